Source: an optimization exercise on an open RTL-to-GDS flow (aim: a short achievable clock period and few clock cycles). Production flows keep margins and buffers that such runs may drop. Function was checked by simulation only, so behaviour that the tests miss may differ from the original. The runs stand in the order in which they began. Some may have run side by side, so a run need not build on the results above it, and the first need not be the original design. Some runs may be left out. An edit can pass the tests and still lose a function that they never use. No activity file was given, so power comes from the tool's default toggle rates.

==> flow/design.v <==
module mux2to1 #(
		parameter DW = 32
)
(
		input select,
		input [DW-1:0] input_a, input_b,
		output [DW-1:0] out
);
assign out = (select) ? input_b : input_a;
endmodule
module mux4to1 #(
		parameter N = 32
)
(
		input[N-1:0] I0,I1,I2,I3,
		input[1:0] s,
		output reg[N-1:0] out
);
always @(*) begin
		case(s)
			2'b00: out = I0;
			2'b01: out = I1;
			2'b10: out = I2;
			2'b11: out = I3;
		endcase
	end	
endmodule 
module Sign_extend(
	input[15:0] in,
	input [1:0] mode,	 
	output reg [31:0] out
);
always @(*) begin
	case (mode)
		2'b00: out = { {16{in[15]}}, in};
		2'b01: out = { 16'h0000, in};
		default: out = { in, 16'h0000};
	endcase
end
endmodule
module ALU #(
	parameter WIDTH = 32
)
(
	output reg [WIDTH -1: 0] y,
	output zero, 
	input [WIDTH -1: 0] a, b,
	input [2:0] select,
	input c_in
);
reg cero;
always @(*) begin
		case ({select, c_in})
			4'b000_0: y = a + b;
			4'b001_0: y = a & b;
			4'b010_0: y = a | b;
			4'b011_0: y = a - b;
			4'b100_0: y = $signed(a) < $signed(b) ? 1 : 0;    
			4'b101_0: y = a << 1;
			4'b110_0: y = a >> 1;
			4'b111_0: y = b;
			default:		y = 32'h0;
		endcase
		cero = (y == 32'h0) ? 1 : 0; 
	end	
		assign zero = cero;
endmodule	
module Register #(
	parameter N=32
)
(	
	input [N-1:0] D,
	input clk, rst, en,  
	output reg [N-1:0] Q	
);
always@(negedge rst or posedge clk) begin	
	if(rst==0)
		Q <= 1'b0;
	else if (en==1)
		Q <= D;
	end
endmodule 
module PC #(
      parameter N = 32
)
(
		input enable , clk, reset,
		input [N-1:0] PCin,
		output reg [N-1:0] PCout
);
always @(posedge clk or negedge reset) begin
		if(!reset)begin	
			PCout <= 32'h400000;
		end
		else if(enable) begin
			PCout <= PCin; 
		end
end 
endmodule 
module Pri_deco(
input [4:0] Wregister,
output reg [31:0] out
);
always @(*) begin
	case(Wregister)
		0: out = 32'b0000_0000_0000_0000_0000_0000_0000_0000;
		1: out = 32'b0000_0000_0000_0000_0000_0000_0000_0010;
		2: out = 32'b0000_0000_0000_0000_0000_0000_0000_0100;
		3: out = 32'b0000_0000_0000_0000_0000_0000_0000_1000;
		4: out = 32'b0000_0000_0000_0000_0000_0000_0001_0000;
		5: out = 32'b0000_0000_0000_0000_0000_0000_0010_0000;
		6: out = 32'b0000_0000_0000_0000_0000_0000_0100_0000; 
		7: out = 32'b0000_0000_0000_0000_0000_0000_1000_0000;
		8: out = 32'b0000_0000_0000_0000_0000_0001_0000_0000;
		9: out = 32'b0000_0000_0000_0000_0000_0010_0000_0000;
		10: out = 32'b0000_0000_0000_0000_0000_0100_0000_0000;
		11: out = 32'b0000_0000_0000_0000_0000_1000_0000_0000;
		12: out = 32'b0000_0000_0000_0000_0001_0000_0000_0000;
		13: out = 32'b0000_0000_0000_0000_0010_0000_0000_0000;
		14: out = 32'b0000_0000_0000_0000_0100_0000_0000_0000;
		15: out = 32'b0000_0000_0000_0000_1000_0000_0000_0000;
		16: out = 32'b0000_0000_0000_0001_0000_0000_0000_0000;
		17: out = 32'b0000_0000_0000_0010_0000_0000_0000_0000;
		18: out = 32'b0000_0000_0000_0100_0000_0000_0000_0000;
		19: out = 32'b0000_0000_0000_1000_0000_0000_0000_0000;
		20: out = 32'b0000_0000_0001_0000_0000_0000_0000_0000;
		21: out = 32'b0000_0000_0010_0000_0000_0000_0000_0000;
		22: out = 32'b0000_0000_0100_0000_0000_0000_0000_0000;
		23: out = 32'b0000_0000_1000_0000_0000_0000_0000_0000;
		24: out = 32'b0000_0001_0000_0000_0000_0000_0000_0000;
		25: out = 32'b0000_0010_0000_0000_0000_0000_0000_0000;
		26: out = 32'b0000_0100_0000_0000_0000_0000_0000_0000;
		27: out = 32'b0000_1000_0000_0000_0000_0000_0000_0000;
		28: out = 32'b0001_0000_0000_0000_0000_0000_0000_0000;
		29: out = 32'b0010_0000_0000_0000_0000_0000_0000_0000;
		30: out = 32'b0100_0000_0000_0000_0000_0000_0000_0000;
		31: out = 32'b1000_0000_0000_0000_0000_0000_0000_0000;
	endcase
end
endmodule 
module Mux32to1 #(
	parameter WIDTH=32
)
(
	input [4:0] Sel,
	input [WIDTH-1:0] I0,I1,I2,I3,I4,I5,I6,I7,I8,I9,I10,I11,I12,I13,I14,I15,I16,I17,I18,I19,I20,
							I21,I22,I23,I24,I25,I26,I27,I28,I29,I30,I31,
   output reg [WIDTH-1:0] Data_out
); 
always@(*) begin
      case(Sel)
         0: Data_out = I0;
         1: Data_out = I1;
         2: Data_out = I2;
			3: Data_out = I3;
         4: Data_out = I4;
         5: Data_out = I5;
			6: Data_out = I6;
         7: Data_out = I7;
         8: Data_out = I8;
			9: Data_out = I9;
         10: Data_out = I10;
			11: Data_out = I11;
         12: Data_out = I12;
			13: Data_out = I13;
         14: Data_out = I14;
         15: Data_out = I15;
			16: Data_out = I16;
         17: Data_out = I17;
         18: Data_out = I18;
			19: Data_out = I19;
         20: Data_out = I20;
			21: Data_out = I21;
         22: Data_out = I22;
			23: Data_out = I23;
         24: Data_out = I24;
         25: Data_out = I25;
			26: Data_out = I26;
         27: Data_out = I27;
         28: Data_out = I28;
			29: Data_out = I29;
         30: Data_out = I30;
			31: Data_out = I31;
			endcase
		end
endmodule
module Register_File
#(
	parameter N = 32
)
(
	input clk, reset, Reg_write_in,
	input [4:0] Write_Register_1, Read_Register_1, Read_Register_2,
	input [N-1:0] Write_Data,
	output wire [N-1:0] Read_Data_1, Read_Data_2
);
wire [32 * N - 1: 0] q;
wire [32:0] t;  
Pri_deco decoprioridad(.Wregister(Write_Register_1), .out(t));
Register zero (.D(Write_Data), .clk(clk), .rst(reset), .en(Reg_write_in & t[0]), .Q(q[N-1:0]));
Register at (.D(Write_Data), .clk(clk), .rst(reset), .en(Reg_write_in & t[1]), .Q(q[2*N-1:1*N]));
Register v0 (.D(Write_Data), .clk(clk), .rst(reset), .en(Reg_write_in & t[2]), .Q(q[3*N-1:2*N]));
Register v1 (.D(Write_Data), .clk(clk), .rst(reset), .en(Reg_write_in & t[3]), .Q(q[4*N-1:3*N]));
Register a0 (.D(Write_Data), .clk(clk), .rst(reset), .en(Reg_write_in & t[4]), .Q(q[5*N-1:4*N]));
Register a1 (.D(Write_Data), .clk(clk), .rst(reset), .en(Reg_write_in & t[5]), .Q(q[6*N-1:5*N]));
Register a2 (.D(Write_Data), .clk(clk), .rst(reset), .en(Reg_write_in & t[6]), .Q(q[7*N-1:6*N]));
Register a3 (.D(Write_Data), .clk(clk), .rst(reset), .en(Reg_write_in & t[7]), .Q(q[8*N-1:7*N]));
Register t0 (.D(Write_Data), .clk(clk), .rst(reset), .en(Reg_write_in & t[8]), .Q(q[9*N-1:8*N]));
Register t1 (.D(Write_Data), .clk(clk), .rst(reset), .en(Reg_write_in & t[9]), .Q(q[10*N-1:9*N]));
Register t2 (.D(Write_Data), .clk(clk), .rst(reset), .en(Reg_write_in & t[10]), .Q(q[11*N-1:10*N]));
Register t3 (.D(Write_Data), .clk(clk), .rst(reset), .en(Reg_write_in & t[11]), .Q(q[12*N-1:11*N]));
Register t4 (.D(Write_Data), .clk(clk), .rst(reset), .en(Reg_write_in & t[12]), .Q(q[13*N-1:12*N]));
Register t5 (.D(Write_Data), .clk(clk), .rst(reset), .en(Reg_write_in & t[13]), .Q(q[14*N-1:13*N]));
Register t6 (.D(Write_Data), .clk(clk), .rst(reset), .en(Reg_write_in & t[14]), .Q(q[15*N-1:14*N]));
Register t7 (.D(Write_Data), .clk(clk), .rst(reset), .en(Reg_write_in & t[15]), .Q(q[16*N-1:15*N]));
Register s0 (.D(Write_Data), .clk(clk), .rst(reset), .en(Reg_write_in & t[16]), .Q(q[17*N-1:16*N]));
Register s1 (.D(Write_Data), .clk(clk), .rst(reset), .en(Reg_write_in & t[17]), .Q(q[18*N-1:17*N]));
Register s2 (.D(Write_Data), .clk(clk), .rst(reset), .en(Reg_write_in & t[18]), .Q(q[19*N-1:18*N]));
Register s3 (.D(Write_Data), .clk(clk), .rst(reset), .en(Reg_write_in & t[19]), .Q(q[20*N-1:19*N]));
Register s4 (.D(Write_Data), .clk(clk), .rst(reset), .en(Reg_write_in & t[20]), .Q(q[21*N-1:20*N]));
Register s5 (.D(Write_Data), .clk(clk), .rst(reset), .en(Reg_write_in & t[21]), .Q(q[22*N-1:21*N]));
Register s6 (.D(Write_Data), .clk(clk), .rst(reset), .en(Reg_write_in & t[22]), .Q(q[23*N-1:22*N]));
Register s7 (.D(Write_Data), .clk(clk), .rst(reset), .en(Reg_write_in & t[23]), .Q(q[24*N-1:23*N]));
Register t8 (.D(Write_Data), .clk(clk), .rst(reset), .en(Reg_write_in & t[24]), .Q(q[25*N-1:24*N]));
Register t9 (.D(Write_Data), .clk(clk), .rst(reset), .en(Reg_write_in & t[25]), .Q(q[26*N-1:25*N]));
Register k0 (.D(Write_Data), .clk(clk), .rst(reset), .en(Reg_write_in & t[26]), .Q(q[27*N-1:26*N]));
Register k1 (.D(Write_Data), .clk(clk), .rst(reset), .en(Reg_write_in & t[27]), .Q(q[28*N-1:27*N]));
Register gp (.D(Write_Data), .clk(clk), .rst(reset), .en(Reg_write_in & t[28]), .Q(q[29*N-1:28*N]));
Register sp (.D(Write_Data), .clk(clk), .rst(reset), .en(Reg_write_in & t[29]), .Q(q[30*N-1:29*N]));
Register fp (.D(Write_Data), .clk(clk), .rst(reset), .en(Reg_write_in & t[30]), .Q(q[31*N-1:30*N]));
Register ra (.D(Write_Data), .clk(clk), .rst(reset), .en(Reg_write_in & t[31]), .Q(q[32*N-1:31*N]));
Mux32to1 MUX1 (.I0(q[N-1:0]),
					.I1(q[2*N-1:1*N]),
					.I2(q[3*N-1:2*N]),
					.I3(q[4*N-1:3*N]),
					.I4(q[5*N-1:4*N]),
					.I5(q[6*N-1:5*N]),
					.I6(q[7*N-1:6*N]),
					.I7(q[8*N-1:7*N]),
					.I8(q[9*N-1:8*N]),
					.I9(q[10*N-1:9*N]),
					.I10(q[11*N-1:10*N]),
					.I11(q[12*N-1:11*N]),
					.I12(q[13*N-1:12*N]),
					.I13(q[14*N-1:13*N]),
					.I14(q[15*N-1:14*N]),
					.I15(q[16*N-1:15*N]),
					.I16(q[17*N-1:16*N]),
					.I17(q[18*N-1:17*N]),
					.I18(q[19*N-1:18*N]),
					.I19(q[20*N-1:19*N]),
					.I20(q[21*N-1:20*N]),
					.I21(q[22*N-1:21*N]),
					.I22(q[23*N-1:22*N]),
					.I23(q[24*N-1:23*N]),
					.I24(q[25*N-1:24*N]),
					.I25(q[26*N-1:25*N]),
					.I26(q[27*N-1:26*N]),
					.I27(q[28*N-1:27*N]),
					.I28(q[29*N-1:28*N]),
					.I29(q[30*N-1:29*N]),
					.I30(q[31*N-1:30*N]),
					.I31(q[32*N-1:31*N]),
					.Sel(Read_Register_1), 
					.Data_out(Read_Data_1));
Mux32to1 MUX2 (.I0(q[N-1:0]),
					.I1(q[2*N-1:1*N]),
					.I2(q[3*N-1:2*N]),
					.I3(q[4*N-1:3*N]),
					.I4(q[5*N-1:4*N]),
					.I5(q[6*N-1:5*N]),
					.I6(q[7*N-1:6*N]),
					.I7(q[8*N-1:7*N]),
					.I8(q[9*N-1:8*N]),
					.I9(q[10*N-1:9*N]),
					.I10(q[11*N-1:10*N]),
					.I11(q[12*N-1:11*N]),
					.I12(q[13*N-1:12*N]),
					.I13(q[14*N-1:13*N]),
					.I14(q[15*N-1:14*N]),
					.I15(q[16*N-1:15*N]),
					.I16(q[17*N-1:16*N]),
					.I17(q[18*N-1:17*N]),
					.I18(q[19*N-1:18*N]),
					.I19(q[20*N-1:19*N]),
					.I20(q[21*N-1:20*N]),
					.I21(q[22*N-1:21*N]),
					.I22(q[23*N-1:22*N]),
					.I23(q[24*N-1:23*N]),
					.I24(q[25*N-1:24*N]),
					.I25(q[26*N-1:25*N]),
					.I26(q[27*N-1:26*N]),
					.I27(q[28*N-1:27*N]),
					.I28(q[29*N-1:28*N]),
					.I29(q[30*N-1:29*N]),
					.I30(q[31*N-1:30*N]),
					.I31(q[32*N-1:31*N]),
					.Sel(Read_Register_2), 
					.Data_out(Read_Data_2));					
endmodule 
module Reg_wrap#(
	parameter N = 32
)
(
	input clk, reset, Reg_write_in,
	input [4:0] Write_Register_1, Read_Register_1, Read_Register_2,
	input [N-1:0] Write_Data,
	output [N-1:0] Read_Data_1, Read_Data_2	
);
Register_File register(
		.clk(clk), 
		.reset(reset), 
		.Reg_write_in(Reg_write_in),
		.Write_Register_1(Write_Register_1), 
		.Read_Register_1(Read_Register_1), 
		.Read_Register_2(Read_Register_2),
		.Write_Data(Write_Data),
		.Read_Data_1(Read_Data_1), 
		.Read_Data_2(Read_Data_2)
);
endmodule 
module data_path #(
	parameter WIDTH = 32
)
(
input clk_dp, rst, IorD, IRWrite, 
input RegWrite, ALUSrcA, MemtoReg, RegDst, PCene,
input [1:0] PCSrc,
input [1:0] ALUSrcB, 
input [1:0] ExtOp,
input [2:0] ALUSControl,
input  [WIDTH-1:0] Mem_Rdata,
output [WIDTH-1:0] Mem_Addr,
output [WIDTH-1:0] Mem_Wdata,
output [5:0] op, funct,
output Zero
);
wire[WIDTH-1:0] Sysmemout, rd1, rd2, adr, SrcA, ALUres; 
wire[WIDTH-1:0] SrcB, ALUout, outPCin, PCout, InstrOut, DataOut;
wire[WIDTH-1:0] wd3, regOUT, outreg1, outreg2, outmux;
wire[WIDTH-1:0] sigextOut, recOut, PCplus4, JumpAddr;
wire[4:0] A1, A2, A3_out;
wire zero_o, zero_i;
assign Zero = zero_i;
assign Mem_Addr = adr;
assign Mem_Wdata = outreg2;
assign Sysmemout = Mem_Rdata;
assign JumpAddr = {PCout[31:28], InstrOut[25:0], 2'b00};
assign op = InstrOut[31:26];
assign funct = InstrOut[5:0];
mux2to1 Adr( 
		.select(IorD),
		.input_a(PCout),
		.input_b(regOUT), 
		.out(adr)  
);
mux2to1 WD3( 
		.select(MemtoReg),
		.input_a(regOUT), 
		.input_b(DataOut),
		.out(wd3)  
);
mux2to1 AnALU( 
		.select(ALUSrcA),
		.input_a(PCout),
		.input_b(outreg1),
		.out(outmux)  
);
mux4to1 deALU( 
		.s(PCSrc),
		.I0(ALUres),  
		.I1(regOUT),
		.I2(JumpAddr),
		.I3(JumpAddr),
		.out(outPCin)  
);
mux2to1 #( .DW(5)) rtorrd
(		
		.select(RegDst),
		.input_a(InstrOut[20:16]),  
		.input_b(InstrOut[15:11]),
		.out(A3_out)  
);
mux4to1 mux4t01(
		.I0(outreg2),
		.I1(32'h4),
		.I2(sigextOut),
		.I3({sigextOut[29:0], 2'b00}),
		.s(ALUSrcB),
		.out(SrcB)
);
Register Instr (	
	.D(Sysmemout),
	.clk(clk_dp), 
	.rst(rst), 
	.en(IRWrite),  
	.Q(InstrOut)	
);
Register Data(	
	.D(Sysmemout),
	.clk(clk_dp), 
	.rst(rst), 
	.en(1'b1),  
	.Q(DataOut)	
);
Register Aluout(	
	.D(ALUres),
	.clk(clk_dp), 
	.rst(rst), 
	.en(1'b1),  
	.Q(regOUT)	
);
Register RD1(	
	.D(rd1),
	.clk(clk_dp), 
	.rst(rst), 
	.en(1'b1),  
	.Q(outreg1)	
);
Register RD2(	
	.D(rd2),
	.clk(clk_dp), 
	.rst(rst), 
	.en(1'b1),  
	.Q(outreg2)	 
);
PC PC(	
	.PCin(outPCin),
	.clk(clk_dp), 
	.reset(rst), 
	.enable(PCene),  
	.PCout(PCout)	
);
Reg_wrap RegiterFile(
	.clk(clk_dp), 
	.reset(rst),
	.Reg_write_in(RegWrite),
	.Write_Register_1(A3_out), 
	.Read_Register_1(InstrOut[25:21]), 
	.Read_Register_2(InstrOut[20:16]),
	.Write_Data(wd3), 
	.Read_Data_1(rd1),  
	.Read_Data_2(rd2)	  
);
ALU ALUv  
(  .y(ALUres), 
	.a(outmux), 
	.b(SrcB),
   .c_in(1'b0),
	.zero(zero_i),
	.select(ALUSControl)
);
Sign_extend sigext(
	.in(InstrOut[15:0]),
	.mode(ExtOp),
	.out(sigextOut)
);
endmodule 
module Data_Path_wrapper #(
	parameter DataWidth = 32
)
(
	input clk,
	input reset,
	input  [31:0] Mem_Rdata,
	output [31:0] Mem_Addr,
	output [31:0] Mem_Wdata,
	input  PCWrite,
	input  [1:0]PCSrc,
	input  RegWrite,
	input  IorD,
	input  IRWrite,
	input  RegDst,
	input  MemtoReg, 
	input  ALUSrcA,
	input  [1:0] ALUSrcB,
	input  [1:0] ExtOp,
	input  [2:0] ALUControl,
	output [5:0] Op,
	output [5:0] Funct,
	output		 Zero
);
data_path DP(
.clk_dp(clk),
.rst(reset),
.IorD(IorD),
.IRWrite(IRWrite), 
.RegWrite(RegWrite), 
.PCSrc(PCSrc), 
.ALUSrcA(ALUSrcA), 
.MemtoReg(MemtoReg), 
.RegDst(RegDst), 
.PCene(PCWrite),
.ALUSrcB(ALUSrcB), 
.ExtOp(ExtOp),
.ALUSControl(ALUControl),
.Mem_Rdata(Mem_Rdata),
.Mem_Addr(Mem_Addr),
.Mem_Wdata(Mem_Wdata),
.op(Op),
.funct(Funct),
.Zero(Zero)
);
endmodule  
module Control_Unit
(
	input clk,reset,Zero,
	input [5:0] Op, Funct, 
	output PCWrite,
	output reg I_or_D, Mem_Write, IR_Write,
	output reg Reg_Write, Mem_to_Reg, Reg_Dst, ALUSrcA,
	output reg [1:0] PC_Src,
	output reg [1:0]ALUSrcB,
	output reg [1:0] Ext_Op,
	output reg [2:0] ALU_Control 
);
	parameter
				FETCH = 4'b0000,
				DECODE = 4'b0001,
				EXECUTION_I = 4'b0010,
				EXECUTION_R = 4'b0011,
				EXECUTION_B = 4'b0100,
				EXECUTION_J = 4'b0101,
				EXECUTION_Iori = 4'b0110, 
				WRITEBACK_I = 4'b0111,
				WRITEBACK_R = 4'b1000,
				MEMADR = 4'b1001,
				MEMREAD = 4'b1010,
				MEMWB = 4'b1011,
				MEMWRITE = 4'b1100;
	reg [3:0] state, next_state;
	reg PC_Write, Branch;
	assign PCWrite = PC_Write | (Branch & (Zero ^ Op[0])); 
  always @ (posedge clk or negedge reset) begin
    if (!reset)
      	state <= FETCH;
    else 
         state <= next_state;
  end
always @(*) begin
	PC_Write = 0;
	Branch = 0;
	I_or_D = 0;
	Mem_Write = 0;
	IR_Write = 0;
	Reg_Write = 0;
	ALUSrcA = 0;
	ALUSrcB = 2'b00;
	ALU_Control = 3'b000;
	PC_Src = 2'b00;
	Reg_Dst = 1'b0;
	Mem_to_Reg = 1'b0;
	Ext_Op = 2'b00;
	next_state = FETCH;
	case (state) 
	FETCH:begin
				PC_Write= 1;
				IR_Write = 1;
				ALUSrcA = 0;
				ALUSrcB = 2'b01;
				ALU_Control  = 3'b000;
				PC_Src = 2'b00;
		next_state = DECODE;
			end
	DECODE:begin
				ALUSrcA = 1'b0;
				ALUSrcB = 2'b11;
				ALU_Control  = 3'b000;
				if(Op == 6'b000000)
					next_state = EXECUTION_R;		
				else if (Op == 6'b000100 || Op == 6'b000101)
					next_state = EXECUTION_B;		
				else if (Op == 6'b000010)
					next_state = EXECUTION_J;		
				else if (Op == 6'b001100 || Op == 6'b001101 || Op == 6'b001111)
					next_state = EXECUTION_Iori; 
				else if (Op == 6'b100011 || Op == 6'b101011)
					next_state = MEMADR;
				else
					next_state = EXECUTION_I;		
          end
	EXECUTION_I:begin
				ALUSrcA = 1;				
				ALUSrcB = 2'b10;		
				Ext_Op = 2'b00;
				if (Op == 6'b001010)
					ALU_Control= 3'b100;	 
				else
					ALU_Control= 3'b000;	 
			next_state = WRITEBACK_I;
		  end
		EXECUTION_R:  begin
			ALUSrcA = 1;
			ALUSrcB = 2'b00;
			case (Funct)
				6'b100010, 6'b100011: ALU_Control = 3'b011;	 
				6'b100100: ALU_Control = 3'b001;				 
				6'b100101: ALU_Control = 3'b010;				 
				6'b101010: ALU_Control = 3'b100;				 
				default:   ALU_Control = 3'b000;				 
			endcase
		next_state = WRITEBACK_R;
		end
		EXECUTION_B:  begin
			ALUSrcA = 1;
			ALUSrcB = 2'b00;
			ALU_Control= 3'b011;  
			PC_Src = 2'b01;				
			Branch = 1;
		next_state = FETCH;
		end
		EXECUTION_J:begin
			PC_Src = 2'b10;	
			PC_Write = 1;
		next_state = FETCH;
		end
		EXECUTION_Iori:begin
				ALUSrcA = 1;
				ALUSrcB = 2'b10;
				if (Op == 6'b001111) begin
					Ext_Op = 2'b10;
					ALU_Control= 3'b111;	 
				end else begin
					Ext_Op = 2'b01;
					ALU_Control= (Op == 6'b001100) ? 3'b001 : 3'b010;	 
				end
			next_state = WRITEBACK_I;
		  end
	MEMADR:begin
				ALUSrcA = 1;
				ALUSrcB = 2'b10;
				Ext_Op = 2'b00;
				ALU_Control = 3'b000;
			if (Op == 6'b100011)
				next_state = MEMREAD;
			else
				next_state = MEMWRITE;
			end
	MEMREAD:begin
				I_or_D = 1'b1;
			next_state = MEMWB;
			end
	MEMWB:begin
				Reg_Dst = 1'b0;
				Mem_to_Reg = 1'b1;
				Reg_Write = 1;
			next_state = FETCH;
			end
	MEMWRITE:begin
				I_or_D = 1'b1;
				Mem_Write = 1;
			next_state = FETCH;
			end
	WRITEBACK_I:begin
	         Reg_Dst = 0; 
            Mem_to_Reg = 0;
            Reg_Write = 1;
			next_state = FETCH;
			end
	WRITEBACK_R: begin
				Reg_Dst = 1;			 
            Mem_to_Reg = 0;
            Reg_Write = 1;
			next_state = FETCH;
			end
	default: next_state = FETCH;
		endcase 
	end
endmodule 
module MIPS
(
input clk_m,
input reset_m,
input  [31:0] mem_rdata,
output [31:0] mem_addr,
output [31:0] mem_wdata,
output        mem_we
);
wire [5:0] OP;
wire [5:0] FUNCT;
wire PCWRITE;
wire IORD;
wire MEMWRITE;
wire IRWRITE;
wire REGDST;
wire MEMREG;
wire REGWRITE;
wire ALUSRCA;
wire [1:0]ALUSRCB;
wire [2:0]ALUCONTROL;
wire [1:0] PCSRC;
wire [1:0] EXTOP;
wire 			ZERO;
Control_Unit cu(
	.clk(clk_m),
	.reset(reset_m),
	.Zero(ZERO),
	.Op(OP), 
	.Funct(FUNCT), 
	.PCWrite(PCWRITE),
	.I_or_D(IORD), 
	.Mem_Write(MEMWRITE), 
	.IR_Write(IRWRITE),
	.PC_Src(PCSRC), 
	.Reg_Write(REGWRITE), 
	.Mem_to_Reg(MEMREG), 
	.Reg_Dst(REGDST), 
	.ALUSrcA(ALUSRCA),
	.ALUSrcB(ALUSRCB),
	.Ext_Op(EXTOP),
	.ALU_Control(ALUCONTROL) 
);
Data_Path_wrapper dpw(
	.clk(clk_m),
	.reset(reset_m),
	.Mem_Rdata(mem_rdata),
	.Mem_Addr(mem_addr),
	.Mem_Wdata(mem_wdata),
	.PCWrite(PCWRITE),
	.PCSrc(PCSRC),
	.RegWrite(REGWRITE),
	.IorD(IORD),
	.IRWrite(IRWRITE),
	.RegDst(REGDST),
	.MemtoReg(MEMREG),
	.ALUSrcA(ALUSRCA),
	.ALUSrcB(ALUSRCB),
	.ExtOp(EXTOP),
	.ALUControl(ALUCONTROL),
	.Op(OP),
	.Funct(FUNCT),
	.Zero(ZERO)
);
assign mem_we = MEMWRITE;
endmodule
==> flow/run.sh <==
#!/bin/bash
# synth_recipe.tcl (not shown) runs the flow's synth.tcl, then flattens the netlist and writes it again
# the make line also repeats each setting of config.mk as NAME=value (left out here)
make -C /OpenROAD-flow-scripts/flow DESIGN_CONFIG=/design/flow/config.mk WORK_HOME=/design/flow/orfs CLKGATE_MAP_FILE= SYNTH_SCRIPT=/design/flow/synth_recipe.tcl finish
==> flow/config.mk <==
export PLATFORM = sky130hd
export DESIGN_NAME = MIPS
export DESIGN_NICKNAME = MIPS
export VERILOG_FILES = /design/flow/design.v
export SDC_FILE = /design/flow/constraint.sdc
export NUM_CORES = 4
export LEC_CHECK = 0
export CAP_MARGIN = 20
export CORE_MARGIN = 2
export CORE_UTILIZATION = 40
export SLEW_MARGIN = 20
==> flow/constraint.sdc <==
create_clock -name core_clock -period 10.0 [get_ports {clk_m}]
set_input_delay 2.0000 -clock core_clock [delete_from_list [all_inputs] [get_ports {clk_m}]]
set_output_delay 2.0000 -clock core_clock [all_outputs]
set_load 0.01 [all_outputs]
==> metrics.cfg, run 1 <==
[run_status]
outcome=complete, no violations

[clock_tree]
clk_path_buf_depth=3
cts_tree=built
cts_resized=0
insertion_delay_ns=0.81
ctsHoldBuffers=0
root_buffer=clkbuf_16
htree_levels=4
clkSinkCount=1188
clkTransAtPathRegs_ns=0.06
post-cts-setup-buffer-count=0
cts_buffers=132

[setup_path]
crit_start=cu.state[3]$_DFF_PN0_
worstPathCellList=nor2b_1 -> inv_1 -> nor2_1 -> nor2_1 -> buf_4 -> nor2_1 -> nand2_1 -> nand3_1 -> o21a_1 -> inv_1 -> ha_1 -> o311ai_0 -> a21oi_1 -> a311oi_1 -> a21oi_1 -> a221oi_1 -> nor4_1 -> nor3b_1 -> o32ai_1 -> or4b_2 -> a311oi_1 -> nand3_2 -> buf_4 -> mux2i_1
cp-start-kind=flip-flop
worst_path_dominant_cell_family=compound AO/OA/AOI/OAI gates
crit_buf_inv=4
required_ns=10.65
critical_path_arrival_ns=9.60
path_class=reg2reg
r2r_cells=24
crit_path_max_incr_delay_ns=0.94
reg2reg_slack_ns=1.05
crit_path_frequent_cell=nor2_1
critPathCaptureType=flip-flop
cp_slowest_cell=a221oi_1
timing.rr.start=cu.state[3]$_DFF_PN0_
crit_fanout=18
rr_endpoint=dpw.DP.PC.PCout[6]$_DFFE_PN0P_

[timing]
slew_headroom_pct=15.0
clock_skew_ns=0.0354
setup_tns_ns=0
fin_crit_sh_pct=89.5
period_needed_ns=8.95
setup_viol=0
drv_slew=0
worst_pin_slew_ns=1.27
max_freq_ghz=0.112
hold_viol_final=0
rsz0062_at_grt=false

[logic_synthesis]
yosys-top-cells-count=dfrtp_1 (1187), nor2_1 (678), a22oi_1 (620)
synth_area_leaders=dfrtp_1 (50%), a22oi_1 (7.9%), a21oi_1 (5.2%)
synth_top_area_share_pct=50.3
yosys_warnings=9
synth-edff-count=0
async_reset_ff_share_pct=100
synth_top_flop_cell=dfrtp_1
synthCells=6324
ys_seq_area_share_pct=50.3
syn-num-nets=6456
synth.most_common_cell=dfrtp_1
avgSynthCellArea_um2=9.34
ys_types=92
syn_area_um2=59100
synth_area_leader_cell=dfrtp_1
ys_ff_latch=1188

[die]
io_pins=99
start_util_pct=40.1
core_area_um2=147000
die-area_um2=151000
die_y_um=388
die_w_um=388
core.rowCount=141

[power_and_ir_drop]
p_per_area_nw_per_um2=351
peakVddDrop_mv=0.146
leakage_nw=29.0

[placed_design]
gp_congestion=0.959
io_buffers=98
hpwl_mm=171
placed_cells=7934

[min_path]
whs_path_depth=2
min_path_type=reg2reg
holdCritStartpoint=dpw.DP.RegiterFile.register.at.Q[0]$_DFFE_PN0P_
min_to=dpw.DP.RegiterFile.register.at.Q[0]$_DFFE_PN0P_

[drt]
first_iter_violations=10200
route.vias.total=57400
wl_mm=302
avgRoutedWirePerCell_um=36.9
route.detailed.drc=0
ant_nets=0
vias_per_cell=7.02
first_pass_iters=10

[final_layout]
drive_gt1_share_pct=10.4
fin_cells=8186
syn_to_final_growth_pct=13.4
nets=6273

[grt]
grt_pass1_wl_mm=422
antenna_found_initial=15
first_global_vias=54400
grt_usage_pct=39.3
grt_max_degree=180
overflow=0

[job]
drv_cap=0

[cell families after synthesis]
| kind of cell | Yosys count | share of synthesized area, % |
|---|---|---|
| compound gates | 2398 | 26.9 |
| simple gates | 1783 | 13.3 |
| flops | 1188 | 50.3 |
| buf+inv | 709 | 4.69 |
| mux | 145 | 2.68 |
| fa+ha+maj | 98 | 2.10 |
| xor+xnor | 3 | 0.0445 |
[stage by stage]
| step | power [mW] | util (%) | instance area (um^2) | hold slack [ns] | setup WS [ns] |
|---|---|---|---|---|---|
| after CTS | 23.0 | 45.5 | 66900 | 0.507 | 1.18 |
| after detailed placement | 17.8 | 42.4 | 62400 | 0.494 | 1.26 |
| after global routing | 24.4 | 45.5 | 67000 | 0.523 | 0.648 |
| after floorplan | 13.3 | - | 59100 | 0.458 | 3.48 |
| final | 23.5 | 45.5 | 67000 | 0.511 | 1.05 |
| after global placement | 17.7 | 42.4 | 62400 | 0.485 | 1.20 |
[cells in the final DEF (no fill, tap or decap), types with 15 or more instances in the layout]
| cell type | n |
|---|---|
| a221oi_1 | 162 |
| nor2_4 | 77 |
| nand3_1 | 174 |
| or4_1 | 58 |
| clkbuf_8 | 27 |
| or3_1 | 23 |
| a22o_1 | 156 |
| mux2i_2 | 29 |
| nor2_1 | 600 |
| nand4_1 | 104 |
| clkinv_2 | 28 |
| a21oi_1 | 611 |
| o21ai_0 | 552 |
| o22a_1 | 16 |
| o221ai_1 | 15 |
| dfrtp_1 | 1187 |
| a222oi_1 | 89 |
| inv_1 | 127 |
| nor3_1 | 21 |
| clkdlybuf4s50_1 | 97 |
| buf_4 | 160 |
| ha_1 | 96 |
| mux2i_1 | 27 |
| nand2_1 | 591 |
| clkbuf_1 | 17 |
| mux2_2 | 80 |
| clkbuf_16 | 138 |
| nor2b_1 | 18 |
| nand2b_1 | 17 |
| a211oi_1 | 16 |
| a22oi_1 | 620 |
[layout make-up]
cell class / instances / area (um^2)
tap: 1930 / 2410
fill: 14000 / 80100
clock buffer: 182 / 3890
multi-input combinational: 4427 / 27500
timing repair buffer: 264 / 2310
antenna: 10 / 25.0
inverter: 128 / 480
clock inverter: 57 / 662
sequential: 1188 / 29700
[power by group]
part / total, mW / switching [mW] / internal (mW)
combinational: 10.6 / 7.34 / 3.21
sequential: 7.79 / 1.55 / 6.24
clock: 5.19 / 2.16 / 3.02
total: 23.5 / 11.1 / 12.5
[per-layer routing]
| layer | global-route usage [%] | routed length [um] |
|---|---|---|
| met1 | 49.1 | 107000 |
| met2 | 55.0 | 122000 |
| met3 | 17.2 | 47800 |
| met4 | 25.3 | 25100 |
| met5 | 1.24 | 316 |
[worst max-delay path by stage]
stage,end,depth (start not counted)
global placement,dpw.DP.PC.PCout[20]$_DFFE_PN0P_,24
floorplan,dpw.DP.PC.PCout[25]$_DFFE_PN0P_,26
global route,dpw.DP.PC.PCout[10]$_DFFE_PN0P_,24
finish,dpw.DP.PC.PCout[6]$_DFFE_PN0P_,24
detailed placement,dpw.DP.PC.PCout[22]$_DFFE_PN1P_,24
CTS,dpw.DP.PC.PCout[22]$_DFFE_PN1P_,24
[worst reg2reg max path, stage by stage, from the launching register on]
cell and delay [ns]:
dfrtp_1 0.70, nor2b_1 0.42, inv_1 0.14, nor2_1 0.23, nor2_1 0.08, buf_4 0.19
nor2_1 0.53, nand2_1 0.11, nand3_1 0.10, o21a_1 0.27, inv_1 0.11, ha_1 0.25
o311ai_0 0.74, a21oi_1 0.26, a311oi_1 0.61, a21oi_1 0.37, a221oi_1 0.94, nor4_1 0.14
nor3b_1 0.25, o32ai_1 0.17, or4b_2 0.71, a311oi_1 0.33, nand3_2 0.57, buf_4 0.45
mux2i_1 0.13
Testbench counts, summed over its fixed seeds: cycles 64,030.
==> inputs of run 2 (changes only) <==
==> flow/design.v (replaced) <==
module MIPS
(
input clk_m,
input reset_m,
input  [31:0] mem_rdata,
output [31:0] mem_addr,
output [31:0] mem_wdata,
output        mem_we
);
localparam [31:0] RESET_PC = 32'h0040_0000;
reg  [31:0] addr_q, wd_q;
reg         we_q;
reg         m_act, m_ld;         
reg  [4:0]  m_rd;
reg         m_wen;
reg  [31:0] fpc;                 
reg  [31:0] ir, dpc;
reg         dv;
reg         xv;
reg  [31:0] xa, xb, xs, x_alt;
reg         fwdA, fwdB, fwdS;
reg  [4:0]  x_rd;
reg         x_wen;
reg         x_sub, x_and, x_or, x_slt;
reg         x_ld, x_st, x_br, x_bne, x_pred;
reg  [31:0] R;
reg  [4:0]  rdR;
reg         wenR;
assign mem_addr  = addr_q;
assign mem_wdata = wd_q;
assign mem_we    = we_q;
wire [31:0] rf [0:31];
assign rf[0] = 32'h0;
genvar gi;
generate
  for (gi = 1; gi < 32; gi = gi + 1) begin : g_rf
    reg [31:0] q;
    always @(posedge clk_m or negedge reset_m) begin
      if (!reset_m)
        q <= 32'h0;
      else if (wenR && rdR == gi)
        q <= R;
    end
    assign rf[gi] = q;
  end
endgenerate
wire [5:0]  op  = ir[31:26];
wire [4:0]  rs  = ir[25:21];
wire [4:0]  rt  = ir[20:16];
wire [4:0]  rd  = ir[15:11];
wire [5:0]  fn  = ir[5:0];
wire [31:0] simm = {{16{ir[15]}}, ir[15:0]};
wire [31:0] zimm = {16'h0, ir[15:0]};
wire d_r    = (op == 6'h00);
wire d_j    = (op == 6'h02);
wire d_beq  = (op == 6'h04);
wire d_bne  = (op == 6'h05);
wire d_br   = d_beq | d_bne;
wire d_slti = (op == 6'h0a);
wire d_andi = (op == 6'h0c);
wire d_ori  = (op == 6'h0d);
wire d_lui  = (op == 6'h0f);
wire d_ld   = (op == 6'h23);
wire d_st   = (op == 6'h2b);
wire d_rsub = d_r & (fn == 6'h22 || fn == 6'h23);
wire d_rand = d_r & (fn == 6'h24);
wire d_ror  = d_r & (fn == 6'h25);
wire d_rslt = d_r & (fn == 6'h2a);
wire [4:0] d_dst = d_r ? rd : rt;
wire       d_wen = !(d_j | d_br | d_st) && d_dst != 5'd0;
wire [31:0] rs_v = (wenR && rdR == rs) ? R : rf[rs];
wire [31:0] rt_v = (wenR && rdR == rt) ? R : rf[rt];
wire        d_bimm = !(d_r | d_br);
wire [31:0] d_b    = d_lui ? {ir[15:0], 16'h0} :
                     (d_andi | d_ori) ? zimm :
                     d_bimm ? simm : rt_v;
wire [31:0] d_a    = d_lui ? 32'h0 : rs_v;
wire x_fw  = xv & x_wen;
wire d_fwA = x_fw & (x_rd == rs) & !d_lui;
wire d_fwB = x_fw & (x_rd == rt) & !d_bimm;
wire d_fwS = x_fw & (x_rd == rt);
wire [31:0] dpc4     = dpc + 32'd4;
wire [31:0] d_btgt   = dpc4 + {simm[29:0], 2'b00};
wire [31:0] d_jtgt   = {dpc4[31:28], ir[25:0], 2'b00};
wire        d_pred   = d_br & ir[15];           
wire [31:0] a = fwdA ? R : xa;
wire [31:0] b = fwdB ? R : xb;
wire [31:0] s = fwdS ? R : xs;
wire [31:0] b2  = x_sub ? ~b : b;
wire [31:0] sum = a + b2 + {31'b0, x_sub};
wire        lt  = (a[31] ^ b[31]) ? a[31] : sum[31];
wire [31:0] res = x_and ? (a & b) :
                  x_or  ? (a | b) :
                  x_slt ? {31'b0, lt} : sum;
wire        eq  = (a == b);
wire        mispred = xv & x_br & ((eq ^ x_bne) ^ x_pred);
wire d_redir = dv & (d_j | d_pred);
wire [31:0] d_raddr = d_j ? d_jtgt : d_btgt;
wire [31:0] nfpc = mispred ? x_alt : d_redir ? d_raddr : (fpc + 32'd4);
always @(posedge clk_m or negedge reset_m) begin
  if (!reset_m) begin
    addr_q <= RESET_PC;
    fpc    <= RESET_PC;
    wd_q   <= 32'h0;
    we_q   <= 1'b0;
    m_act  <= 1'b0;
    m_ld   <= 1'b0;
    m_rd   <= 5'd0;
    m_wen  <= 1'b0;
    ir     <= 32'h0;
    dpc    <= 32'h0;
    dv     <= 1'b0;
    xv     <= 1'b0;
    xa     <= 32'h0;
    xb     <= 32'h0;
    xs     <= 32'h0;
    x_alt  <= 32'h0;
    fwdA   <= 1'b0;
    fwdB   <= 1'b0;
    fwdS   <= 1'b0;
    x_rd   <= 5'd0;
    x_wen  <= 1'b0;
    x_sub  <= 1'b0;
    x_and  <= 1'b0;
    x_or   <= 1'b0;
    x_slt  <= 1'b0;
    x_ld   <= 1'b0;
    x_st   <= 1'b0;
    x_br   <= 1'b0;
    x_bne  <= 1'b0;
    x_pred <= 1'b0;
    R      <= 32'h0;
    rdR    <= 5'd0;
    wenR   <= 1'b0;
  end else if (m_act) begin
    m_act  <= 1'b0;
    we_q   <= 1'b0;
    addr_q <= fpc;
    if (m_ld) begin
      R    <= mem_rdata;
      rdR  <= m_rd;
      wenR <= m_wen;
    end
  end else begin
    if (xv & x_wen & !x_ld) begin
      R    <= res;
      rdR  <= x_rd;
      wenR <= 1'b1;
    end
    if (xv & (x_ld | x_st) & !mispred) begin
      m_act  <= 1'b1;
      m_ld   <= x_ld;
      m_rd   <= x_rd;
      m_wen  <= x_wen;
      we_q   <= x_st;
      wd_q   <= s;
      addr_q <= sum;
    end else begin
      addr_q <= nfpc;
    end
    fpc <= nfpc;
    xv     <= dv & !mispred;
    xa     <= d_a;
    xb     <= d_b;
    xs     <= rt_v;
    fwdA   <= d_fwA;
    fwdB   <= d_fwB;
    fwdS   <= d_fwS;
    x_rd   <= d_dst;
    x_wen  <= d_wen;
    x_sub  <= d_rsub | d_rslt | d_slti;
    x_and  <= d_rand | d_andi;
    x_or   <= d_ror | d_ori;
    x_slt  <= d_rslt | d_slti;
    x_ld   <= d_ld;
    x_st   <= d_st;
    x_br   <= d_br;
    x_bne  <= d_bne;
    x_pred <= d_pred;
    x_alt  <= d_pred ? dpc4 : d_btgt;
    ir  <= mem_rdata;
    dpc <= fpc;
    dv  <= !mispred & !d_redir;
  end
end
endmodule
==> run 2 against run 1 <==
Effect of this change:
- global-route usage fell by 1.3 points
- hold slack worse by 0.030 ns
- first-iteration DRC count rose by 18%
- register-to-register slack improved by 3.1 ns
- synthesized cell count increased by 4.5%
- cell count rose by 9.2%
- clock power increased by 8.9%
- sequential power is 31% higher
- largest cell class is now multi-input combinational cells
- critical endpoint is now addr_q[27]$_DFF_PN0_
- still clean on timing, DRC and antenna
- non-clock buffer count is 39 higher
- worst setup slack improved by 3.1 ns
==> metrics.cfg, run 2 <==
[die]
die-area_um2=182000  ; was 151000 um^2
core_area_um2=178000  ; was 147000 um^2
start_util_pct=40.2  ; was 40.1%
die_y_um=427  ; was 388 um
core.rowCount=155  ; was 141
io_pins=99  ; unchanged
die_w_um=427  ; was 388 um

[logic_synthesis]
yosys-top-cells-count=dfrtp_1 (1345), mux2_2 (994), clkbuf_1 (574)  ; was dfrtp_1 (1187), nor2_1 (678), a22oi_1 (620)
async_reset_ff_share_pct=100  ; unchanged
synthCells=6608  ; was 6324
synth-compound-area-share_pct=18.2  ; was 26.9%
synth-edff-count=0  ; unchanged
syn-num-nets=6776  ; was 6456
synth_xor_area_share_pct=1.96  ; was 0.0445%
synth_simple_gate_area_share_pct=8.32  ; was 13.3%
ys_seq_area_share_pct=47.1  ; was 50.3%
synth_area_leaders=dfrtp_1 (47%), mux2_2 (16%), a22oi_1 (5.5%)  ; was dfrtp_1 (50%), a22oi_1 (7.9%), a21oi_1 (5.2%)
synth_top_family_by_area=multiplexers  ; was compound AO/OA/AOI/OAI gates
avgSynthCellArea_um2=10.8  ; was 9.34 um^2
ys_ff_latch=1347  ; was 1188
yosys_warnings=1  ; was 9
synth_top_area_share_pct=47.1  ; was 50.3%
synth_top_flop_cell=dfrtp_1  ; unchanged
ys_types=90  ; was 92
synthAdderAreaFrac_pct=2.37  ; was 2.10%
synth_mux_area_share_pct=18.3  ; was 2.68%
syn_area_um2=71500  ; was 59100 um^2
synth.most_common_cell=dfrtp_1  ; unchanged
synth_area_leader_cell=dfrtp_1  ; unchanged

[placed_design]
hpwl_mm=204  ; was 171 mm
placed_cells=8651  ; was 7934
dpl-instance-area_um2=75400  ; was 62400 um^2
gp_congestion=1.05  ; was 0.959
io_buffers=98  ; unchanged

[final_layout]
drive_gt1_share_pct=23.9  ; was 10.4%
final_cell_mix=dfrtp_1 (1338), mux2_2 (994), a22oi_1 (524), nand2_1 (474), nor2_1 (229)  ; was dfrtp_1 (1187), a22oi_1 (620), a21oi_1 (611), nor2_1 (600), nand2_1 (591)
largest_reg_flops=992
regMostFlops=g_rf.q
layout.cells.most_common=dfrtp_1  ; unchanged
fill_cells=16400  ; was 14000
syn_to_final_growth_pct=12.3  ; was 13.4%
fin_area_um2=80300  ; was 67000 um^2
fin_cells=8943  ; was 8186
nets=6613  ; was 6273
post-route-util_pct=45.1  ; was 45.5%

[grt]
met1_usage_pct=46.3  ; was 49.1%
grt_usage_pct=38.0  ; was 39.3%
grt_max_degree=199  ; was 180
grt_busiest_layer=met2  ; unchanged
antenna_found_initial=24  ; was 15
grtUsageMet3_pct=17.1  ; was 17.2%
use_met2_pct=51.6  ; was 55.0%
overflow=0  ; unchanged
grt_pass1_wl_mm=485  ; was 422 mm
first_global_vias=60900  ; was 54400

[power_and_ir_drop]
p_per_area_nw_per_um2=295  ; was 351 nW/um^2
sequentialPowerShare_pct=42.9  ; was 33.1%
p_sw_mw=9.28  ; was 11.1 mW
leakage_nw=33.7  ; was 29.0 nW
power.internal_mw=14.5  ; was 12.5 mW
p_comb_share_pct=33.3  ; was 44.9%
power.share.clock_pct=23.8  ; was 22.0%
peakVddDrop_mv=0.217  ; was 0.146 mV
sw_frac_of_total_pct=39.1  ; was 47.0%

[timing]
hold_viol_final=0  ; unchanged
setup_tns_ns=0  ; unchanged
setup_viol=0  ; unchanged
fin_crit_sh_pct=58.0  ; was 89.5%
slew_headroom_pct=15.3  ; was 15.0%
rsz0062_at_grt=false  ; unchanged
max_freq_ghz=0.172  ; was 0.112 GHz
clock_skew_ns=0.0376  ; was 0.0354 ns
hold_ws_ns=0.481  ; was 0.511 ns
worst_pin_slew_ns=1.27  ; about the same
period_needed_ns=5.80  ; was 8.95 ns
drv_slew=0  ; unchanged

[setup_path]
reg2reg_slack_ns=4.20  ; was 1.05 ns
crit_start=fwdB$_DFFE_PN0N_  ; was cu.state[3]$_DFF_PN0_
critPathCaptureType=flip-flop  ; unchanged
required_ns=10.75  ; was 10.65 ns
crit_end=addr_q[27]$_DFF_PN0_  ; was dpw.DP.PC.PCout[6]$_DFFE_PN0P_
cp-start-kind=flip-flop  ; unchanged
crit_fanout=79  ; was 18
r2r_cells=13  ; was 24
timing.rr.start=fwdB$_DFFE_PN0N_  ; was cu.state[3]$_DFF_PN0_
rr_endpoint=addr_q[27]$_DFF_PN0_  ; was dpw.DP.PC.PCout[6]$_DFFE_PN0P_
critical_path_arrival_ns=6.55  ; was 9.60 ns
path_class=reg2reg  ; unchanged

[drt]
route.detailed.drc=0  ; unchanged
vias_per_cell=7.28  ; was 7.02
route.vias.total=65100  ; was 57400
first_iter_violations=12000  ; was 10200
wl_mm=353  ; was 302 mm
avgRoutedWirePerCell_um=39.5  ; was 36.9 um
first_pass_iters=13  ; was 10
ant_nets=0  ; unchanged

[clock_tree]
htree_levels=4  ; unchanged
root_buffer=clkbuf_16  ; unchanged
cts_buffers=147  ; was 132
insertion_delay_ns=0.85  ; was 0.81 ns
cts_resized=0  ; unchanged
clk_path_buf_depth=3  ; unchanged
cts_tree=built  ; unchanged
post-cts-setup-buffer-count=0  ; unchanged
clkTransAtPathRegs_ns=0.07  ; was 0.06 ns
ctsHoldBuffers=0  ; unchanged
clkSinkCount=1347  ; was 1188

[job]
drv_cap=0  ; unchanged

[min_path]
min_path_type=reg2reg  ; unchanged
holdCritStartpoint=wd_q[26]$_DFFE_PN0P_  ; was dpw.DP.RegiterFile.register.at.Q[0]$_DFFE_PN0P_

[run_status]
outcome=complete, no violations  ; unchanged

[run 2: changes by cell type after synthesis, moves of 51 or more]
cell / change
nand2_1: -121
a21oi_1: -428
mux2i_1: +77
mux2_2: +914
nor2_1: -399
o21ai_0: -401
xnor2_1: +112
a22oi_1: -96
or4_1: -51
dfrtp_1: +158
o21ai_1: +122
[run 2: per-layer routing]
metal | routed length, um | part of all wire, %
met5 | 437 | 0.12
met3 | 54500 | 15
met2 | 139000 | 39
met4 | 35600 | 10
met1 | 124000 | 35
[run 2: worst max-delay path: stages, from the launching register on]
cell and delay, ns:
dfrtp_2 0.34, buf_4 0.64, mux2i_1 0.41, ha_1 0.29, nor4_1 0.61, nand4_1 0.52
o21ai_1 0.32, and3_2 0.21, buf_4 0.52, nor2_1 0.20, nand2_4 0.72, inv_2 0.37
and3_1 0.28, nor4_1 0.21
[run 2: final cells by class]
| type | instances | area, um^2 | area share [%] |
|---|---|---|---|
| Multi-Input combinational cell | 4541 | 35700 | 44.4 |
| Antenna cell | 31 | 77.6 | 0.0966 |
| Clock inverter | 54 | 669 | 0.833 |
| Timing Repair Buffer | 303 | 2630 | 3.27 |
| Inverter | 105 | 399 | 0.497 |
| Clock buffer | 207 | 4230 | 5.26 |
| Sequential cell | 1347 | 33700 | 42.0 |
| Tap cell | 2355 | 2950 | 3.67 |
[run 2: worst min path at each step]
stage	endpoint	slack, ns	cells past startpoint
2_1_floorplan	wenR$_DFFE_PN0P_	0.44	2
3_3_place_gp	xs[0]$_DFFE_PN0N_	0.46	2
3_5_place_dp	x_alt[14]$_DFFE_PN0N_	0.46	2
4_1_cts	x_alt[14]$_DFFE_PN0N_	0.48	2
5_1_grt	xb[30]$_DFFE_PN0N_	0.50	1
6_report	wd_q[26]$_DFFE_PN0P_	0.48	2
[run 2: power groups by stage]
stage	registers (mW)	logic, mW	clock network [mW]
final	10.2	7.90	5.65
after global routing	10.4	8.36	5.87
after CTS	10.1	7.63	5.65
after detailed placement	10.1	7.60	0
after global placement	10.1	7.44	0
after floorplan	9.29	5.25	0
[run 2: logic make-up (layout without fill, tap and decap cells)]
logic type	Yosys count	in the layout
other	0	31
muxes	1174	1174
and+or+nand+nor	1292	1292
adders and majority gates	134	134
AOI/OAI and AO/OA	1781	1781
buffers and inverters	720	669
DFF	1347	1347
xor gates and xnor gates	160	160
[run 2: stage by stage]
step	setup WS (ns)	total power, mW
after floorplan	6.31	14.5
after global placement	4.42	17.5
after detailed placement	4.39	17.7
after CTS	4.36	23.3
after global routing	4.01	24.6
final	4.20	23.7
Testbench counts for the RTL of run 2, summed over its fixed seeds: cycles 22,933.
==> inputs of run 3 (changes only) <==
==> flow/design.v (replaced) <==
module MIPS
(
input clk_m,
input reset_m,
input  [31:0] mem_rdata,
output [31:0] mem_addr,
output [31:0] mem_wdata,
output        mem_we
);
localparam [31:0] RESET_PC = 32'h0040_0000;
reg  [31:0] addr_q;              
reg         we_q;
reg  [31:0] fpc;                 
reg         m_act;               
reg         dv, xv;              
reg         wenR;                
reg  [31:1] rv;                  
reg  [31:0] wd_q;
reg         m_ld, m_wen;
reg  [4:0]  m_rd;
reg  [31:0] ir, dpc4;            
reg         dpred;               
reg  [31:0] xa, xb, xs, x_alt;   
reg         ldfA, ldfB, ldfS;    
reg         ldnB;                
reg  [4:0]  x_rd;
reg         x_wen;
reg         x_sub, x_and, x_or, x_slt, x_ar;
reg         x_ld, x_st, x_br, x_bne, x_pred;
reg  [31:0] R;
reg  [4:0]  rdR;
assign mem_addr  = addr_q;
assign mem_wdata = wd_q;
assign mem_we    = we_q;
reg  [31:1] rs_oh, rt_oh;
wire [31:0] rf [1:31];
genvar gi;
generate
  for (gi = 1; gi < 32; gi = gi + 1) begin : g_rf
    reg [31:0] q;
    always @(posedge clk_m) begin
      if (wenR && rdR == gi)
        q <= R;
    end
    always @(posedge clk_m or negedge reset_m) begin
      if (!reset_m)
        rv[gi] <= 1'b0;
      else if (wenR && rdR == gi)
        rv[gi] <= 1'b1;
    end
    assign rf[gi] = q;
  end
endgenerate
reg [31:0] rf_rs, rf_rt;
integer ri;
always @(*) begin
  rf_rs = 32'h0;
  rf_rt = 32'h0;
  for (ri = 1; ri < 32; ri = ri + 1) begin
    rf_rs = rf_rs | ({32{rs_oh[ri] & rv[ri]}} & rf[ri]);
    rf_rt = rf_rt | ({32{rt_oh[ri] & rv[ri]}} & rf[ri]);
  end
end
wire [5:0]  op  = ir[31:26];
wire [4:0]  rs  = ir[25:21];
wire [4:0]  rt  = ir[20:16];
wire [4:0]  rd  = ir[15:11];
wire [5:0]  fn  = ir[5:0];
wire [31:0] simm = {{16{ir[15]}}, ir[15:0]};
wire [31:0] zimm = {16'h0, ir[15:0]};
wire d_r    = (op == 6'h00);
wire d_j    = (op == 6'h02);
wire d_beq  = (op == 6'h04);
wire d_bne  = (op == 6'h05);
wire d_br   = d_beq | d_bne;
wire d_slti = (op == 6'h0a);
wire d_andi = (op == 6'h0c);
wire d_ori  = (op == 6'h0d);
wire d_lui  = (op == 6'h0f);
wire d_ld   = (op == 6'h23);
wire d_st   = (op == 6'h2b);
wire d_rsub = d_r & (fn == 6'h22 || fn == 6'h23);
wire d_rand = d_r & (fn == 6'h24);
wire d_ror  = d_r & (fn == 6'h25);
wire d_rslt = d_r & (fn == 6'h2a);
wire d_sub  = d_rsub | d_rslt | d_slti;
wire [4:0] d_dst = d_r ? rd : rt;
wire       d_wen = !(d_j | d_br | d_st) && d_dst != 5'd0;
wire [31:0] rs_v = (wenR && rdR == rs) ? R : rf_rs;
wire [31:0] rt_v = (wenR && rdR == rt) ? R : rf_rt;
wire        d_bimm = !(d_r | d_br);
wire [31:0] d_b    = d_lui ? {ir[15:0], 16'h0} :
                     (d_andi | d_ori) ? zimm :
                     d_bimm ? simm : rt_v;
wire [31:0] d_a    = d_lui ? 32'h0 : rs_v;
wire x_fw   = xv & x_wen;
wire d_mA   = x_fw & (x_rd == rs) & !d_lui;
wire d_mB   = x_fw & (x_rd == rt) & !d_bimm;
wire d_mS   = x_fw & (x_rd == rt);
wire [31:0] d_btgt = dpc4 + {simm[29:0], 2'b00};
wire        d_pred = dpred;
wire [31:0] sum = xa + xb + {31'b0, x_sub};
wire        lt  = (xa[31] == xb[31]) ? xa[31] : sum[31];    
wire [31:0] lg  = ({32{x_and}} & (xa & xb)) | ({32{x_or}} & (xa | xb)) |
                  {31'b0, x_slt & lt};
wire [31:0] res = x_ar ? sum : lg;
wire        eq  = (xa == xb);
wire        mispred = xv & x_br & ((eq ^ x_bne) ^ x_pred);
wire        x_go    = xv & (x_ld | x_st);       
wire        x_alu   = xv & x_wen & !x_ld;       
wire [31:0] fpc4    = fpc + 32'd4;
wire [5:0]  f_op    = mem_rdata[31:26];
wire        f_j     = (f_op == 6'h02);
wire        f_bp    = (f_op == 6'h04 || f_op == 6'h05) && f_short && f_blo[6];
wire [31:0] f_jt    = {fpc4[31:28], mem_rdata[25:0], 2'b00};
wire        f_short = &mem_rdata[15:6];
wire [6:0]  f_blo   = {1'b0, fpc4[7:2]} + {1'b0, mem_rdata[5:0]};
wire [31:0] f_bt    = {fpc4[31:8], f_blo[5:0], 2'b00};
wire [31:0] f_next  = f_j ? f_jt : f_bp ? f_bt : fpc4;
wire [31:0] nfpc    = mispred ? x_alt : f_next;
wire        fA = x_alu & d_mA;
wire        fB = x_alu & d_mB;
wire        fS = x_alu & d_mS;
wire [31:0] sum_b = sum ^ {32{d_sub}};
wire [31:0] lg_b  = lg ^ {32{d_sub}};
wire [31:0] db_b  = d_b ^ {32{d_sub}};
wire [31:0] xa_n = (fA & x_ar) ? sum   : fA ? lg   : d_a;
wire [31:0] xb_n = (fB & x_ar) ? sum_b : fB ? lg_b : db_b;
wire [31:0] xs_n = (fS & x_ar) ? sum   : fS ? lg   : rt_v;
always @(posedge clk_m or negedge reset_m) begin
  if (!reset_m) begin
    fpc    <= RESET_PC;
    m_act  <= 1'b0;
    dv     <= 1'b0;
    xv     <= 1'b0;
    wenR   <= 1'b0;
  end else begin
    if (m_act) begin
      m_act  <= 1'b0;
      if (m_ld)
        wenR <= m_wen;
    end else begin
      if (x_alu)
        wenR <= 1'b1;
      m_act  <= x_go;
      fpc    <= {nfpc[31:2], 2'b00};   
      xv     <= dv & !mispred;
      dv     <= !mispred;
    end
  end
end
always @(posedge clk_m) begin
  if (!reset_m) begin
    addr_q <= RESET_PC;
    we_q   <= 1'b0;
  end else if (m_act) begin
    addr_q <= fpc;
    we_q   <= 1'b0;
  end else begin
    addr_q <= x_go ? sum : nfpc;
    we_q   <= x_go & x_st;
  end
end
always @(posedge clk_m) begin
  wd_q <= xs;                    
  if (m_act) begin
    if (m_ld) begin
      R   <= mem_rdata;
      rdR <= m_rd;
      if (ldfA) xa <= mem_rdata;
      if (ldfB) xb <= ldnB ? ~mem_rdata : mem_rdata;
      if (ldfS) xs <= mem_rdata;
    end
    ldfA <= 1'b0;
    ldfB <= 1'b0;
    ldfS <= 1'b0;
  end else begin
    if (x_alu) begin
      R   <= res;
      rdR <= x_rd;
    end
    m_ld  <= x_ld;
    m_rd  <= x_rd;
    m_wen <= x_wen;
    xa     <= xa_n;
    xb     <= xb_n;
    xs     <= xs_n;
    ldfA   <= x_go & x_ld & x_wen & d_mA;
    ldfB   <= x_go & x_ld & x_wen & d_mB;
    ldfS   <= x_go & x_ld & x_wen & d_mS;
    ldnB   <= x_go & x_ld & x_wen & d_mB & d_sub;
    x_rd   <= d_dst;
    x_wen  <= d_wen;
    x_sub  <= d_sub;
    x_and  <= d_rand | d_andi;
    x_or   <= d_ror | d_ori;
    x_slt  <= d_rslt | d_slti;
    x_ar   <= !(d_rand | d_andi | d_ror | d_ori | d_rslt | d_slti);
    x_ld   <= d_ld;
    x_st   <= d_st;
    x_br   <= d_br;
    x_bne  <= d_bne;
    x_pred <= d_pred;
    x_alt  <= d_pred ? dpc4 : d_btgt;
    ir   <= mem_rdata;
    for (ri = 1; ri < 32; ri = ri + 1) begin
      rs_oh[ri] <= (mem_rdata[25:21] == ri);
      rt_oh[ri] <= (mem_rdata[20:16] == ri);
    end
    dpred <= f_bp;
    dpc4 <= fpc4;
  end
end
endmodule
==> flow/flow/run.sh (new file) <==
#!/bin/bash
# Layout flow: the standard flow (standard synthesis, floorplan, placement,
# CTS, routing), with the timing repair steps aiming for extra setup slack so
# that the layout closes at a shorter period than the design's clock.
set -euo pipefail
MARGIN=$(cat flow/setup_margin.txt)
bash standard.sh SETUP_SLACK_MARGIN=$MARGIN finish > standard_flow.log 2>&1
==> flow/flow/setup_margin.txt (new file) <==
7.0
==> flow/standard.sh (new file) <==
#!/bin/bash
# synth_recipe.tcl (not shown) runs the flow's synth.tcl, then flattens the netlist and writes it again
# the make line also repeats each setting of config.mk as NAME=value (left out here)
make -C /OpenROAD-flow-scripts/flow DESIGN_CONFIG=/design/flow/config.mk WORK_HOME=/design/flow/orfs CLKGATE_MAP_FILE= SYNTH_SCRIPT=/design/flow/synth_recipe.tcl "${@:-finish}"
--- a/flow/config.mk
+++ b/flow/config.mk
@@ -8,4 +8,4 @@
 export CAP_MARGIN = 20
 export CORE_MARGIN = 2
-export CORE_UTILIZATION = 40
+export CORE_UTILIZATION = 45
 export SLEW_MARGIN = 20
removed: flow/run.sh
==> run 3 against run 2 <==
Effect of this change:
- register-to-register slack better by 2.3 ns
- still clean
- routed wire length fell by 11%
- sequential share of layout area grew 10 points
- critical path depth stayed put
- hold slack worse by 0.17 ns
- global-route usage is 2.4 points higher
- maximum frequency grew 65%
- largest power group is now combinational cells
==> metrics.cfg, run 3 <==
[run_status]
outcome=complete, no violations  ; unchanged

[logic_synthesis]
synth_simple_gate_area_share_pct=8.98  ; was 8.32%
avgSynthCellArea_um2=12.9  ; was 10.8 um^2
async_reset_ff_share_pct=4.52  ; was 100%
yosys-top-cells-count=edfxtp_1 (1304), a22oi_1 (508), clkbuf_1 (317)  ; was dfrtp_1 (1345), mux2_2 (994), clkbuf_1 (574)
synth.most_common_cell=edfxtp_1  ; was dfrtp_1
synth-compound-area-share_pct=18.3  ; was 18.2%
syn-num-nets=5244  ; was 6776
synth-edff-count=1304  ; was 0
synth_xor_area_share_pct=1.96  ; about the same
synth_top_area_share_pct=59.6  ; was 47.1%
synthCells=5106  ; was 6608
yosys_warnings=1  ; unchanged
synthAdderAreaFrac_pct=2.03  ; was 2.37%
ys_ff_latch=1437  ; was 1347
synth_mux_area_share_pct=1.72  ; was 18.3%
ys_seq_area_share_pct=64.1  ; was 47.1%
syn_area_um2=65700  ; was 71500 um^2
synth_area_leader_cell=edfxtp_1  ; was dfrtp_1
synth_top_flop_cell=edfxtp_1  ; was dfrtp_1
ys_types=88  ; was 90
synth_area_leaders=edfxtp_1 (60%), a22oi_1 (5.8%), a22o_1 (2.7%)  ; was dfrtp_1 (47%), mux2_2 (16%), a22oi_1 (5.5%)
synth_top_family_by_area=compound AO/OA/AOI/OAI gates  ; was multiplexers

[setup_path]
crit_fanout=5  ; was 79
worst_path_dominant_cell_family=compound AO/OA/AOI/OAI gates  ; was simple AND/OR/NAND/NOR gates
crit_buf_inv=1  ; was 3
critPathCaptureType=flip-flop  ; unchanged
cp_slowest_cell=or3b_4  ; was nand2_4
worstPathCellList=fa_2 -> inv_2 -> fa_2 -> nand2b_4 -> a21oi_4 -> o221a_4 -> a21oi_4 -> o211a_1 -> or3b_4 -> a41oi_4 -> o22ai_2 -> a21oi_2 -> o22ai_2  ; was buf_4 -> mux2i_1 -> ha_1 -> nor4_1 -> nand4_1 -> o21ai_1 -> and3_2 -> buf_4 -> nor2_1 -> nand2_4 -> inv_2 -> and3_1 -> nor4_1
crit_path_max_incr_delay_ns=0.42  ; was 0.72 ns
required_ns=10.58  ; was 10.75 ns
path_class=reg2reg  ; unchanged
cp-start-kind=flip-flop  ; unchanged
critical_path_arrival_ns=4.11  ; was 6.55 ns

[drt]
avgRoutedWirePerCell_um=42.0  ; was 39.5 um
wl_mm=313  ; was 353 mm
vias_per_cell=7.51  ; was 7.28
route.detailed.drc=0  ; unchanged
first_pass_iters=11  ; was 13
ant_nets=0  ; unchanged
first_iter_violations=10900  ; was 12000
route.vias.total=55900  ; was 65100

[clock_tree]
cts_buffers=153  ; was 147
htree_levels=4  ; unchanged
clk_path_buf_depth=3  ; unchanged
cts_tree=built  ; unchanged
insertion_delay_ns=0.85  ; about the same
root_buffer=clkbuf_16  ; unchanged
clkTransAtPathRegs_ns=0.07  ; about the same
ctsHoldBuffers=0  ; unchanged
clkSinkCount=1437  ; was 1347

[die]
io_pins=99  ; unchanged
die_w_um=386  ; was 427 um
start_util_pct=45.2  ; was 40.2%
die-area_um2=149000  ; was 182000 um^2
die_y_um=386  ; was 427 um
core_area_um2=145000  ; was 178000 um^2
core.rowCount=140  ; was 155

[timing]
max_freq_ghz=0.284  ; was 0.172 GHz
setup_viol=0  ; unchanged
setup_tns_ns=0  ; unchanged
rsz0062_at_grt=true  ; was false
fin_crit_sh_pct=35.2  ; was 58.0%
hold_viol_final=0  ; unchanged
drv_slew=0  ; unchanged
hold_ws_ns=0.312  ; was 0.481 ns
period_needed_ns=3.52  ; was 5.80 ns
slew_headroom_pct=18.2  ; was 15.3%
clock_skew_ns=0.0461  ; was 0.0376 ns
worst_pin_slew_ns=1.23  ; was 1.27 ns

[grt]
first_global_vias=51200  ; was 60900
antenna_found_initial=13  ; was 24
grt_pass1_wl_mm=413  ; was 485 mm
overflow=0  ; unchanged
grt_usage_pct=40.3  ; was 38.0%
grt_max_degree=93  ; was 199

[power_and_ir_drop]
p_per_area_nw_per_um2=364  ; was 295 nW/um^2
peakVddDrop_mv=0.232  ; was 0.217 mV
leakage_nw=27.6  ; was 33.7 nW

[final_layout]
regMostFlops=g_rf.q  ; unchanged
layout.cells.most_common=edfxtp_1  ; was dfrtp_1
fill_cells=11600  ; was 16400
final_cell_mix=edfxtp_1 (1304), a22oi_1 (508), buf_4 (283), nand2_1 (236), nor2_1 (223)  ; was dfrtp_1 (1338), mux2_2 (994), a22oi_1 (524), nand2_1 (474), nor2_1 (229)
syn_to_final_growth_pct=22.9  ; was 12.3%
largest_reg_flops=992  ; unchanged
nets=5547  ; was 6613
drive_gt1_share_pct=25.5  ; was 23.9%

[placed_design]
gp_congestion=0.983  ; was 1.05
hpwl_mm=170  ; was 204 mm
io_buffers=98  ; unchanged

[min_path]
min_path_type=reg2reg  ; unchanged

[job]
drv_cap=0  ; unchanged

## run 3: routing by layer
metal	up-vias	GRT usage, %	routed length, um
li1	21000	-	-
met1	27200	49.1	102000
met2	5905	56.9	125000
met3	1811	18.7	55400
met4	20	27.1	29600
met5	-	1.98	660
## run 3: final cells by class
cell class	count	area [um^2]	share of cell area, %
flip-flops and latches	1437	42200	52.3
multi-input cells	3175	25300	31.3
repair buffers	535	5420	6.71
clock buffers	191	4060	5.03
well taps	1917	2400	2.97
clock inverters	78	883	1.09
inverters	107	424	0.525
diodes	11	27.5	0.0341
## run 3: path summary, 6_finish.rpt
check,startpoint,endpoint,slack [ns],depth (start not counted)
worst max-delay path,xb[0]$_DFFE_PP_,xb[28]$_DFFE_PP_,6.48,13
worst min-delay path,xs[15]$_DFFE_PP_,wd_q[15]$_DFF_P_,0.31,0
worst max register to register,xb[0]$_DFFE_PP_,xb[28]$_DFFE_PP_,6.48,13
worst min register to register,xs[15]$_DFFE_PP_,wd_q[15]$_DFF_P_,0.31,0
max in group asynchronous,reset_m,fpc[8]$_DFFE_PN0N_,7.68,3
min in group asynchronous,reset_m,rv[26]$_DFFE_PN0P_,1.26,2
## run 3: cells by family after synthesis
kind of cell             count (synthesis)
AO/OA/AOI/OAI                         1622
flip-flops                            1437
adder cells (fa/ha/maj)                104
buffers and inverters                  499
multiplexers                           107
XOR/XNOR                               147
AND/OR/NAND/NOR                       1190
## run 3: timing repair
item / 4_1_cts / 5_1_grt
pin swaps: 137 / 250
setup endpoints to repair: 372 / 628
gates cloned: 6 / 7
buffers inserted: 125 / 156
gates resized for setup: 892 / 433
## run 3: report_power, final
part	total (mW)	leakage (nW)	switching, mW	internal, mW
Sequential	10.0	13.4	1.08	8.94
Combinational	13.6	11.9	8.76	4.85
Clock	5.74	2.40	2.57	3.17
## run 3: stage by stage
stage          power (mW)  cell area, um^2  std cells  setup slack, ns  utilization [%]
2_1_floorplan        15.0            65900       5106             5.86                -
3_3_place_gp         19.6            69200       6876             4.75             47.6
3_5_place_dp         19.7            69200       6876             4.70             47.6
6_report             29.4            80700       7451             6.48             55.5
4_1_cts              27.0            77400       7276             6.57             53.3
5_1_grt              29.8            80700       7443             6.42             55.5
Testbench counts for the RTL of run 3, summed over its fixed seeds: cycles 22,124.
==> inputs of run 4 (changes only) <==
--- a/flow/design.v
+++ b/flow/design.v
@@ -1,2 +1,32 @@
+module ks_add #(parameter W = 32)
+(
+  input  [W-1:0] a,
+  input  [W-1:0] b,
+  input          cin,
+  output [W-1:0] s
+);
+  localparam L = 5;               
+  wire [W-1:0] g [0:L];
+  wire [W-1:0] p [0:L];
+  wire [W-1:0] h = a ^ b;
+  assign g[0] = (a & b) | {{(W-1){1'b0}}, h[0] & cin};
+  assign p[0] = h;
+  genvar i, k;
+  generate
+    for (k = 0; k < L; k = k + 1) begin : g_lvl
+      for (i = 0; i < W; i = i + 1) begin : g_bit
+        if (i >= (1 << k)) begin : g_comb
+          assign g[k+1][i] = g[k][i] | (p[k][i] & g[k][i-(1<<k)]);
+          assign p[k+1][i] = p[k][i] & p[k][i-(1<<k)];
+        end else begin : g_pass
+          assign g[k+1][i] = g[k][i];
+          assign p[k+1][i] = p[k][i];
+        end
+      end
+    end
+  endgenerate
+  wire [W-1:0] c = {g[L][W-2:0], cin};
+  assign s = h ^ c;
+endmodule
 module MIPS
 (
@@ -11,5 +41,5 @@
 reg  [31:0] addr_q;              
 reg         we_q;
-reg  [31:0] fpc;                 
+reg  [31:0] rpc;                 
 reg         m_act;               
 reg         dv, xv;              
@@ -24,4 +54,5 @@
 reg         ldfA, ldfB, ldfS;    
 reg         ldnB;                
+reg  [31:0] sa, sb;              
 reg  [4:0]  x_rd;
 reg         x_wen;
@@ -87,6 +118,7 @@
 wire [4:0] d_dst = d_r ? rd : rt;
 wire       d_wen = !(d_j | d_br | d_st) && d_dst != 5'd0;
-wire [31:0] rs_v = (wenR && rdR == rs) ? R : rf_rs;
-wire [31:0] rt_v = (wenR && rdR == rt) ? R : rf_rt;
+reg         byp_s, byp_t;
+wire [31:0] rs_v = byp_s ? R : rf_rs;
+wire [31:0] rt_v = byp_t ? R : rf_rt;
 wire        d_bimm = !(d_r | d_br);
 wire [31:0] d_b    = d_lui ? {ir[15:0], 16'h0} :
@@ -100,5 +132,6 @@
 wire [31:0] d_btgt = dpc4 + {simm[29:0], 2'b00};
 wire        d_pred = dpred;
-wire [31:0] sum = xa + xb + {31'b0, x_sub};
+wire [31:0] sum;
+ks_add #(32) u_sum (.a(xa), .b(xb), .cin(x_sub), .s(sum));
 wire        lt  = (xa[31] == xb[31]) ? xa[31] : sum[31];    
 wire [31:0] lg  = ({32{x_and}} & (xa & xb)) | ({32{x_or}} & (xa | xb)) |
@@ -109,14 +142,27 @@
 wire        x_go    = xv & (x_ld | x_st);       
 wire        x_alu   = xv & x_wen & !x_ld;       
-wire [31:0] fpc4    = fpc + 32'd4;
+wire [31:0] fpc4    = {addr_q[31:2] + 30'd1, 2'b00};
 wire [5:0]  f_op    = mem_rdata[31:26];
 wire        f_j     = (f_op == 6'h02);
-wire        f_bp    = (f_op == 6'h04 || f_op == 6'h05) && f_short && f_blo[6];
+wire        f_bp    = (f_op == 6'h04 || f_op == 6'h05) && f_short && f_c6;
 wire [31:0] f_jt    = {fpc4[31:28], mem_rdata[25:0], 2'b00};
 wire        f_short = &mem_rdata[15:6];
 wire [6:0]  f_blo   = {1'b0, fpc4[7:2]} + {1'b0, mem_rdata[5:0]};
+wire [63:0] f_ctab;
+genvar ck;
+generate
+  for (ck = 0; ck < 64; ck = ck + 1) begin : g_ctab
+    assign f_ctab[ck] = ({1'b0, fpc4[7:2]} + ck) >= 64;
+  end
+endgenerate
+wire        f_c6    = f_ctab[mem_rdata[5:0]];
 wire [31:0] f_bt    = {fpc4[31:8], f_blo[5:0], 2'b00};
-wire [31:0] f_next  = f_j ? f_jt : f_bp ? f_bt : fpc4;
-wire [31:0] nfpc    = mispred ? x_alt : f_next;
+wire        f_sel   = reset_m & !m_act & !x_go & !mispred & (f_j | f_bp);
+wire [31:0] f_raddr = f_j ? f_jt : f_bt;
+wire [31:0] d_jtgt  = {dpc4[31:28], ir[25:0], 2'b00};
+wire [31:0] resume  = (dv & d_j) ? d_jtgt : (dv & d_pred) ? d_btgt : rpc;
+wire [31:0] a_early = !reset_m ? RESET_PC : m_act ? resume : x_go ? sum :
+                      mispred ? x_alt : fpc4;
+wire [31:0] addr_n  = f_sel ? f_raddr : a_early;
 wire        fA = x_alu & d_mA;
 wire        fB = x_alu & d_mB;
@@ -128,7 +174,14 @@
 wire [31:0] xb_n = (fB & x_ar) ? sum_b : fB ? lg_b : db_b;
 wire [31:0] xs_n = (fS & x_ar) ? sum   : fS ? lg   : rt_v;
+wire        wenR_n = m_act ? (m_ld ? m_wen : wenR) : (x_alu | wenR);
+wire [4:0]  rdR_n  = m_act ? (m_ld ? m_rd : rdR) : (x_alu ? x_rd : rdR);
+wire [4:0]  nrs    = m_act ? rs : mem_rdata[25:21];
+wire [4:0]  nrt    = m_act ? rt : mem_rdata[20:16];
+always @(posedge clk_m) begin
+  byp_s <= wenR_n && rdR_n == nrs;
+  byp_t <= wenR_n && rdR_n == nrt;
+end
 always @(posedge clk_m or negedge reset_m) begin
   if (!reset_m) begin
-    fpc    <= RESET_PC;
     m_act  <= 1'b0;
     dv     <= 1'b0;
@@ -144,5 +197,4 @@
         wenR <= 1'b1;
       m_act  <= x_go;
-      fpc    <= {nfpc[31:2], 2'b00};   
       xv     <= dv & !mispred;
       dv     <= !mispred;
@@ -151,14 +203,6 @@
 end
 always @(posedge clk_m) begin
-  if (!reset_m) begin
-    addr_q <= RESET_PC;
-    we_q   <= 1'b0;
-  end else if (m_act) begin
-    addr_q <= fpc;
-    we_q   <= 1'b0;
-  end else begin
-    addr_q <= x_go ? sum : nfpc;
-    we_q   <= x_go & x_st;
-  end
+  addr_q <= addr_n;
+  we_q   <= reset_m & !m_act & x_go & x_st;
 end
 always @(posedge clk_m) begin
@@ -168,8 +212,8 @@
       R   <= mem_rdata;
       rdR <= m_rd;
-      if (ldfA) xa <= mem_rdata;
-      if (ldfB) xb <= ldnB ? ~mem_rdata : mem_rdata;
       if (ldfS) xs <= mem_rdata;
     end
+    xa <= ldfA ? mem_rdata : sa;
+    xb <= ldfB ? (ldnB ? ~mem_rdata : mem_rdata) : sb;
     ldfA <= 1'b0;
     ldfB <= 1'b0;
@@ -185,4 +229,6 @@
     xa     <= xa_n;
     xb     <= xb_n;
+    sa     <= xa_n;
+    sb     <= xb_n;
     xs     <= xs_n;
     ldfA   <= x_go & x_ld & x_wen & d_mA;
@@ -210,4 +256,5 @@
     dpred <= f_bp;
     dpc4 <= fpc4;
+    rpc  <= fpc4;
   end
 end
==> run 4 against run 3 <==
Effect of this change:
- register-to-register slack worse by 0.04 ns
- highest routed layer unchanged
- critical endpoint is now xs[0]$_DFFE_PP_
- routed wire length is 2.7% higher
- count of clock-buffer cells in the layout unchanged
==> metrics.cfg, run 4 <==
[die]
core.rowCount=142  ; was 140
io_pins=99  ; unchanged
die_w_um=392  ; was 386 um
start_util_pct=45.3  ; was 45.2%
core_area_um2=150000  ; was 145000 um^2
die_y_um=392  ; was 386 um
die-area_um2=154000  ; was 149000 um^2

[grt]
antenna_found_initial=13  ; unchanged
first_global_vias=53500  ; was 51200
grt_usage_pct=40.6  ; was 40.3%
grt_pass1_wl_mm=430  ; was 413 mm
grt_max_degree=134  ; was 93
overflow=0  ; unchanged

[drt]
first_iter_violations=11500  ; was 10900
wl_mm=322  ; was 313 mm
route.detailed.drc=0  ; unchanged
avgRoutedWirePerCell_um=40.9  ; was 42.0 um
ant_nets=0  ; unchanged
first_pass_iters=8  ; was 11
vias_per_cell=7.34  ; was 7.51
route.vias.total=57700  ; was 55900

[logic_synthesis]
syn-num-nets=5502  ; was 5244
synth-edff-count=1299  ; was 1304
ys_types=98  ; was 88
synth.most_common_cell=edfxtp_1  ; unchanged
ys_seq_area_share_pct=63.0  ; was 64.1%
avgSynthCellArea_um2=12.6  ; was 12.9 um^2
synth_area_leader_cell=edfxtp_1  ; unchanged
synthCells=5362  ; was 5106
synth_top_area_share_pct=57.6  ; was 59.6%
async_reset_ff_share_pct=2.38  ; was 4.52%
ys_ff_latch=1473  ; was 1437
synth_top_flop_cell=edfxtp_1  ; unchanged
syn_area_um2=67700  ; was 65700 um^2
synth_area_leaders=edfxtp_1 (58%), a22oi_1 (5.9%), dfxtp_1 (4.1%)  ; was edfxtp_1 (60%), a22oi_1 (5.8%), a22o_1 (2.7%)
yosys_warnings=2  ; was 1
yosys-top-cells-count=edfxtp_1 (1299), a22oi_1 (536), clkbuf_1 (314)  ; was edfxtp_1 (1304), a22oi_1 (508), clkbuf_1 (317)

[placed_design]
placed_cells=7255  ; was 6876
post-place-ws_ns=4.21  ; was 4.70 ns
dpl-instance-area_um2=71400  ; was 69200 um^2
io_buffers=98  ; unchanged
hpwl_mm=174  ; was 170 mm
gp_congestion=0.966  ; was 0.983

[power_and_ir_drop]
power.internal_mw=17.0  ; about the same
power.share.clock_pct=20.9  ; was 19.6%
sequentialPowerShare_pct=34.0  ; was 34.1%
sw_frac_of_total_pct=41.5  ; was 42.2%
p_comb_share_pct=45.2  ; was 46.3%
leakage_nw=28.8  ; was 27.6 nW
p_per_area_nw_per_um2=351  ; was 364 nW/um^2
peakVddDrop_mv=0.226  ; was 0.232 mV
p_sw_mw=12.1  ; was 12.4 mW
total_power_mw=29.1  ; was 29.4 mW

[final_layout]
drive_gt1_share_pct=24.3  ; was 25.5%
multiInputGateArea_um2=26300  ; was 25300 um^2
syn_to_final_growth_pct=22.5  ; was 22.9%
layout.cells.most_common=edfxtp_1  ; unchanged
fill_cells=12100  ; was 11600
largest_reg_flops=992  ; unchanged
nets=5843  ; was 5547
final_cell_mix=edfxtp_1 (1299), a22oi_1 (535), buf_4 (315), nand2_1 (237), a21oi_1 (218)  ; was edfxtp_1 (1304), a22oi_1 (508), buf_4 (283), nand2_1 (236), nor2_1 (223)
post-route-util_pct=55.5  ; about the same
fin_cells=7861  ; was 7451
final-seq-area_um2=42800  ; was 42200 um^2
fin_area_um2=83000  ; was 80700 um^2
regMostFlops=g_rf.q  ; unchanged

[clock_tree]
clk_path_buf_depth=3  ; unchanged
cts_tree=built  ; unchanged
root_buffer=clkbuf_16  ; unchanged
ctsHoldBuffers=0  ; unchanged
htree_levels=4  ; unchanged
clkSinkCount=1473  ; was 1437
insertion_delay_ns=0.83  ; was 0.85 ns
cts_buffers=156  ; was 153
clkTransAtPathRegs_ns=0.06  ; was 0.07 ns

[timing]
max_freq_ghz=0.281  ; was 0.284 GHz
setup_slack_ns=6.44  ; was 6.48 ns
hold_viol_final=0  ; unchanged
drv_slew=0  ; unchanged
setup_viol=0  ; unchanged
rsz0062_at_grt=true  ; unchanged
period_needed_ns=3.56  ; was 3.52 ns
setup_tns_ns=0  ; unchanged
clock_skew_ns=0.0286  ; was 0.0461 ns
hold_ws_ns=0.325  ; was 0.312 ns
slew_headroom_pct=19.8  ; was 18.2%
fin_crit_sh_pct=35.6  ; was 35.2%
worst_pin_slew_ns=1.20  ; was 1.23 ns

[setup_path]
worst_path_dominant_cell_family=compound AO/OA/AOI/OAI gates  ; unchanged
reg2reg_slack_ns=6.44  ; was 6.48 ns
crit_path_frequent_cell=buf_6
crit_path_max_incr_delay_ns=0.42  ; about the same
path_class=reg2reg  ; unchanged
critical_path_arrival_ns=4.12  ; was 4.11 ns
cp-start-kind=flip-flop  ; unchanged
crit_fanout=5  ; unchanged
required_ns=10.56  ; was 10.58 ns
crit_buf_inv=5  ; was 1
cp_slowest_cell=a21oi_2  ; was or3b_4
critPathCaptureType=flip-flop  ; unchanged
worstPathCellList=fa_2 -> buf_4 -> buf_6 -> buf_6 -> buf_6 -> a21oi_4 -> nand4b_1 -> nand3_4 -> nand3_4 -> a31oi_4 -> buf_6 -> a21oi_4 -> a41oi_2 -> nor2_1 -> nor3_1 -> a21oi_2  ; was fa_2 -> inv_2 -> fa_2 -> nand2b_4 -> a21oi_4 -> o221a_4 -> a21oi_4 -> o211a_1 -> or3b_4 -> a41oi_4 -> o22ai_2 -> a21oi_2 -> o22ai_2

[run_status]
outcome=complete, no violations  ; unchanged

[min_path]
min_path_type=reg2reg  ; unchanged

[job]
drv_cap=0  ; unchanged

run 4: cell count changes after synthesis, sizes merged, moves of 49 or more:
| cell | change |
|---|---|
| a31oi | -49 |
| dfxtp | +71 |
| nand3 | +54 |
| a222oi | -58 |
| nor3 | -52 |
| a21oi | +100 |
run 4: cells by family (layout without fill, tap and decap cells):
family,after synthesis,after routing,synth area share [%]
AOI/OAI and AO/OA,1766,1766,18.9
xor gates and xnor gates,171,171,2.21
adders and majority gates,107,107,2.02
buffers and inverters,521,989,2.98
DFF,1473,1473,63.0
muxes,130,130,1.97
other,0,10,0
and+or+nand+nor,1194,1199,8.89
run 4: power by group through the flow:
stage	Clock [mW]	Sequential [mW]	Combinational [mW]
floorplan	0	9.80	5.05
global placement	0	9.96	9.37
detailed placement	0	9.96	9.46
CTS	6.05	9.85	11.4
global route	6.30	9.96	13.4
finish	6.07	9.88	13.1
run 4: path summary, 6_finish.rpt:
path / start / end / cells after the start
max: x_sub$_DFFE_PN_ / xs[0]$_DFFE_PP_ / 16
min: xs[19]$_DFFE_PP_ / wd_q[19]$_DFF_P_ / 0
max reg2reg: x_sub$_DFFE_PN_ / xs[0]$_DFFE_PP_ / 16
min reg2reg: xs[19]$_DFFE_PP_ / wd_q[19]$_DFF_P_ / 0
max in group asynchronous: reset_m / rv[7]$_DFFE_PN0P_ / 2
min in group asynchronous: reset_m / wenR$_DFFE_PN0P_ / 2
run 4: final cells by class:
type	instances	share of cell area, %
sequential	1473	51.6
timing repair buffer	573	6.69
multi-input combinational	3373	31.7
clock inverter	99	1.38
antenna	10	0.0301
inverter	126	0.611
clock buffer	191	4.95
tap	2016	3.04
run 4: metal layers:
layer	wire, um	vias to the layer above	track usage, %
li1	-	22100	-
met5	159	-	0.574
met1	104000	27900	48.5
met4	33900	13	30.8
met3	52300	1826	16.3
met2	132000	5823	58.5
run 4: repair_timing:
item                       CTS  global route
pin swaps                  156           130
gates resized for setup    987           307
setup buffers              187           110
setup endpoints to repair  322           339
gates cloned                 6             2
Testbench counts for the RTL of run 4, summed over its fixed seeds: cycles 22,124.
==> inputs of run 5 (changes only) <==
--- a/flow/design.v
+++ b/flow/design.v
@@ -52,11 +52,12 @@
 reg         dpred;               
 reg  [31:0] xa, xb, xs, x_alt;   
-reg         ldfA, ldfB, ldfS;    
+reg         ldfA, ldfB;          
+reg         fwS;                 
 reg         ldnB;                
-reg  [31:0] sa, sb;              
 reg  [4:0]  x_rd;
 reg         x_wen;
 reg         x_sub, x_and, x_or, x_slt, x_ar;
 reg         x_ld, x_st, x_br, x_bne, x_pred;
+reg         x_n0, x_n1;          
 reg  [31:0] R;
 reg  [4:0]  rdR;
@@ -140,4 +141,7 @@
 wire        eq  = (xa == xb);
 wire        mispred = xv & x_br & ((eq ^ x_bne) ^ x_pred);
+wire        d_rdr    = dv & (d_j | d_pred);
+wire        mis_skip = mispred & x_n1 & !d_rdr;
+wire        mis_full = mispred & !x_n0 & !(x_n1 & !d_rdr);
 wire        x_go    = xv & (x_ld | x_st);       
 wire        x_alu   = xv & x_wen & !x_ld;       
@@ -158,14 +162,13 @@
 wire        f_c6    = f_ctab[mem_rdata[5:0]];
 wire [31:0] f_bt    = {fpc4[31:8], f_blo[5:0], 2'b00};
-wire        f_sel   = reset_m & !m_act & !x_go & !mispred & (f_j | f_bp);
+wire        f_sel   = reset_m & !m_act & !x_go & !mis_full & (f_j | f_bp);
 wire [31:0] f_raddr = f_j ? f_jt : f_bt;
 wire [31:0] d_jtgt  = {dpc4[31:28], ir[25:0], 2'b00};
 wire [31:0] resume  = (dv & d_j) ? d_jtgt : (dv & d_pred) ? d_btgt : rpc;
 wire [31:0] a_early = !reset_m ? RESET_PC : m_act ? resume : x_go ? sum :
-                      mispred ? x_alt : fpc4;
+                      mis_full ? x_alt : fpc4;
 wire [31:0] addr_n  = f_sel ? f_raddr : a_early;
 wire        fA = x_alu & d_mA;
 wire        fB = x_alu & d_mB;
-wire        fS = x_alu & d_mS;
 wire [31:0] sum_b = sum ^ {32{d_sub}};
 wire [31:0] lg_b  = lg ^ {32{d_sub}};
@@ -173,5 +176,4 @@
 wire [31:0] xa_n = (fA & x_ar) ? sum   : fA ? lg   : d_a;
 wire [31:0] xb_n = (fB & x_ar) ? sum_b : fB ? lg_b : db_b;
-wire [31:0] xs_n = (fS & x_ar) ? sum   : fS ? lg   : rt_v;
 wire        wenR_n = m_act ? (m_ld ? m_wen : wenR) : (x_alu | wenR);
 wire [4:0]  rdR_n  = m_act ? (m_ld ? m_rd : rdR) : (x_alu ? x_rd : rdR);
@@ -197,6 +199,6 @@
         wenR <= 1'b1;
       m_act  <= x_go;
-      xv     <= dv & !mispred;
-      dv     <= !mispred;
+      xv     <= dv & !mis_full & !mis_skip;
+      dv     <= !mis_full;
     end
   end
@@ -207,16 +209,14 @@
 end
 always @(posedge clk_m) begin
-  wd_q <= xs;                    
+  wd_q <= fwS ? R : xs;
   if (m_act) begin
     if (m_ld) begin
       R   <= mem_rdata;
       rdR <= m_rd;
-      if (ldfS) xs <= mem_rdata;
-    end
-    xa <= ldfA ? mem_rdata : sa;
-    xb <= ldfB ? (ldnB ? ~mem_rdata : mem_rdata) : sb;
+    end
+    if (ldfA) xa <= mem_rdata;
+    if (ldfB) xb <= ldnB ? ~mem_rdata : mem_rdata;
     ldfA <= 1'b0;
     ldfB <= 1'b0;
-    ldfS <= 1'b0;
   end else begin
     if (x_alu) begin
@@ -229,10 +229,8 @@
     xa     <= xa_n;
     xb     <= xb_n;
-    sa     <= xa_n;
-    sb     <= xb_n;
-    xs     <= xs_n;
+    xs     <= rt_v;
+    fwS    <= d_mS;
     ldfA   <= x_go & x_ld & x_wen & d_mA;
     ldfB   <= x_go & x_ld & x_wen & d_mB;
-    ldfS   <= x_go & x_ld & x_wen & d_mS;
     ldnB   <= x_go & x_ld & x_wen & d_mB & d_sub;
     x_rd   <= d_dst;
@@ -248,4 +246,6 @@
     x_bne  <= d_bne;
     x_pred <= d_pred;
+    x_n0   <= (ir[15:0] == 16'd0);
+    x_n1   <= (ir[15:0] == 16'd1);
     x_alt  <= d_pred ? dpc4 : d_btgt;
     ir   <= mem_rdata;
==> run 5 against run 4 <==
Effect of this change:
- first-iteration DRC count increased by 20%
- non-clock buffer count grew 43
- sequential power is 4.4% lower
- clock skew rose by 0.048 ns
- critical path type is now in2reg
- sequential cell count down 62
- hold slack better by 0.15 ns
- cell count shrank 1.8%
- register-to-register slack better by 0.04 ns
- largest cell class unchanged
- combinational power down 6%
- worst setup slack worse by 0.0055 ns
- highest routed layer unchanged
- die area decreased by 2.2%
- sequential share of layout area shrank 0.92 points
==> metrics.cfg, run 5 <==
[logic_synthesis]
yosys_warnings=2  ; unchanged
synth_top_area_share_pct=59.0  ; was 57.6%
synthCells=5233  ; was 5362
synth_area_leader_cell=edfxtp_1  ; unchanged
async_reset_ff_share_pct=2.48  ; was 2.38%
syn_area_um2=66300  ; was 67700 um^2
ys_seq_area_share_pct=62.6  ; was 63.0%
synth_area_leaders=edfxtp_1 (59%), a22oi_1 (4.8%), a221oi_1 (3.3%)  ; was edfxtp_1 (58%), a22oi_1 (5.9%), dfxtp_1 (4.1%)
yosys-top-cells-count=edfxtp_1 (1302), a22oi_1 (420), clkbuf_1 (300)  ; was edfxtp_1 (1299), a22oi_1 (536), clkbuf_1 (314)
ys_types=94  ; was 98
synth_top_flop_cell=edfxtp_1  ; unchanged
avgSynthCellArea_um2=12.7  ; was 12.6 um^2
syn-num-nets=5375  ; was 5502
synth.most_common_cell=edfxtp_1  ; unchanged
ys_ff_latch=1411  ; was 1473
synth-edff-count=1302  ; was 1299

[setup_path]
rr_endpoint=addr_q[16]$_DFF_P_  ; was xs[0]$_DFFE_PP_
reg2reg_slack_ns=6.48  ; was 6.44 ns
required_ns=10.73  ; was 10.56 ns
crit_buf_inv=4  ; was 5
crit_path_frequent_cell=buf_12  ; was buf_6
r2r_cells=7  ; was 16
crit_fanout=7  ; was 5
timing.rr.start=m_act$_DFF_PN0_  ; was x_sub$_DFFE_PN_
crit_path_max_incr_delay_ns=0.32  ; was 0.42 ns
worstPathCellList=buf_12 -> and2_4 -> o31ai_4 -> o31ai_2 -> a211oi_1 -> o211ai_1 -> a2111oi_4 -> buf_4 -> buf_6 -> o2111a_2 -> buf_12 -> nor2_2 -> a31oi_1  ; was fa_2 -> buf_4 -> buf_6 -> buf_6 -> buf_6 -> a21oi_4 -> nand4b_1 -> nand3_4 -> nand3_4 -> a31oi_4 -> buf_6 -> a21oi_4 -> a41oi_2 -> nor2_1 -> nor3_1 -> a21oi_2
critical_path_arrival_ns=4.30  ; was 4.12 ns
cp-start-kind=primary input  ; was flip-flop
worst_path_dominant_cell_family=compound AO/OA/AOI/OAI gates  ; unchanged
critPathCaptureType=flip-flop  ; unchanged
cp_slowest_cell=a2111oi_4  ; was a21oi_2
path_class=in2reg  ; was reg2reg

[placed_design]
post-place-ws_ns=4.33  ; was 4.21 ns
io_buffers=98  ; unchanged
placed_cells=7059  ; was 7255
gp_congestion=1.01  ; was 0.966
hpwl_mm=189  ; was 174 mm

[min_path]
min_to=wd_q[10]$_DFF_P_  ; was wd_q[19]$_DFF_P_
holdCritStartpoint=xs[10]$_DFFE_PN_  ; was xs[19]$_DFFE_PP_
min_path_type=reg2reg  ; unchanged
whs_path_depth=1  ; was 0

[timing]
hold_viol_final=0  ; unchanged
hold_ws_ns=0.472  ; was 0.325 ns
rsz0062_at_grt=true  ; unchanged
period_needed_ns=3.57  ; was 3.56 ns
fin_crit_sh_pct=35.7  ; was 35.6%
clock_skew_ns=0.0769  ; was 0.0286 ns
slew_headroom_pct=14.2  ; was 19.8%
max_freq_ghz=0.280  ; was 0.281 GHz
setup_viol=0  ; unchanged
worst_pin_slew_ns=1.29  ; was 1.20 ns
drv_slew=0  ; unchanged
setup_slack_ns=6.43  ; was 6.44 ns
setup_tns_ns=0  ; unchanged

[grt]
overflow=0  ; unchanged
antenna_found_initial=27  ; was 13
first_global_vias=54600  ; was 53500
grt_usage_pct=44.5  ; was 40.6%
grt_pass1_wl_mm=458  ; was 430 mm
grt_max_degree=80  ; was 134

[final_layout]
largest_reg_flops=992  ; unchanged
multiInputGateArea_um2=26300  ; about the same
final-seq-area_um2=41600  ; was 42800 um^2
fill_cells=11700  ; was 12100
drive_gt1_share_pct=25.9  ; was 24.3%
nets=5772  ; was 5843
layout.cells.most_common=edfxtp_1  ; unchanged
syn_to_final_growth_pct=24.0  ; was 22.5%
final_cell_mix=edfxtp_1 (1302), a22oi_1 (409), buf_4 (351), nand2_1 (273), nand3_1 (253)  ; was edfxtp_1 (1299), a22oi_1 (535), buf_4 (315), nand2_1 (237), a21oi_1 (218)
fin_cells=7723  ; was 7861
regMostFlops=g_rf.q  ; unchanged

[run_status]
outcome=complete, no violations  ; unchanged

[drt]
first_pass_iters=14  ; was 8
route.detailed.drc=0  ; unchanged
avgRoutedWirePerCell_um=45.4  ; was 40.9 um
first_iter_violations=13800  ; was 11500
route.vias.total=61400  ; was 57700
ant_nets=0  ; unchanged
vias_per_cell=7.96  ; was 7.34
wl_mm=350  ; was 322 mm

[clock_tree]
insertion_delay_ns=0.86  ; was 0.83 ns
cts_tree=built  ; unchanged
clkTransAtPathRegs_ns=0.06  ; about the same
ctsHoldBuffers=0  ; unchanged
clkSinkCount=1411  ; was 1473
root_buffer=clkbuf_16  ; unchanged
htree_levels=4  ; unchanged
cts_buffers=151  ; was 156
clk_path_buf_depth=3  ; unchanged

[die]
io_pins=99  ; unchanged
die-area_um2=150000  ; was 154000 um^2
core.rowCount=140  ; was 142
core_area_um2=146000  ; was 150000 um^2
die_y_um=388  ; was 392 um
start_util_pct=45.4  ; was 45.3%
die_w_um=388  ; was 392 um

[job]
drv_cap=0  ; unchanged

[power_and_ir_drop]
p_per_area_nw_per_um2=334  ; was 351 nW/um^2
peakVddDrop_mv=0.189  ; was 0.226 mV
leakage_nw=28.4  ; was 28.8 nW

[run 5: cell types whose count changed after synthesis, moves of 28 or more]
cell      change
a221oi_1     +35
inv_1        -28
nand4_1      +31
a21oi_1      -64
mux2i_1      -35
nand3_1      +54
o22ai_1      -28
nor2_1       -43
dfxtp_1      -65
nand2_1      +38
a22oi_1     -116
a22o_1       +28
a21o_1       -29
[run 5: logic make-up (layout without fill, tap and decap cells)]
| logic type | Yosys count | in the layout | share of synthesized area (%) |
|---|---|---|---|
| compound gates | 1653 | 1656 | 18.5 |
| flops | 1411 | 1411 | 62.6 |
| simple gates | 1325 | 1328 | 10.2 |
| xor+xnor | 142 | 142 | 1.92 |
| mux | 115 | 115 | 1.83 |
| fa+ha+maj | 108 | 108 | 2.08 |
| buf+inv | 479 | 995 | 2.86 |
| other cells | 0 | 51 | 0 |
[run 5: repair_timing]
item                                    in CTS  in global routing
endpoints found under the hold margin        0                  0
setup buffers                              240                 68
pin swaps                                  130                145
endpoints found under the setup margin     260                216
gates resized for setup                    992                324
gates cloned                                22                  4
[run 5: how the worst max path moves through the flow]
stage / depth (start not counted) / startpoint / slack, ns / to
after floorplan: 12 / mem_rdata[1] / 6.05 / addr_q[26]$_DFF_P_
after detailed placement: 10 / mem_rdata[1] / 4.33 / addr_q[13]$_DFF_P_
after CTS: 9 / mem_rdata[31] / 6.52 / addr_q[24]$_DFF_P_
after global routing: 13 / mem_rdata[1] / 6.40 / addr_q[2]$_DFF_P_
final: 13 / mem_rdata[1] / 6.43 / addr_q[2]$_DFF_P_
after global placement: 10 / mem_rdata[1] / 4.37 / addr_q[12]$_DFF_P_
[run 5: metal layers]
metal  vias to the layer above  GRT usage, %  routed length [um]
met4                        28          30.8               34400
met2                      7411          58.8              133000
li1                      22000             -                   -
met5                         -         0.383                 668
met3                      2262          24.5               68600
met1                     29700          54.7              114000
[run 5: through the flow]
step                power (mW)  utilization [%]  instance area [um^2]
floorplan                 13.9                -                 66300
global placement          18.3             47.9                 69900
detailed placement        18.4             47.9                 70000
CTS                       25.6             54.8                 80000
global route              27.6             56.2                 82000
finish                    27.5             56.3                 82100
[run 5: worst reg2reg max path, delay by kind of cell, from the launching register on]
family / cells / cell delay (ns)
buffers and inverters: 2 / 1.32
and+or+nand+nor: 4 / 1.32
AOI/OAI and AO/OA: 1 / 0.10
DFF: 1 / 0.70
[run 5: report_power, final]
group / switching, mW / leakage (nW) / internal [mW] / total [mW]
sequential: 0.856 / 13.0 / 8.60 / 9.45
clock: 2.54 / 2.42 / 3.17 / 5.71
combinational: 8.23 / 12.9 / 4.08 / 12.3
[run 5: area by class of cell]
cell class	count	area share (%)
Clock buffer	199	5.08
Clock inverter	79	0.922
Sequential cell	1411	50.7
Antenna cell	51	0.155
Multi-Input combinational cell	3349	32.0
Timing Repair Buffer	616	7.76
Tap cell	1917	2.92
Inverter	101	0.486
Testbench counts for the RTL of run 5, summed over its fixed seeds: cycles 21,962.
==> inputs of run 6 (changes only) <==
--- a/flow/design.v
+++ b/flow/design.v
@@ -149,17 +149,9 @@
 wire [5:0]  f_op    = mem_rdata[31:26];
 wire        f_j     = (f_op == 6'h02);
-wire        f_bp    = (f_op == 6'h04 || f_op == 6'h05) && f_short && f_c6;
+wire        f_bp    = (f_op == 6'h04 || f_op == 6'h05) && f_short;
 wire [31:0] f_jt    = {fpc4[31:28], mem_rdata[25:0], 2'b00};
-wire        f_short = &mem_rdata[15:6];
-wire [6:0]  f_blo   = {1'b0, fpc4[7:2]} + {1'b0, mem_rdata[5:0]};
-wire [63:0] f_ctab;
-genvar ck;
-generate
-  for (ck = 0; ck < 64; ck = ck + 1) begin : g_ctab
-    assign f_ctab[ck] = ({1'b0, fpc4[7:2]} + ck) >= 64;
-  end
-endgenerate
-wire        f_c6    = f_ctab[mem_rdata[5:0]];
-wire [31:0] f_bt    = {fpc4[31:8], f_blo[5:0], 2'b00};
+wire        f_short = (&mem_rdata[15:3]) & (|fpc4[7:5]);
+wire [5:0]  f_blo   = fpc4[7:2] + mem_rdata[5:0];
+wire [31:0] f_bt    = {fpc4[31:8], f_blo, 2'b00};
 wire        f_sel   = reset_m & !m_act & !x_go & !mis_full & (f_j | f_bp);
 wire [31:0] f_raddr = f_j ? f_jt : f_bt;
==> run 6 against run 5 <==
Effect of this change:
- synthesized cell count down 3.1%
- power down 0.84%
- core utilization down 0.31 points
- count of clock-buffer cells in the layout down 15
- clock skew down 0.035 ns
- register-to-register slack better by 0.03 ns
- cell count down 3.3%
- maximum frequency up 2.1%
- worst setup slack better by 0.074 ns
- routed wire length down 8.2%
- global-route usage down 2.6 points
- critical endpoint is now xb[26]$_DFFE_PP_
==> metrics.cfg, run 6 <==
[setup_path]
critPathCaptureType=flip-flop  ; unchanged
reg2reg_slack_ns=6.51  ; was 6.48 ns
crit_start=xb[0]$_DFFE_PP_  ; was mem_rdata[1]
path_class=reg2reg  ; was in2reg
rr_endpoint=xb[26]$_DFFE_PP_  ; was addr_q[16]$_DFF_P_
r2r_cells=14  ; was 7
crit_end=xb[26]$_DFFE_PP_  ; was addr_q[2]$_DFF_P_
crit_fanout=4  ; was 7
timing.rr.start=xb[0]$_DFFE_PP_  ; was m_act$_DFF_PN0_
required_ns=10.52  ; was 10.73 ns
cp-start-kind=flip-flop  ; was primary input
critical_path_arrival_ns=4.01  ; was 4.30 ns

[clock_tree]
clk_path_buf_depth=3  ; unchanged
ctsHoldBuffers=0  ; unchanged
clkSinkCount=1411  ; unchanged
clkTransAtPathRegs_ns=0.06  ; about the same
cts_tree=built  ; unchanged
insertion_delay_ns=0.83  ; was 0.86 ns
root_buffer=clkbuf_16  ; unchanged
htree_levels=4  ; unchanged
cts_buffers=149  ; was 151

[final_layout]
final_cell_mix=edfxtp_1 (1302), a22oi_1 (406), buf_4 (320), a22o_1 (272), a221oi_1 (256)  ; was edfxtp_1 (1302), a22oi_1 (409), buf_4 (351), nand2_1 (273), nand3_1 (253)
multiInputGateArea_um2=25100  ; was 26300 um^2
layout.cells.most_common=edfxtp_1  ; unchanged
syn_to_final_growth_pct=23.1  ; was 24.0%
drive_gt1_share_pct=25.6  ; was 25.9%
final-seq-area_um2=41600  ; about the same
fill_cells=11600  ; was 11700
largest_reg_flops=992  ; unchanged
regMostFlops=g_rf.q  ; unchanged
nets=5572  ; was 5772

[logic_synthesis]
async_reset_ff_share_pct=2.48  ; unchanged
synth_area_leaders=edfxtp_1 (60%), a22oi_1 (4.7%), a221oi_1 (3.7%)  ; was edfxtp_1 (59%), a22oi_1 (4.8%), a221oi_1 (3.3%)
synthCells=5073  ; was 5233
avgSynthCellArea_um2=12.9  ; was 12.7 um^2
synth_top_flop_cell=edfxtp_1  ; unchanged
synth_top_area_share_pct=59.7  ; was 59.0%
synth-edff-count=1302  ; unchanged
ys_types=102  ; was 94
ys_ff_latch=1411  ; unchanged
yosys_warnings=2  ; unchanged
synth_area_leader_cell=edfxtp_1  ; unchanged
syn_area_um2=65500  ; was 66300 um^2
syn-num-nets=5210  ; was 5375
ys_seq_area_share_pct=63.3  ; was 62.6%
yosys-top-cells-count=edfxtp_1 (1302), a22oi_1 (409), clkbuf_1 (297)  ; was edfxtp_1 (1302), a22oi_1 (420), clkbuf_1 (300)
synth.most_common_cell=edfxtp_1  ; unchanged

[timing]
worst_pin_slew_ns=1.17  ; was 1.29 ns
slew_headroom_pct=21.7  ; was 14.2%
setup_viol=0  ; unchanged
max_freq_ghz=0.286  ; was 0.280 GHz
rsz0062_at_grt=true  ; unchanged
setup_tns_ns=0  ; unchanged
hold_ws_ns=0.472  ; about the same
drv_slew=0  ; unchanged
hold_viol_final=0  ; unchanged
clock_skew_ns=0.0418  ; was 0.0769 ns
fin_crit_sh_pct=34.9  ; was 35.7%
period_needed_ns=3.49  ; was 3.57 ns

[power_and_ir_drop]
peakVddDrop_mv=0.183  ; was 0.189 mV
leakage_nw=28.1  ; was 28.4 nW
p_per_area_nw_per_um2=338  ; was 334 nW/um^2

[grt]
grt_max_degree=101  ; was 80
grt_usage_pct=41.9  ; was 44.5%
overflow=0  ; unchanged
antenna_found_initial=23  ; was 27
grt_pass1_wl_mm=427  ; was 458 mm
first_global_vias=52100  ; was 54600

[die]
start_util_pct=45.5  ; was 45.4%
die_w_um=385  ; was 388 um
die-area_um2=149000  ; was 150000 um^2
die_y_um=385  ; was 388 um
io_pins=99  ; unchanged
core.rowCount=139  ; was 140
core_area_um2=144000  ; was 146000 um^2

[job]
drv_cap=0  ; unchanged

[drt]
vias_per_cell=7.56  ; was 7.96
avgRoutedWirePerCell_um=43.1  ; was 45.4 um
ant_nets=0  ; unchanged
route.vias.total=56400  ; was 61400
first_iter_violations=11300  ; was 13800
first_pass_iters=12  ; was 14
route.detailed.drc=0  ; unchanged
wl_mm=322  ; was 350 mm

[placed_design]
hpwl_mm=176  ; was 189 mm
io_buffers=98  ; unchanged
gp_congestion=0.996  ; was 1.01

[min_path]
min_path_type=reg2reg  ; unchanged

[run_status]
outcome=complete, no violations  ; unchanged

-- run 6: cell types whose count changed after synthesis, moves of 20 or more --
cell / change
nand3_1: -112
o21ai_0: -69
nand2_1: -39
a22o_1: +37
inv_1: +34
o21ai_1: +30
nand4_1: -29
a221oi_1: +28
o22ai_1: +25
a2111oi_0: +20
-- run 6: what timing repair did --
item	CTS	global route
setup endpoints to repair	293	292
cloned	13	8
buffers inserted	174	107
gates resized for setup	965	268
pin swaps	182	147
-- run 6: power by group --
part           switching, mW  leakage [nW]  internal, mW  total, mW
clock                   2.46          2.34          3.20       5.67
combinational           7.92          12.7          4.21       12.1
sequential             0.852          13.0          8.59       9.44
total                   11.2          28.1          16.0       27.2
-- run 6: worst max-delay path, cell delays in order (launching register included) --
cell	delay [ns]
edfxtp_1	0.43
fa_2	0.50
inv_2	0.09
fa_2	0.20
nand2b_4	0.13
a21o_4	0.14
a21oi_4	0.08
a211oi_4	0.22
buf_6	0.17
o31ai_2	0.07
a211o_1	0.36
a311oi_2	0.39
a31oi_1	0.10
mux2i_1	0.21
a21oi_2	0.08
-- run 6: cell type report --
class | count | share of cell area, %
flip-flops and latches | 1411 | 51.6
clock buffers | 184 | 4.89
clock inverters | 86 | 1.12
well taps | 1903 | 2.95
inverters | 134 | 0.653
multi-input cells | 3154 | 31.1
diodes | 11 | 0.0341
repair buffers | 585 | 7.67
-- run 6: logic make-up (layout without fill, tap and decap cells) --
kind of cell / count (synthesis) / in the layout / synth area share, %
adders and majority gates: 103 / 103 / 2.01
muxes: 142 / 142 / 2.30
buffers and inverters: 510 / 989 / 3.05
xor gates and xnor gates: 154 / 154 / 2.06
AOI/OAI and AO/OA: 1641 / 1641 / 18.8
and+or+nand+nor: 1112 / 1114 / 8.50
other: 0 / 11 / 0
DFF: 1411 / 1411 / 63.3
-- run 6: how the worst min path moves through the flow --
stage / from / depth (start not counted) / slack (ns) / end
2_1_floorplan: x_ld$_DFFE_PN_ / 0 / 0.42 / m_ld$_DFFE_PN_
3_3_place_gp: xs[10]$_DFFE_PN_ / 1 / 0.45 / wd_q[10]$_DFF_P_
3_5_place_dp: x_wen$_DFFE_PN_ / 0 / 0.45 / m_wen$_DFFE_PN_
4_1_cts: x_wen$_DFFE_PN_ / 0 / 0.47 / m_wen$_DFFE_PN_
5_1_grt: x_wen$_DFFE_PN_ / 0 / 0.48 / m_wen$_DFFE_PN_
6_report: xs[10]$_DFFE_PN_ / 1 / 0.47 / wd_q[10]$_DFF_P_
-- run 6: routing by layer --
metal / track usage [%] / up-vias / wire length (um)
li1: - / 21100 / -
met1: 49.7 / 27400 / 102000
met2: 59.3 / 6065 / 131000
met3: 18.1 / 1890 / 54700
met4: 33.0 / 20 / 33500
met5: 1.40 / - / 335
-- run 6: per-stage QoR --
stage	cells	total power, mW	instance area, um^2	setup slack (ns)	utilization, %
finish	7468	27.2	80600	6.51	56.0
global placement	6877	18.2	69200	3.66	48.0
CTS	7334	25.6	78300	6.59	54.4
detailed placement	6877	18.3	69200	3.55	48.0
global route	7459	27.7	80600	6.45	56.0
floorplan	5073	13.9	65600	6.08	-
Testbench counts for the RTL of run 6, summed over its fixed seeds: cycles 22,004.
==> inputs of run 7 (changes only) <==
--- a/flow/config.mk
+++ b/flow/config.mk
@@ -8,4 +8,4 @@
 export CAP_MARGIN = 20
 export CORE_MARGIN = 2
-export CORE_UTILIZATION = 45
+export CORE_UTILIZATION = 50
 export SLEW_MARGIN = 20
==> run 7 against run 6 <==
Effect of this change:
- still clean on timing, DRC and antenna
- design area is 0.14% lower
- register-to-register slack worse by 0.06 ns
- clock power grew 3.9%
- largest power group unchanged
==> metrics.cfg, run 7 <==
[final_layout]
largest_reg_flops=992  ; unchanged
fill_cells=9912  ; was 11600
final_cell_mix=edfxtp_1 (1302), a22oi_1 (407), buf_4 (329), a22o_1 (272), a221oi_1 (257)  ; was edfxtp_1 (1302), a22oi_1 (406), buf_4 (320), a22o_1 (272), a221oi_1 (256)
fin_area_um2=80500  ; was 80600 um^2
layout.cells.most_common=edfxtp_1  ; unchanged
regMostFlops=g_rf.q  ; unchanged
syn_to_final_growth_pct=22.9  ; was 23.1%
nets=5575  ; was 5572
drive_gt1_share_pct=25.9  ; was 25.6%

[logic_synthesis]
synth_xor_area_share_pct=2.06  ; unchanged
yosys-top-cells-count=edfxtp_1 (1302), a22oi_1 (409), clkbuf_1 (297)  ; unchanged
synth_top_flop_cell=edfxtp_1  ; unchanged
async_reset_ff_share_pct=2.48  ; unchanged
synth_area_leaders=edfxtp_1 (60%), a22oi_1 (4.7%), a221oi_1 (3.7%)  ; unchanged
synth_simple_gate_area_share_pct=8.50  ; unchanged
synth_mux_area_share_pct=2.30  ; unchanged
synth-edff-count=1302  ; unchanged
syn-num-nets=5210  ; unchanged
synthCells=5073  ; unchanged
yosys_warnings=2  ; unchanged
synth.most_common_cell=edfxtp_1  ; unchanged
ys_types=102  ; unchanged
synth_area_leader_cell=edfxtp_1  ; unchanged
synthAdderAreaFrac_pct=2.01  ; unchanged
ys_ff_latch=1411  ; unchanged
avgSynthCellArea_um2=12.9  ; unchanged
ys_seq_area_share_pct=63.3  ; unchanged
synth_top_family_by_area=compound AO/OA/AOI/OAI gates  ; unchanged
syn_area_um2=65500  ; unchanged
synth-compound-area-share_pct=18.8  ; unchanged
synth_top_area_share_pct=59.7  ; unchanged

[grt]
first_global_vias=52000  ; was 52100
grt_pass1_wl_mm=429  ; was 427 mm
overflow=0  ; unchanged
grt_usage_pct=46.5  ; was 41.9%
antenna_found_initial=20  ; was 23
grt_max_degree=86  ; was 101

[timing]
worst_pin_slew_ns=1.23  ; was 1.17 ns
slew_headroom_pct=17.9  ; was 21.7%
fin_crit_sh_pct=35.5  ; was 34.9%
setup_tns_ns=0  ; unchanged
setup_viol=0  ; unchanged
hold_viol_final=0  ; unchanged
drv_slew=0  ; unchanged
clock_skew_ns=0.0455  ; was 0.0418 ns
period_needed_ns=3.55  ; was 3.49 ns
max_freq_ghz=0.282  ; was 0.286 GHz
rsz0062_at_grt=true  ; unchanged

[die]
die_w_um=366  ; was 385 um
die_y_um=366  ; was 385 um
io_pins=99  ; unchanged
start_util_pct=50.4  ; was 45.5%
die-area_um2=134000  ; was 149000 um^2
core_area_um2=130000  ; was 144000 um^2
core.rowCount=132  ; was 139

[drt]
wl_mm=325  ; was 322 mm
avgRoutedWirePerCell_um=44.3  ; was 43.1 um
vias_per_cell=7.73  ; was 7.56
first_pass_iters=8  ; was 12
first_iter_violations=11700  ; was 11300
ant_nets=0  ; unchanged
route.vias.total=56600  ; was 56400
route.detailed.drc=0  ; unchanged

[setup_path]
reg2reg_slack_ns=6.45  ; was 6.51 ns
path_class=reg2reg  ; unchanged
timing.rr.start=rv[9]$_DFFE_PN0P_  ; was xb[0]$_DFFE_PP_
worstPathCellList=and2_4 -> buf_6 -> a22oi_1 -> and4_1 -> a32oi_1 -> o21ai_0 -> and3_1 -> a21oi_1 -> a21oi_2 -> a211oi_2  ; was fa_2 -> inv_2 -> fa_2 -> nand2b_4 -> a21o_4 -> a21oi_4 -> a211oi_4 -> buf_6 -> o31ai_2 -> a211o_1 -> a311oi_2 -> a31oi_1 -> mux2i_1 -> a21oi_2
critPathCaptureType=flip-flop  ; unchanged
required_ns=10.64  ; was 10.52 ns
r2r_cells=10  ; was 14
crit_fanout=20  ; was 4
crit_path_max_incr_delay_ns=0.57  ; was 0.50 ns
cp_slowest_cell=a32oi_1  ; was fa_2
rr_endpoint=xb[29]$_DFFE_PP_  ; was xb[26]$_DFFE_PP_
cp-start-kind=flip-flop  ; unchanged
critical_path_arrival_ns=4.19  ; was 4.01 ns

[clock_tree]
insertion_delay_ns=0.85  ; was 0.83 ns
cts_buffers=152  ; was 149
clkSinkCount=1411  ; unchanged
ctsHoldBuffers=0  ; unchanged
cts_tree=built  ; unchanged
clkTransAtPathRegs_ns=0.06  ; about the same
htree_levels=4  ; unchanged
clk_path_buf_depth=3  ; unchanged
root_buffer=clkbuf_16  ; unchanged

[min_path]
min_to=wd_q[7]$_DFF_P_  ; was wd_q[10]$_DFF_P_
holdCritStartpoint=xs[7]$_DFFE_PN_  ; was xs[10]$_DFFE_PN_
min_path_type=reg2reg  ; unchanged
whs_path_depth=1  ; unchanged

[job]
drv_cap=0  ; unchanged

[placed_design]
dpl-instance-area_um2=68900  ; was 69200 um^2
hpwl_mm=174  ; was 176 mm
gp_congestion=0.992  ; was 0.996
io_buffers=98  ; unchanged

[run_status]
outcome=complete, no violations  ; unchanged

[power_and_ir_drop]
total_power_mw=27.6  ; was 27.2 mW
p_per_area_nw_per_um2=343  ; was 338 nW/um^2
leakage_nw=28.2  ; was 28.1 nW
peakVddDrop_mv=0.191  ; was 0.183 mV

-- run 7: kinds of logic after synthesis --
logic type	count (synthesis)
mux	142
buf+inv	510
xor+xnor	154
fa+ha+maj	103
flops	1411
compound gates	1641
simple gates	1112
-- run 7: worst max-delay path, delay by kind of cell, from the launching register on --
kind / cells / cell delay (ns)
AO/OA/AOI/OAI: 6 / 1.53
buffers and inverters: 1 / 0.45
flip-flops: 1 / 0.39
AND/OR/NAND/NOR: 3 / 0.97
-- run 7: how the worst max path moves through the flow --
| stage | from | to | slack (ns) | cells past startpoint |
|---|---|---|---|---|
| 2_1_floorplan | mem_rdata[29] | addr_q[31]$_DFF_P_ | 6.08 | 8 |
| 3_3_place_gp | mem_rdata[29] | addr_q[31]$_DFF_P_ | 4.60 | 10 |
| 3_5_place_dp | mem_rdata[29] | addr_q[31]$_DFF_P_ | 4.58 | 10 |
| 4_1_cts | mem_rdata[30] | addr_q[31]$_DFF_P_ | 6.54 | 10 |
| 5_1_grt | xa[0]$_DFFE_PP_ | addr_q[30]$_DFF_P_ | 6.52 | 14 |
| 6_report | rv[9]$_DFFE_PN0P_ | xb[29]$_DFFE_PP_ | 6.45 | 10 |
-- run 7: report_power, final --
part	internal (mW)	switching, mW
Sequential	8.59	0.867
Combinational	4.21	8.06
Clock	3.38	2.51
-- run 7: cell type report --
cell class	count	area (um^2)	share of cell area [%]
repair buffers	585	5980	7.43
well taps	1742	2180	2.71
diodes	17	42.5	0.0529
flip-flops and latches	1411	41600	51.7
clock inverters	87	990	1.23
inverters	134	522	0.648
multi-input cells	3154	25000	31.1
clock buffers	197	4170	5.18
-- run 7: what timing repair did --
action	4_1_cts	5_1_grt
buffers inserted	172	129
setup endpoints to repair	287	219
pin swaps	135	162
cloned	15	4
gates resized for setup	920	303
-- run 7: routing by layer --
metal  up-vias  wire length (um)  GRT usage, %  share of wire, %
li1      21200                 -             -                 -
met1     27500            103000          55.4                32
met2      5977            133000          66.4                41
met3      1985             54400          19.8                17
met4        12             34400          36.1                11
met5         -               100          1.85             0.031
-- run 7: through the flow --
| step | hold slack (ns) | setup slack (ns) | instances | utilization [%] |
|---|---|---|---|---|
| 6_report | 0.474 | 6.45 | 7327 | 62.0 |
| 5_1_grt | 0.483 | 6.52 | 7313 | 62.0 |
| 4_1_cts | 0.473 | 6.54 | 7174 | 60.1 |
| 3_5_place_dp | 0.459 | 4.58 | 6703 | 53.1 |
| 3_3_place_gp | 0.452 | 4.60 | 6702 | 53.0 |
| 2_1_floorplan | 0.424 | 6.08 | 5073 | - |
==> inputs of run 8 (changes only) <==
==> flow/flow/setup_margin.txt (replaced) <==
7.5
--- a/flow/config.mk
+++ b/flow/config.mk
@@ -8,4 +8,4 @@
 export CAP_MARGIN = 20
 export CORE_MARGIN = 2
-export CORE_UTILIZATION = 50
+export CORE_UTILIZATION = 45
 export SLEW_MARGIN = 20
==> run 8 against run 7 <==
Effect of this change:
- design area rose by 5.4%
- power rose by 2.1%
- non-clock buffer count rose by 206
- largest cell class unchanged
- worst setup slack improved by 0.072 ns
- area after synthesis did not move
- register-to-register slack improved by 0.07 ns
- still clean on timing, DRC and antenna
- clock power barely moved
- maximum frequency rose by 2.1%
- highest routed layer unchanged
- cell count rose by 5.0%
- synthesized cell count did not move
==> metrics.cfg, run 8 <==
[die]
core_area_um2=144000  ; was 130000 um^2
start_util_pct=45.5  ; was 50.4%
die-area_um2=149000  ; was 134000 um^2
io_pins=99  ; unchanged
die_w_um=385  ; was 366 um
die_y_um=385  ; was 366 um
core.rowCount=139  ; was 132

[timing]
setup_viol=0  ; unchanged
clock_skew_ns=0.0351  ; was 0.0455 ns
period_needed_ns=3.48  ; was 3.55 ns
rsz0062_at_grt=true  ; unchanged
drv_slew=0  ; unchanged
setup_tns_ns=0  ; unchanged
fin_crit_sh_pct=34.8  ; was 35.5%
worst_pin_slew_ns=1.21  ; was 1.23 ns
max_freq_ghz=0.287  ; was 0.282 GHz
hold_viol_final=0  ; unchanged
slew_headroom_pct=19.1  ; was 17.9%

[job]
drv_cap=0  ; unchanged

[drt]
first_iter_violations=12300  ; was 11700
wl_met2_mm=128  ; was 133 mm
ant_nets=0  ; unchanged
highest-signal-layer=met5  ; unchanged
route.detailed.drc=0  ; unchanged
vias_per_cell=7.70  ; was 7.73
avgRoutedWirePerCell_um=43.5  ; was 44.3 um
route.met3.wl_mm=65.9  ; was 54.4 mm
met1_length_mm=111  ; was 103 mm
route.vias.total=59200  ; was 56600
wl_mm=334  ; was 325 mm
first_pass_iters=13  ; was 8

[setup_path]
cp_slowest_cell=edfxtp_1  ; was a32oi_1
rr_endpoint=xb[14]$_DFFE_PP_  ; was xb[29]$_DFFE_PP_
timing.rr.start=xb[0]$_DFFE_PP_  ; was rv[9]$_DFFE_PN0P_
worst_path_dominant_cell_family=compound AO/OA/AOI/OAI gates  ; unchanged
required_ns=10.55  ; was 10.64 ns
r2r_cells=16  ; was 10
crit_path_max_incr_delay_ns=0.39  ; was 0.57 ns
crit_path_frequent_cell=buf_6
critPathCaptureType=flip-flop  ; unchanged
reg2reg_slack_ns=6.52  ; was 6.45 ns
crit_buf_inv=4  ; was 1
crit_fanout=3  ; was 20
critical_path_arrival_ns=4.03  ; was 4.19 ns
worstPathCellList=fa_2 -> inv_2 -> fa_2 -> nand2b_4 -> a21o_1 -> buf_6 -> buf_6 -> buf_6 -> a211o_1 -> a21boi_2 -> o21a_1 -> o21ai_2 -> a31oi_4 -> o22ai_2 -> xnor2_1 -> o21ai_1  ; was and2_4 -> buf_6 -> a22oi_1 -> and4_1 -> a32oi_1 -> o21ai_0 -> and3_1 -> a21oi_1 -> a21oi_2 -> a211oi_2
cp-start-kind=flip-flop  ; unchanged
path_class=reg2reg  ; unchanged

[clock_tree]
clkSinkCount=1411  ; unchanged
root_buffer=clkbuf_16  ; unchanged
htree_levels=4  ; unchanged
cts_tree=built  ; unchanged
clkTransAtPathRegs_ns=0.07  ; was 0.06 ns
clk_path_buf_depth=3  ; unchanged
cts_buffers=150  ; was 152
ctsHoldBuffers=0  ; unchanged
insertion_delay_ns=0.82  ; was 0.85 ns

[logic_synthesis]
syn_area_um2=65500  ; unchanged
avgSynthCellArea_um2=12.9  ; unchanged
synth_xor_area_share_pct=2.06  ; unchanged
yosys_warnings=2  ; unchanged
synthAdderAreaFrac_pct=2.01  ; unchanged
synth_area_leader_cell=edfxtp_1  ; unchanged
synth.most_common_cell=edfxtp_1  ; unchanged
ys_seq_area_share_pct=63.3  ; unchanged
synth-edff-count=1302  ; unchanged
synth_simple_gate_area_share_pct=8.50  ; unchanged
async_reset_ff_share_pct=2.48  ; unchanged
synth_top_flop_cell=edfxtp_1  ; unchanged
synthCells=5073  ; unchanged
synth_area_leaders=edfxtp_1 (60%), a22oi_1 (4.7%), a221oi_1 (3.7%)  ; unchanged
ys_types=102  ; unchanged
syn-num-nets=5210  ; unchanged
synth_top_area_share_pct=59.7  ; unchanged
yosys-top-cells-count=edfxtp_1 (1302), a22oi_1 (409), clkbuf_1 (297)  ; unchanged
synth-compound-area-share_pct=18.8  ; unchanged
synth_mux_area_share_pct=2.30  ; unchanged
ys_ff_latch=1411  ; unchanged
synth_top_family_by_area=compound AO/OA/AOI/OAI gates  ; unchanged

[placed_design]
hpwl_mm=174  ; about the same
gp_congestion=0.974  ; was 0.992
dpl-instance-area_um2=69600  ; was 68900 um^2
io_buffers=98  ; unchanged

[final_layout]
regMostFlops=g_rf.q  ; unchanged
drive_gt1_share_pct=31.2  ; was 25.9%
fin_area_um2=84800  ; was 80500 um^2
layout.cells.most_common=edfxtp_1  ; unchanged
final_cell_mix=edfxtp_1 (1302), buf_4 (413), a22oi_1 (400), a22o_1 (272), nand2_1 (225)  ; was edfxtp_1 (1302), a22oi_1 (407), buf_4 (329), a22o_1 (272), a221oi_1 (257)
largest_reg_flops=992  ; unchanged
syn_to_final_growth_pct=29.5  ; was 22.9%
nets=5779  ; was 5575

[grt]
overflow=0  ; unchanged
grt_max_degree=91  ; was 86
grt_usage_pct=43.3  ; was 46.5%
first_global_vias=53500  ; was 52000
antenna_found_initial=35  ; was 20
grt_pass1_wl_mm=440  ; was 429 mm

[power_and_ir_drop]
peakVddDrop_mv=0.186  ; was 0.191 mV
p_per_area_nw_per_um2=332  ; was 343 nW/um^2
leakage_nw=29.9  ; was 28.2 nW

[min_path]
min_path_type=reg2reg  ; unchanged
whs_path_depth=1  ; unchanged
min_to=wd_q[19]$_DFF_P_  ; was wd_q[7]$_DFF_P_
holdCritStartpoint=xs[19]$_DFFE_PN_  ; was xs[7]$_DFFE_PN_

[run_status]
outcome=complete, no violations  ; unchanged

==> run 8: cell counts after synthesis <==
No cell type changed its count.
==> run 8: logic make-up after synthesis <==
logic type	Yosys count
adder cells (fa/ha/maj)	103
multiplexers	142
XOR/XNOR	154
buffers and inverters	510
flip-flops	1411
AO/OA/AOI/OAI	1641
AND/OR/NAND/NOR	1112
==> run 8: layer usage <==
layer	vias to the layer above	GRT usage, %
met5	-	2.05
met4	39	26.9
met3	1941	22.2
met2	6746	57.2
met1	28900	55.5
li1	21600	-
==> run 8: how the worst max path moves through the flow <==
stage	startpoint	end	depth (start not counted)
2_1_floorplan	mem_rdata[29]	addr_q[31]$_DFF_P_	8
3_3_place_gp	mem_rdata[29]	addr_q[25]$_DFF_P_	10
3_5_place_dp	mem_rdata[29]	addr_q[25]$_DFF_P_	10
4_1_cts	dpc4[2]$_DFFE_PN_	addr_q[24]$_DFF_P_	13
5_1_grt	dpc4[2]$_DFFE_PN_	addr_q[24]$_DFF_P_	13
6_report	xb[0]$_DFFE_PP_	xb[14]$_DFFE_PP_	16
==> run 8: timing repair <==
action	4_1_cts	5_1_grt
gates cloned	31	7
resized for setup	1256	303
endpoints found under the hold margin	0	0
setup endpoints to repair	523	325
pin swaps	242	213
setup buffers	361	109
==> run 8: through the flow <==
stage	power [mW]	util, %	cells	worst slack, ns	hold slack, ns
floorplan	14.1	-	5073	6.08	0.424
global placement	18.1	48.3	6878	4.52	0.459
detailed placement	18.1	48.3	6878	4.51	0.446
CTS	26.2	57.2	7545	6.62	0.460
global route	28.5	58.9	7669	6.41	0.491
finish	28.2	58.9	7694	6.52	0.475
==> run 8: final cells by class <==
class	instances	area (um^2)
fill	11100	59200
clock inverter	69	798
inverter	134	536
clock buffer	206	4220
sequential	1411	41600
timing repair buffer	791	9100
antenna	26	65.1
multi-input combinational	3154	26100
tap	1903	2380
==> run 8: worst register-to-register path, cell delays in order, from the launching register on <==
cell,delay (ns)
edfxtp_1,0.39
fa_2,0.26
inv_2,0.05
fa_2,0.35
nand2b_4,0.15
a21o_1,0.20
buf_6,0.13
buf_6,0.11
buf_6,0.11
a211o_1,0.34
a21boi_2,0.17
o21a_1,0.19
o21ai_2,0.13
a31oi_4,0.27
o22ai_2,0.12
xnor2_1,0.17
o21ai_1,0.08
==> run 8: power by group <==
part / switching [mW] / internal [mW] / total [mW]
logic: 7.94 / 4.79 / 12.7
clock network: 2.49 / 3.37 / 5.87
registers: 0.997 / 8.60 / 9.59

[what the ideal ports hide]
The flow's constraints put no driver on any port. The routed layouts listed below were extracted and timed again, unchanged, in two steps.
Step 1 assumes that a clkbuf_16 drives the clock port and a buf_2 every other input.
Step 2 times the ports against the registers' clock, not the clock port: input delays grow and output delays shrink by t, the midpoint of the rising clock arrivals with the driver on.
a / b / c = no drivers / after step 1 / after step 2; a / b = the first two.
run | shift t [ns] | setup WS [ns] | worst setup path at the end | clock arrival spread, ns | pins driven straight from the clock port
run 1 | 0.869 | 1.053 / 1.053 / 1.053 | register to register | 0.037 / 0.037 | 1
run 2 | 0.921 | 4.197 / 4.197 / 4.197 | register to register | 0.039 / 0.038 | 1
run 3 | 0.905 | 6.478 / 6.478 / 5.642 | input to register | 0.050 / 0.050 | 1
run 4 | 0.893 | 6.439 / 6.439 / 5.675 | input to register | 0.034 / 0.034 | 1
run 5 | 0.898 | 6.434 / 6.467 / 5.569 | input to register | 0.078 / 0.078 | 1
run 6 | 0.897 | 6.508 / 6.508 / 5.773 | input to register | 0.044 / 0.044 | 1
run 7 | 0.897 | 6.449 / 6.449 / 5.638 | input to register | 0.051 / 0.051 | 1
run 8 | 0.889 | 6.521 / 6.521 / 5.790 | input to register | 0.039 / 0.039 | 1
After both steps every run listed still meets setup and hold. For run 5, which loses most, drivers alone change the setup slack by +0.033 ns; drivers and shift together by -0.865 ns.
